This design comes from an exercise in tuning for small area and a short achievable clock period on the open sky130 flow, not from production work. At most, simulation tests tie the RTL to the original design; equivalence was not proved. The runs stand in the order in which they began. Some may have run side by side, so a run need not build on the results above it, and the first need not be the original design. Some runs may be left out. An edit can pass the tests and still lose a function that they never use. No functional check of the RTL was part of runs 1 and 2.

==> design/flow/design.v <==
`timescale 1ns / 1ps
module alu(input logic [1:0] aluOP, input logic [7:0] data1, data2, output logic [7:0] sum, output logic equals);      
    always_comb
        case ( aluOP)
            2'b10:  
                begin 
                    equals = ( data1 == data2); 
                    sum = 8'b0; 
                end 
            2'b11:  
                begin 
                    equals = 0; 
                    sum = data1 + data2; 
                end 
            default: begin equals = 0;  sum = 8'b0; end
        endcase
endmodule
`timescale 1ns / 1ps
module register_file(input logic clk, reset, writeEnable,
input logic [3:0] readAddress1, readAddress2, writeAddress, input logic [7:0] writeData, output logic [7:0] readData1, readData2);
    logic [7:0] register [15:0];  
    always_ff @( posedge clk, posedge reset)
        if ( reset) begin
            for ( int i = 0; i < 16; i++) begin
                register[i] <= 8'b0;
            end
        end
        else if ( writeEnable)
            register[writeAddress] <= writeData;
    assign readData1 = register[readAddress1];
    assign readData2 = register[readAddress2];
endmodule
`timescale 1ns / 1ps
module dataMemory(input logic clk, reset, writeEnable, input logic [3:0] readAddress1, readAddress2, 
input logic [7:0] writeData,output logic [7:0] readData1, readData2);
    logic [7:0] memory [15:0];  
    always_ff @( posedge clk, posedge reset)
        if ( reset) begin
            for ( int i = 0; i < 16; i++) begin
                memory[i] <= 8'b0;
            end
        end
        else if ( writeEnable)
            memory[readAddress1] <= writeData;
    assign readData1 = memory[readAddress1];
    assign readData2 = memory[readAddress2];
endmodule
`timescale 1ns / 1ps
module instruction_memory(input logic [4:0] address, output logic [15:0] instruction);
    always_comb
            case ( address)
                5'b00000: instruction = 16'b001_0_0000_0000_0000;
                5'b00001: instruction = 16'b001_0_0000_0001_0001;
                5'b00010: instruction = 16'b001_1_0010_00000000;
                5'b00011: instruction = 16'b001_1_1111_00000000;
                5'b00100: instruction = 16'b001_1_0100_00000001;
                5'b00101: instruction = 16'b101_01001_0010_0001;
                5'b00110: instruction = 16'b010_0_1111_1111_0000;
                5'b00111: instruction = 16'b010_0_0010_0010_0100;
                5'b01000: instruction = 16'b101_00101_0000_0000;
                5'b01001: instruction = 16'b000_0_0000_1111_1111;
            default: instruction = 16'b111_0000000000000;
            endcase
endmodule
`timescale 1ns / 1ps
module controller_module(input logic clk, reset, insMem, inputInstr,
input logic [2:0] opcode,input logic immediateBit, equals,output logic outcnt, 
addr, data, regWriteEnable, memWriteEnable, memToReg, jumpEnable, stopEnable,output logic [1:0] aluOp);
    logic [8:0] controlOutputs; 
    assign {addr, data, regWriteEnable, memWriteEnable, memToReg, stopEnable, aluOp} = controlOutputs;
    always_comb
        case ( opcode)
            4'b010: controlOutputs = 9'b10100011;  
            4'b101: controlOutputs = 9'b00000010;  
            4'b111: controlOutputs = 9'b00000100;  
            default: case ( {opcode, immediateBit})
                4'b000_0: controlOutputs = 9'b00010000;  
                4'b000_1: controlOutputs = 9'b11010000;  
                4'b001_0: controlOutputs = 9'b00101000;  
                4'b001_1: controlOutputs = 9'b11100000;  
                default: controlOutputs = 9'b00000000;  
            endcase
        endcase
    assign outcnt = insMem;
    assign jumpEnable = equals;
endmodule
`timescale 1ns / 1ps
module datapath_module(input logic clk, reset, loadProgramCount,
output logic [4:0] outputCount,input logic [15:0] instruction,input logic address, data, regWriteEnable, 
memWriteEnable, memToReg, jumpEnable, stopEnable,input logic [1:0] aluOp,output logic equals,
output logic [3:0] addressMem,output logic [7:0] writeMemData,input logic [7:0] readMemData);
    logic [4:0] countTmp;
    logic [7:0] regData, readReg1, readReg2;
    logic [7:0] sum;
    logic [3:0] regAddr;
    logic [31:0] rom;
    always_ff @( posedge clk, posedge reset)
        if (reset) outputCount <= 5'b0000;
        else if ( (loadProgramCount && ~stopEnable) || jumpEnable) outputCount <= countTmp;
    assign countTmp = jumpEnable ? instruction[12:8] : (outputCount + 1);
    register_file registerfile( clk, reset, regWriteEnable, instruction[7:4], instruction[3:0], regAddr, regData,
                     readReg1, readReg2);
    assign regAddr = address ? instruction[11:8] : instruction[7:4];
    assign regData = data ? instruction[7:0] : ( memToReg ? readMemData : sum);
    alu ArithmeticLogicUnit( aluOp, readReg1, readReg2, sum, equals);
    assign addressMem = memWriteEnable ? (address ? instruction[11:8] : instruction[7:4]) : instruction[3:0];
    assign writeMemData = data ? instruction[7:0] : readReg2;
endmodule
`timescale 1ns / 1ps
module singleCycleProcessor(input logic clk, reset, nextInstruction, inputInstr,
output logic [4:0] outcnt,input logic [15:0] instrInMem, inputInstruction,
output logic memWriteEnable,output logic [3:0] addressMem,
output logic [7:0] writeMemData,input logic [7:0] readMemData);
    logic [15:0] instruction;         
    logic equals, stopEnable,  data, regWriteEnable,addr, memToReg, jumpEnable, loadcnt;
    logic [1:0] aluOp;
    always_ff @( posedge clk, posedge reset) begin
        if ( reset)
            instruction <= 16'b011_0000000000000;
        else if ( ~stopEnable) begin
            if ( nextInstruction)
                instruction <= instrInMem;
            else if ( inputInstr)
                instruction <= inputInstruction;
            else
                instruction <= 16'b011_0000000000000;
        end
    end
    controller_module controller( clk, reset, nextInstruction, inputInstr, instruction[15:13], instruction[12], equals, loadcnt,
                           addr, data, regWriteEnable, memWriteEnable, memToReg, jumpEnable, stopEnable, aluOp);
    datapath_module datapath( clk, reset, loadcnt, outcnt, instruction,
                       addr, data, regWriteEnable, memWriteEnable, memToReg, jumpEnable, stopEnable, aluOp,
                       equals, addressMem, writeMemData, readMemData);
endmodule
`timescale 1ns / 1ps
module cpu_system(input logic clk, reset,
input logic nextInstr, inputInstr, prevData, nextData,
input logic [15:0] inputInstruction,
output logic [15:0] nextInstruction,
output logic [4:0] pc,
output logic [3:0] dispAddr,
output logic [7:0] dispData);
    logic [4:0] count;
    logic memWrite;
    logic [3:0] addressMem;
    logic [3:0] addressSevSeg;
    logic [7:0] writeMemData, readMemData, readSevSegData;
    always_ff @( posedge clk, posedge reset)
    begin
        if ( reset)
            addressSevSeg <= 4'b0;
        else if ( prevData)
            addressSevSeg <= addressSevSeg - 1;
        else if ( nextData)
            addressSevSeg <= addressSevSeg + 1;
    end
    singleCycleProcessor processor( clk, reset, nextInstr, inputInstr, count, nextInstruction, inputInstruction, memWrite, addressMem, writeMemData, readMemData);
    instruction_memory instMem( count, nextInstruction);
    dataMemory dataMem( clk, reset, memWrite, addressMem, addressSevSeg, writeMemData, readMemData, readSevSegData);
    assign pc = count;
    assign dispAddr = addressSevSeg;
    assign dispData = readSevSegData;
endmodule
==> design/flow/run.sh <==
#!/bin/bash
# synth_recipe.tcl (not shown) runs the flow's synth.tcl, then flattens the netlist and writes it again
# the make line also repeats each setting of config.mk as NAME=value (left out here)
make -C /OpenROAD-flow-scripts/flow DESIGN_CONFIG=/design/flow/config.mk WORK_HOME=/design/flow/orfs CLKGATE_MAP_FILE= SYNTH_SCRIPT=/design/flow/synth_recipe.tcl finish
==> design/flow/config.mk <==
export PLATFORM = sky130hd
export DESIGN_NAME = cpu_system
export DESIGN_NICKNAME = cpu_system
export VERILOG_FILES = /design/flow/design.v
export SDC_FILE = /design/flow/constraint.sdc
export NUM_CORES = 4
export LEC_CHECK = 0
export CAP_MARGIN = 20
export CORE_MARGIN = 2
export CORE_UTILIZATION = 40
export SLEW_MARGIN = 20
==> design/flow/constraint.sdc <==
create_clock -name core_clock -period 6.5 [get_ports {clk}]
set_input_delay 1.3000 -clock core_clock [delete_from_list [all_inputs] [get_ports {clk}]]
set_output_delay 1.3000 -clock core_clock [all_outputs]
set_load 0.01 [all_outputs]
==> results of run 1 <==
## cell families (layout without fill, tap and decap cells)
logic type | Yosys count | count (layout) | synth area share, %
buf+inv | 211 | 214 | 5.18
mux | 118 | 118 | 7.79
simple gates | 614 | 614 | 16.7
xor+xnor | 7 | 7 | 0.359
fa+ha+maj | 19 | 19 | 1.44
flops | 281 | 281 | 41.2
compound gates | 702 | 702 | 27.3
## layer usage
metal	vias to the layer above	track usage [%]	routed length, microns
li1	7190	-	-
met1	7842	41.1	27200
met2	1029	44.9	28900
met3	231	5.21	6330
met4	0	14.6	3700
met5	-	0	0
## per-stage QoR
step                      cell area [sq um]  instances  hold slack, ns
final                                 19100       2494           0.512
after detailed placement              18000       2439           0.495
after global routing                  19100       2494           0.534
after global placement                18000       2438           0.488
after floorplan                       17100       1952           0.458
after CTS                             19100       2494           0.507
## layout make-up
| class | instances | area share [%] |
|---|---|---|
| clock inverter | 10 | 0.747 |
| clock buffer | 45 | 4.81 |
| inverter | 50 | 1.00 |
| tap | 539 | 3.53 |
| multi-input combinational | 1460 | 48.0 |
| sequential | 281 | 36.9 |
| timing repair buffer | 109 | 5.08 |
## cell usage in the layout, fill, tap and decap left out, types with 7 or more instances in the layout
cell             count
buf_4               53
o21ai_1              8
o2111ai_1           11
inv_1               46
a222oi_1            15
nand2b_1            19
nand3_1             49
and3_1              16
nor3_1              19
nand2_1            202
xnor2_1              7
clkdlybuf4s50_1     54
a221oi_1            32
mux2i_1             52
a22o_1              11
ha_1                18
a211oi_1            11
o31ai_1             37
a31oi_1             61
nand3b_1             7
mux2_2              58
clkbuf_8             9
a32oi_1             14
and2_1              17
o21ai_0            170
a22oi_1             59
dfrtp_1            277
a21oi_1            146
o22ai_1             38
nor2b_1             24
nor2_1             214
nand4_1              7
clkbuf_16           31
## synth_stat cells, types with 8 or more instances
library cell    n
nand3_1        49
a222oi_1       15
o22ai_1        38
a32oi_1        14
dfrtp_1       279
nor2_1        214
a22o_1         11
nor2b_1        24
clkbuf_1      108
o21ai_1         8
a21oi_1       146
a22oi_1        59
a31oi_1        61
buf_1          14
o2111ai_1      11
a221oi_1       32
nor3_1         19
and3_1         16
mux2_2         58
and2_1         17
nand2b_1       19
buf_2          28
mux2i_1        53
nand2_1       202
ha_1           18
o21ai_0       170
o31ai_1        37
a211oi_1       12
inv_1          47
## worst register-to-register path: cells and delay by family, from the launching register on
kind / cells / cell delay [ns]
AOI/OAI and AO/OA: 6 / 1.42
adders and majority gates: 2 / 0.68
buffers and inverters: 2 / 0.51
DFF: 1 / 0.60
and+or+nand+nor: 4 / 1.57
## path summary, 6_finish.rpt
check                                                                               to  depth (start not counted)
max in group asynchronous  processor.datapath.registerfile.register[14][1]$_DFFE_PP0P_                          4
setup reg to reg            processor.datapath.registerfile.register[0][4]$_DFFE_PP0P_                         14
setup / recovery                                                           dispData[0]                          9
min in group asynchronous                             dataMem.memory[6][2]$_DFFE_PP0P_                          3
hold reg to reg                                       dataMem.memory[2][0]$_DFFE_PP0P_                          2
hold / removal                                        dataMem.memory[2][0]$_DFFE_PP0P_                          2
## state kept, by name, indices dropped and copies added (netlist names)
name and cells:
addressSevSeg 4, dataMem.memory 128, processor.datapath.outputCount 5, processor.instruction 16, processor.datapath.registerfile.register 128
==> impl_results.md, run 1 <==
- Outcome: no timing/DRC/antenna violations
- Final ANT Viol Nets: 0
- Most used flip-flop cell after synthesis: dfrtp_1
- CTS tree: built
- Starting Density: between 40% and 50%
- IO Count: between 50 and 60
- Critical Path, Cell by Cell: inv_1 > ha_1 > buf_4 > a222oi_1 > and3_1 > a31oi_1 > a21oi_1 > a21oi_1 > clkdlybuf4s50_1
- Synth warn: 10
- CP Launch Type: flip-flop
- Cell area after synthesis: between 15000 and 20000 sq um
- Yosys reg bits: around 280
- Htree depth: 1
- Die W: approximately 210 microns
- Syn Inst Count: between 1500 and 2000
- Crit-path max cell delay: between 0.9 and 1 ns
- Clock skew: ~0.013 ns
- Drt pass-1 iters: 9
- Register Area: just over 7000 sq um
- Clock buffer depth: 3
- Reg2reg start: processor.instruction[3]$_DFFE_PP0N_
- Die Y: between 200 and 250 microns
- Post-route worst setup slack: 1.33 ns
- Distinct cells, synth: 90
- Clock sinks: 281
- Tcrit/Tclk final: between 70% and 80%
- Via count: ~16000
- CORE AREA: about 42000 sq um
- Fmax: around 0.19 GHz
- Required @ worst endpoint: 5.20 ns
- Syn avg cell area: 8.74 sq um
- Top cells by area, synth: dfrtp_1, o21ai_0, nor2_1, nand2_1, a21oi_1
- Max FO, Critical Path: 23
- Total GRT Usage: 29.7%
- Worst-Skew Late Latency: 0.60 ns
- Die area: about 44000 sq um
- CTS Hold Buffers Added: 0
- Setup TNS Final: 0 ns
- CP max stage cell: ha_1
- Worst EP arrival: around 3.9 ns
- CP top delay family: buffers and inverters
- Pin count of the biggest net entering global routing: 141
- Congestion Overflow GR: 0
- DRC viols: 0
- Unrepaired setup endpoints after global routing: no
- Dpl hpwl: around 46000 microns
- Max Slew Vio Count: 0
- WL per Instance: about 27 microns
- Reg2reg setup slack: ~1.6 ns
- Hold_sp: dataMem.memory[2][0]$_DFFE_PP0P_
- Fillcell total: just over 4000
- GP Congestion: slightly above 1
- Port Buffer Count: 54
- WL final: 66200 microns
- Async set-or-reset flop fraction in the synthesized netlist: 100%
- Min Tclk post-route: ~5.2 ns
- Post-synth top area cell: dfrtp_1
- Clock-pin slew on the worst setup and hold paths: ~0.060 ns
- Hold Vio Cnt, Final: 0
- Initial DRC Count: approximately 2100
- CTS root buf: clkbuf_16
- Crit. Startpoint: addressSevSeg[1]$_DFFE_PP0P_
- Relative slew slack: between 20% and 30%
- Max_cap viols: 0
- CP endpoint kind: output pin
- First-pass GRT wire length: about 100000 microns
- Setup bufs post-CTS: 0
- Num CTS Buffers: 31
- Rows: 75
- Number of flops mapped to enable cells by yosys: 0
- Synth top area share: around two fifths
- P&R area growth vs syn: 11.9%
- Antenna violations before repair: 0
- CP most frequent cell: a21oi_1
- Seq/Total Area, Yosys: 41.2%
- Post-CTS Resized: 0
- Footprint of the multi-input gates: 9150 sq um
- Setup CP Type: reg2out
- Vias in the first global route: roughly 15000
- Pre-CTS WS: about 1.7 ns
- Buf/Inv on CP: 3
- Post-layout util: between 40% and 50%
- Final Net Count: between 1500 and 2000
- Antenna cells: 0
- Setup-failing EPs final: 0
- Worst Max-Slew Pin Slew: 1.09 ns
- Hold WC Path Type: reg2reg
- Vias per inst: between 6 and 7
- Syn nets: roughly 2000
- Share of layout cells above drive strength 1: about a tenth
Power of run 1 is not shown: the default activity estimate is doubtful for this run.
==> run 2: changes to the inputs <==
==> design/flow/design.v (replaced) <==
module cpu_system(input logic clk, reset,
input logic nextInstr, inputInstr, prevData, nextData,
input logic [15:0] inputInstruction,
output logic [15:0] nextInstruction,
output logic [4:0] pc,
output logic [3:0] dispAddr,
output logic [7:0] dispData);
    logic [15:0] ir;
    logic [4:0]  pcr;
    logic [3:0]  dr;
    logic [7:0]  dd;         
    logic [15:0] ni;         
    logic [7:0]  opa, opb;   
    logic [7:0]  R [16];
    logic [7:0]  M [16];
    function automatic logic [15:0] rom(input logic [4:0] a);
        case (a)
            5'd0: rom = 16'b001_0_0000_0000_0000;
            5'd1: rom = 16'b001_0_0000_0001_0001;
            5'd2: rom = 16'b001_1_0010_00000000;
            5'd3: rom = 16'b001_1_1111_00000000;
            5'd4: rom = 16'b001_1_0100_00000001;
            5'd5: rom = 16'b101_01001_0010_0001;
            5'd6: rom = 16'b010_0_1111_1111_0000;
            5'd7: rom = 16'b010_0_0010_0010_0100;
            5'd8: rom = 16'b101_00101_0000_0000;
            5'd9: rom = 16'b000_0_0000_1111_1111;
            default: rom = 16'b111_0000000000000;
        endcase
    endfunction
    logic [127:0] Rf, Mf, Mn;
    always_comb
        for (int k = 0; k < 16; k++) begin
            Rf[k*8 +: 8] = R[k];
            Mf[k*8 +: 8] = M[k];
        end
    wire [2:0] op     = ir[15:13];
    wire       imm    = ir[12];
    wire       is_st  = (op == 3'b000);
    wire       is_ld  = (op == 3'b001);
    wire       is_add = (op == 3'b010);
    wire       is_br  = (op == 3'b101);
    wire       is_stop= (op == 3'b111);
    wire [7:0] ml;
    read_port rp_ml(ir[3:0], Mf, ml);
    wire [7:0] sum   = opa + opb;
    wire       taken = is_br & (opa == opb);
    wire       r_we = is_add | is_ld;
    wire [3:0] r_wa = (is_add | imm) ? ir[11:8] : ir[7:4];
    wire [7:0] r_wd = is_add ? sum : (imm ? ir[7:0] : ml);
    wire       m_we = is_st;
    wire [3:0] m_wa = imm ? ir[11:8] : ir[7:4];
    wire [7:0] m_wd = imm ? ir[7:0] : opb;
    wire [15:0] rom_pc = rom(pcr);
    wire [15:0] ir_n = is_stop    ? ir :
                       nextInstr  ? rom_pc :
                       inputInstr ? inputInstruction : 16'h6000;
    wire [4:0]  pc_n = taken ? ir[12:8] : (nextInstr && !is_stop) ? pcr + 5'd1 : pcr;
    wire [3:0]  dr_n = prevData ? dr - 4'd1 : nextData ? dr + 4'd1 : dr;
    wire [7:0]  ra, rb, dd_n;
    read_port rp_a(ir_n[7:4], Rf, ra);
    read_port rp_b(ir_n[3:0], Rf, rb);
    wire [7:0]  opa_n = (r_we && r_wa == ir_n[7:4]) ? r_wd : ra;
    wire [7:0]  opb_n = (r_we && r_wa == ir_n[3:0]) ? r_wd : rb;
    logic [15:0] sd, sd_n;
    always_comb
        for (int k = 0; k < 16; k++) begin
            sd[k] = (dr == k);
            Mn[k*8 +: 8] = (m_we && m_wa == k) ? m_wd : M[k];
        end
    always_comb
        for (int k = 0; k < 16; k++)
            sd_n[k] = prevData ? sd[(k+1)%16] : nextData ? sd[(k+15)%16] : sd[k];
    read_sel rp_d(sd_n, Mn, dd_n);
    always_ff @(posedge clk, posedge reset)
        if (reset) begin
            ir  <= 16'h6000;
            opa <= 8'd0;
            opb <= 8'd0;
            pcr <= 5'd0;
            ni  <= rom(5'd0);
            dr  <= 4'd0;
            dd  <= 8'd0;
        end else begin
            ir  <= ir_n;
            opa <= opa_n;
            opb <= opb_n;
            pcr <= pc_n;
            ni  <= rom(pc_n);
            dr  <= dr_n;
            dd  <= dd_n;
        end
    always_ff @(posedge clk, posedge reset)
        if (reset) begin
            for (int k = 0; k < 16; k++) R[k] <= 8'd0;
        end else if (r_we)
            R[r_wa] <= r_wd;
    always_ff @(posedge clk, posedge reset)
        if (reset) begin
            for (int k = 0; k < 16; k++) M[k] <= 8'd0;
        end else
            for (int k = 0; k < 16; k++) M[k] <= Mn[k*8 +: 8];
    assign nextInstruction = ni;
    assign pc       = pcr;
    assign dispAddr = dr;
    assign dispData = dd;
endmodule
module read_port(input logic [3:0] a, input logic [127:0] arr, output logic [7:0] q);
    logic [15:0] sel;
    decode16 dec(a, sel);
    read_sel rs(sel, arr, q);
endmodule
module read_sel(input logic [15:0] sel, input logic [127:0] arr, output logic [7:0] q);
    for (genvar b = 0; b < 8; b++) begin : g_bit
        logic [15:0] col;
        for (genvar k = 0; k < 16; k++) begin : g_word
            assign col[k] = arr[k*8 + b];
        end
        and_or16 ao(sel, col, q[b]);
    end
endmodule
module decode16(input logic [3:0] a, output logic [15:0] sel);
    always_comb
        for (int k = 0; k < 16; k++) sel[k] = (a == k);
endmodule
module and_or16(input logic [15:0] s, input logic [15:0] d, output logic q);
    assign q = |(s & d);
endmodule
--- a/design/flow/config.mk
+++ b/design/flow/config.mk
@@ -7,5 +7,9 @@
 export LEC_CHECK = 0
 export CAP_MARGIN = 20
 export CORE_MARGIN = 2
-export CORE_UTILIZATION = 40
+export CORE_UTILIZATION = 60
+export SETUP_SLACK_MARGIN = 4.1
 export SLEW_MARGIN = 20
+export SYNTH_HIERARCHICAL = 1
+export SYNTH_MINIMUM_KEEP_SIZE = 0
+export TNS_END_PERCENT = 5
==> run 2 against run 1 <==
  * Die area decreased by 32%
  * Critical endpoint is now opb[3]$_DFF_PP0_
  * First-iteration DRC count decreased by 28%
  * Clock skew increased by 0.0028 ns
  * Still clean
  * Count of clock-buffer cells in the layout increased by 9
  * Synthesized area increased by 1.8%
  * Cell area increased by 12%
  * Sequential cell count increased by 38
  * Core utilization increased by 30 points
  * Critical path type is now in2reg
  * Critical path depth increased by 2
==> impl_results.md, run 2 <==
- Synth top area share: 45.5% (+4.6 points)
- DP Area: 18300 sq um (+1.4%)
- Setup CP Type: in2reg
- Unrepaired setup endpoints after global routing: yes
- Dpl hpwl: 35500 microns (-23%)
- WL per Instance: 27.1 microns (+2.2%)
- Reg2reg start: ir[13]$_DFFE_PP1N_
- Post-synth top area cell: dfrtp_1
- Worst EP arrival: 3.54 ns (-0.33 ns)
- Fmax: 0.317 GHz (+64%)
- Congestion Overflow GR: 0 (unchanged)
- Port Buffer Count: 54 (unchanged)
- GP Congestion: 0.973 (-4.3%)
- Min Tclk post-route: 3.15 ns (-2.02 ns)
- DRC viols: 0 (unchanged)
- CP endpoint kind: flip-flop
- Hold WS: 0.524 ns (+0.0120 ns)
- Outcome: no timing/DRC/antenna violations
- Initial DRC Count: 1480 (-28%)
- Max_cap viols: 0 (unchanged)
- Hold WC Path Type: reg2reg
- First-pass GRT wire length: 82300 microns (-17%)
- Post-synth top cells: dfrtp_1, a22o_1, a221oi_2
- Clock-pin slew on the worst setup and hold paths: 0.06 ns (about the same)
- Hold path cells: 2 (unchanged)
- Drt pass-1 iters: 6 (-3)
- Most common cell after layout, fill and taps aside: dfrtp_1
- Syn avg cell area: 11.7 sq um (+33%)
- Clock buffer depth: 3 (unchanged)
- IO Count: 55 (unchanged)
- Hold_sp: M[2][4]$_DFF_PP0_
- Commonest cells after routing, fill and taps aside: dfrtp_1, a22o_1, mux2_2
- Syn nets: 1529 (-23%)
- Tcrit/Tclk final: 48.5% (-31 points)
- Final Net Count: 1708 (-13%)
- Seq/Total Area, Yosys: 46.0% (+4.8 points)
- CTS root buf: clkbuf_16
- Count leader, synth: dfrtp_1
- Rows: 62 (-17%)
- Antenna violations before repair: 1 (+1)
- CORE AREA: 28600 sq um (-32%)
- Die Y: 174 microns (-17%)
- CP Launch Type: input pin
- Pin count of the biggest net entering global routing: 131 (-7.1%)
- Required @ worst endpoint: 6.89 ns (+1.69 ns)
- Max Slew Vio Count: 0 (unchanged)
- Vias in the first global route: 13732 (-9.9%)
- Cell area after synthesis: 17400 sq um (+1.8%)
- Share of layout cells above drive strength 1: 36.2% (+26 points)
- Reg-to-reg critical path endpoint: R[3][1]$_DFFE_PP0P_
- Hold Vio Cnt, Final: 0 (unchanged)
- Setup TNS Final: 0 ns (unchanged)
- Die area: 30300 sq um (-32%)
- WL final: 56200 microns (-15%)
- Via count: 14308 (-12%)
- Syn Inst Count: 1489 (-24%)
- Top cells by area, synth: dfrtp_1, a221oi_2, mux2_2, a22o_1, nand2_1
- Most used flip-flop cell after synthesis: dfrtp_1
- Yosys reg bits: 319 (+14%)
- Setup-failing EPs final: 0 (unchanged)
- Distinct cells, synth: 64 (-29%)
- Relative slew slack: 28.3% (+1.3 points)
- Clock sinks: 319 (+14%)
- P&R area growth vs syn: 23.6%
- CTS tree: built
- Cell count of the worst reg-to-reg path: 7 (-7)
- Num CTS Buffers: 36 (+16%)
- Worst hold endpoint: M[2][4]$_DFF_PP0_
- Biggest regs: M x128, R x128, ir x16
- Die W: 174 microns (-17%)
- Worst Max-Slew Pin Slew: 1.07 ns (-0.0190 ns)
- Worst-Skew Late Latency: 0.51 ns (-0.09 ns)
- Post-layout instance area: 21500 sq um (+12%)
- Synth warn: 10 (unchanged)
- Number of flops mapped to enable cells by yosys: 0 (unchanged)
- Max FO, Critical Path: 8 (-65%)
- Final ANT Viol Nets: 0 (unchanged)
- Clock skew: 0.0162 ns (+0.00278 ns)
- Vias per inst: 6.91 (+5.7%)
- Starting Density: 60.7% (+20 points)
- Async set-or-reset flop fraction in the synthesized netlist: 100% (unchanged)
- Htree depth: 2 (+1)
- Total GRT Usage: 35.2% (+5.5 points)
- Reg2reg setup slack: 3.43 ns (+1.87 ns)
-- run 2: kinds of logic (layout without fill, tap and decap cells) --
logic type                 count (synthesis)  after routing  share of synthesized area [%]
adders and majority gates                 19             19                           1.40
buffers and inverters                     90            278                           2.58
and+or+nand+nor                          384            385                           12.9
muxes                                    171            173                           11.3
AOI/OAI and AO/OA                        487            494                           24.9
xor gates and xnor gates                  19             19                          0.958
other                                      0              1                              0
DFF                                      319            319                           46.0
-- run 2: worst max path at each step --
| stage | from | to | slack [ns] | cells after the start |
|---|---|---|---|---|
| 4_1_cts | nextInstr | opb[7]$_DFF_PP0_ | 3.40 | 10 |
| 3_5_place_dp | nextInstr | opb[7]$_DFF_PP0_ | 1.68 | 9 |
| 2_1_floorplan | reset | M[0][0]$_DFF_PP0_ | 0.95 | 1 |
| 5_1_grt | inputInstr | opb[6]$_DFF_PP0_ | 3.37 | 12 |
| 6_report | nextInstr | opb[3]$_DFF_PP0_ | 3.35 | 11 |
| 3_3_place_gp | nextInstr | opb[0]$_DFF_PP0_ | 1.71 | 9 |
-- run 2: stage by stage --
step	instances	worst slack, ns	util (%)
after global placement	1883	1.71	63.9
after CTS	2007	3.40	71.5
after floorplan	1489	0.950	-
after global routing	2071	3.37	75.0
after detailed placement	1883	1.68	63.9
final	2072	3.35	75.0
-- run 2: layout make-up --
cell class,count,area [sq um]
Timing Repair Buffer,201,1940
Inverter,20,78.8
Sequential cell,319,8010
Antenna cell,1,2.50
Fill cell,1783,7160
Tap cell,384,480
Clock inverter,3,43.8
Clock buffer,54,1050
Multi-Input combinational cell,1090,9860
-- run 2: per-module statistics from Yosys (local to each module, per instance), a selection --
module	cells inside	times used	flip-flops and latches	area [sq um]
decode16	20	3	0	277
and_or16	9	32	0	101
cpu_system	1141	1	319	13300
-- run 2: repair_timing --
item / 4_1_cts / 5_1_grt
setup endpoints to repair: 342 / 337
setup buffers: 57 / 61
gates cloned: 10 / 3
hold buffers: 0 / 0
resized for setup: 154 / 89
pin swaps: 48 / 57
-- run 2: routing by layer --
| metal | track usage (%) | vias up | routed length (microns) |
|---|---|---|---|
| met4 | 20.1 | 0 | 4010 |
| met3 | 4.09 | 256 | 3780 |
| met5 | 0 | - | 0 |
| li1 | - | 6186 | - |
| met2 | 57.7 | 802 | 26800 |
| met1 | 45.5 | 7064 | 21600 |
-- run 2: critical path, cell delays in order --
cell and delay [ns]:
buf_12 0.11, and2b_4 0.20, a22oi_2 0.18, buf_4 0.17, a21oi_4 0.09, buf_4 0.17
and4b_2 0.32, a22o_1 0.24, a221oi_2 0.29, nand4_1 0.17, mux2_4 0.30
Power of run 2 is not shown: the default activity estimate is doubtful for this run.
==> run 3: changes to the inputs <==
--- a/design/flow/design.v
+++ b/design/flow/design.v
@@ -6,6 +6,8 @@
 output logic [3:0] dispAddr,
 output logic [7:0] dispData);
     logic [15:0] ir;
+    logic [3:0]  wa;         
+    logic        rwe, mwe;   
     logic [4:0]  pcr;
     logic [3:0]  dr;
     logic [7:0]  dd;         
@@ -28,7 +30,7 @@
             default: rom = 16'b111_0000000000000;
         endcase
     endfunction
-    logic [127:0] Rf, Mf, Mn;
+    logic [127:0] Rf, Mf;
     always_comb
         for (int k = 0; k < 16; k++) begin
             Rf[k*8 +: 8] = R[k];
@@ -36,8 +38,6 @@
         end
     wire [2:0] op     = ir[15:13];
     wire       imm    = ir[12];
-    wire       is_st  = (op == 3'b000);
-    wire       is_ld  = (op == 3'b001);
     wire       is_add = (op == 3'b010);
     wire       is_br  = (op == 3'b101);
     wire       is_stop= (op == 3'b111);
@@ -45,36 +45,45 @@
     read_port rp_ml(ir[3:0], Mf, ml);
     wire [7:0] sum   = opa + opb;
     wire       taken = is_br & (opa == opb);
-    wire       r_we = is_add | is_ld;
-    wire [3:0] r_wa = (is_add | imm) ? ir[11:8] : ir[7:4];
-    wire [7:0] r_wd = is_add ? sum : (imm ? ir[7:0] : ml);
-    wire       m_we = is_st;
-    wire [3:0] m_wa = imm ? ir[11:8] : ir[7:4];
-    wire [7:0] m_wd = imm ? ir[7:0] : opb;
-    wire [15:0] rom_pc = rom(pcr);
+    wire [7:0] r_wd  = is_add ? sum : (imm ? ir[7:0] : ml);
+    wire [7:0] m_wd  = imm ? ir[7:0] : opb;
+    logic [15:0] wsel;
+    always_comb
+        for (int k = 0; k < 16; k++) wsel[k] = (wa == k);
     wire [15:0] ir_n = is_stop    ? ir :
-                       nextInstr  ? rom_pc :
+                       nextInstr  ? ni :
                        inputInstr ? inputInstruction : 16'h6000;
+    wire [2:0]  op_n  = ir_n[15:13];
+    wire        add_n = (op_n == 3'b010);
+    wire [3:0]  wa_n  = (add_n | ir_n[12]) ? ir_n[11:8] : ir_n[7:4];
+    wire        rwe_n = add_n | (op_n == 3'b001);
+    wire        mwe_n = (op_n == 3'b000);
     wire [4:0]  pc_n = taken ? ir[12:8] : (nextInstr && !is_stop) ? pcr + 5'd1 : pcr;
     wire [3:0]  dr_n = prevData ? dr - 4'd1 : nextData ? dr + 4'd1 : dr;
-    wire [7:0]  ra, rb, dd_n;
-    read_port rp_a(ir_n[7:4], Rf, ra);
-    read_port rp_b(ir_n[3:0], Rf, rb);
-    wire [7:0]  opa_n = (r_we && r_wa == ir_n[7:4]) ? r_wd : ra;
-    wire [7:0]  opb_n = (r_we && r_wa == ir_n[3:0]) ? r_wd : rb;
+    wire [3:0]  a_n = nextInstr ? ni[7:4] : inputInstruction[7:4];
+    wire [3:0]  b_n = nextInstr ? ni[3:0] : inputInstruction[3:0];
+    wire [7:0]  ra, rb, md;
+    read_port rp_a(a_n, Rf, ra);
+    read_port rp_b(b_n, Rf, rb);
+    wire [7:0]  opa_n = (rwe && wa == a_n) ? r_wd : ra;
+    wire [7:0]  opb_n = (rwe && wa == b_n) ? r_wd : rb;
     logic [15:0] sd, sd_n;
     always_comb
         for (int k = 0; k < 16; k++) begin
             sd[k] = (dr == k);
-            Mn[k*8 +: 8] = (m_we && m_wa == k) ? m_wd : M[k];
         end
     always_comb
         for (int k = 0; k < 16; k++)
             sd_n[k] = prevData ? sd[(k+1)%16] : nextData ? sd[(k+15)%16] : sd[k];
-    read_sel rp_d(sd_n, Mn, dd_n);
+    read_sel rp_d(sd_n, Mf, md);
+    wire        dhit = mwe & |(sd_n & wsel);
+    wire [7:0]  dd_n = dhit ? m_wd : md;
     always_ff @(posedge clk, posedge reset)
         if (reset) begin
             ir  <= 16'h6000;
+            wa  <= 4'd0;
+            rwe <= 1'b0;
+            mwe <= 1'b0;
             opa <= 8'd0;
             opb <= 8'd0;
             pcr <= 5'd0;
@@ -83,6 +92,9 @@
             dd  <= 8'd0;
         end else begin
             ir  <= ir_n;
+            wa  <= wa_n;
+            rwe <= rwe_n;
+            mwe <= mwe_n;
             opa <= opa_n;
             opb <= opb_n;
             pcr <= pc_n;
@@ -93,13 +105,15 @@
     always_ff @(posedge clk, posedge reset)
         if (reset) begin
             for (int k = 0; k < 16; k++) R[k] <= 8'd0;
-        end else if (r_we)
-            R[r_wa] <= r_wd;
+        end else
+            for (int k = 0; k < 16; k++)
+                if (rwe && wsel[k]) R[k] <= r_wd;
     always_ff @(posedge clk, posedge reset)
         if (reset) begin
             for (int k = 0; k < 16; k++) M[k] <= 8'd0;
         end else
-            for (int k = 0; k < 16; k++) M[k] <= Mn[k*8 +: 8];
+            for (int k = 0; k < 16; k++)
+                if (mwe && wsel[k]) M[k] <= m_wd;
     assign nextInstruction = ni;
     assign pc       = pcr;
     assign dispAddr = dr;
@@ -120,9 +134,36 @@
     end
 endmodule
 module decode16(input logic [3:0] a, output logic [15:0] sel);
+    logic [3:0] lo_n, hi_n;
+    decode4n dlo(a[1:0], lo_n);
+    decode4n dhi(a[3:2], hi_n);
+    for (genvar k = 0; k < 16; k++) begin : g_sel
+        nor2 u(lo_n[k%4], hi_n[k/4], sel[k]);
+    end
+endmodule
+module decode4n(input logic [1:0] a, output logic [3:0] y_n);
     always_comb
-        for (int k = 0; k < 16; k++) sel[k] = (a == k);
+        for (int k = 0; k < 4; k++) y_n[k] = (a != k);
+endmodule
+module nor2(input logic a, b, output logic y);
+    assign y = ~(a | b);
 endmodule
 module and_or16(input logic [15:0] s, input logic [15:0] d, output logic q);
-    assign q = |(s & d);
+    logic [5:0] t;
+    aoi222 u0(s[0], d[0], s[1], d[1], s[2], d[2], t[0]);
+    aoi222 u1(s[3], d[3], s[4], d[4], s[5], d[5], t[1]);
+    aoi222 u2(s[6], d[6], s[7], d[7], s[8], d[8], t[2]);
+    aoi222 u3(s[9], d[9], s[10], d[10], s[11], d[11], t[3]);
+    aoi222 u4(s[12], d[12], s[13], d[13], s[14], d[14], t[4]);
+    nand2  u5(s[15], d[15], t[5]);
+    nand6  u6(t, q);
 endmodule
+module aoi222(input logic a0, a1, b0, b1, c0, c1, output logic y);
+    assign y = ~(a0 & a1 | b0 & b1 | c0 & c1);
+endmodule
+module nand2(input logic a, b, output logic y);
+    assign y = ~(a & b);
+endmodule
+module nand6(input logic [5:0] a, output logic y);
+    assign y = ~&a;
+endmodule
--- a/design/flow/config.mk
+++ b/design/flow/config.mk
@@ -8,7 +8,7 @@
 export CAP_MARGIN = 20
 export CORE_MARGIN = 2
 export CORE_UTILIZATION = 60
-export SETUP_SLACK_MARGIN = 4.1
+export SETUP_SLACK_MARGIN = 4.2
 export SLEW_MARGIN = 20
 export SYNTH_HIERARCHICAL = 1
 export SYNTH_MINIMUM_KEEP_SIZE = 0
==> run 3 against run 2 <==
  * Clock skew up 0.0088 ns
  * Register-to-register slack improved by 0.22 ns
  * Sequential cell count is 6 higher
  * Count of clock-buffer cells in the layout is 2 lower
  * Cell count rose by 4.0%
  * Synthesized cell count increased by 13%
  * Worst setup slack better by 0.23 ns
  * Synthesized area fell by 8.6%
  * Maximum frequency grew 7.8%
  * Routed wire length is 2.8% lower
  * Non-clock buffer count shrank 51
  * Largest cell class unchanged
  * Hold slack worse by 0.015 ns
==> impl_results.md, run 3 <==
- Port Buffer Count: 54 (unchanged)
- Biggest regs: M x128, R x128, ir x16
- Worst Max-Slew Pin Slew: 1.09 ns (+0.0211 ns)
- Post-route worst setup slack: 3.58 ns (+0.228 ns)
- Max FO, Critical Path: 8 (unchanged)
- Synth warn: 10 (unchanged)
- Final Net Count: 1836 (+7.5%)
- P&R area growth vs syn: 23.2%
- Reg-to-reg critical path endpoint: R[12][7]$_DFFE_PP0P_
- Hold Vio Cnt, Final: 0 (unchanged)
- Num CTS Buffers: 36 (unchanged)
- Post-synthesis adder-cell area fraction: 1.70% (+0.30 points)
- Dpl hpwl: 36800 microns (+3.6%)
- Required @ worst endpoint: 6.89 ns (about the same)
- WL final: 54600 microns (-2.8%)
- Cell count of the worst reg-to-reg path: 11 (+4)
- Hold WC Path Type: reg2reg
- Count leader, synth: dfrtp_1
- Max Slew Vio Count: 0 (unchanged)
- CORE AREA: 26100 sq um (-9.0%)
- CTS Hold Buffers Added: 0 (unchanged)
- Post-layout util: 75.1% (+0.091 points)
- XOR/XNOR Fraction of Synth Area: 1.16% (+0.20 points)
- Drt pass-1 iters: 14 (+8)
- Pre-CTS WS: 2.03 ns (+0.347 ns)
- Critical Path Sink: opa[7]$_DFF_PP0_
- Syn avg cell area: 9.45 sq um (-19%)
- Min Tclk post-route: 2.92 ns (-0.228 ns)
- GP Congestion: 0.982 (+0.91%)
- Die Y: 167 microns (-4.3%)
- Htree depth: 2 (unchanged)
- Async set-or-reset flop fraction in the synthesized netlist: 100% (unchanged)
- Compound-Gate Fraction of Synth Area: 22.3% (-2.5 points)
- DRC viols: 0 (unchanged)
- Clock sinks: 325 (+1.9%)
- CTS tree: built
- Post-synth top cells: dfrtp_1, nand2_1, o21ai_0
- Register Area: 8150 sq um (+1.8%)
- Outcome: no timing/DRC/antenna violations
- Fmax: 0.342 GHz (+7.8%)
- Cell area after synthesis: 15900 sq um (-8.6%)
- Setup TNS Final: 0 ns (unchanged)
- Initial DRC Count: 3284 (+120%)
- DP Area: 16700 sq um (-8.6%)
- Clock buffer depth: 3 (unchanged)
- Setup CP Type: in2reg
- Relative slew slack: 26.9% (-1.4 points)
- Pin count of the biggest net entering global routing: 172 (+31%)
- First-pass GRT wire length: 83900 microns (+1.9%)
- Largest family of logic cells by synthesized area: compound AO/OA/AOI/OAI gates
- Max_cap viols: 0 (unchanged)
- Yosys reg bits: 325 (+1.9%)
- Clock skew: 0.0251 ns (+0.00885 ns)
- Number of flops mapped to enable cells by yosys: 0 (unchanged)
- Worst-Skew Late Latency: 0.54 ns (+0.03 ns)
- Post-synth top area cell: dfrtp_1
- Antenna violations before repair: 1 (unchanged)
- IO Count: 55 (unchanged)
- Reg2reg setup slack: 3.65 ns (+0.22 ns)
- Starting Density: 61.0% (+0.27 points)
- Antenna cells: 0 (-1)
- Syn nets: 1723 (+13%)
- Mux cell area share after synthesis: 2.71% (-8.6 points)
- CTS root buf: clkbuf_16
- Commonest cells after routing, fill and taps aside: dfrtp_1, nand2_1, o21ai_0
- Setup-failing EPs final: 0 (unchanged)
- Total GRT Usage: 38.6% (+3.4 points)
- Reg2reg start: ir[2]$_DFFE_PP0N_
- Die W: 167 microns (-4.3%)
- Worst EP arrival: 3.32 ns (-0.22 ns)
- Vias in the first global route: 14338 (+4.4%)
- Synth top area share: 50.7% (+5.2 points)
- Footprint of the multi-input gates: 8150 sq um (-17%)
- Clock-pin slew on the worst setup and hold paths: 0.06 ns (about the same)
- Via count: 15023 (+5.0%)
- Top cells by area, synth: dfrtp_1, a222oi_1, nand2_1, o21ai_0, nor2_1
- Congestion Overflow GR: 0 (unchanged)
- Final ANT Viol Nets: 0 (unchanged)
- Syn Inst Count: 1680 (+13%)
- Share of layout cells above drive strength 1: 18.3% (-18 points)
- WL per Instance: 25.3 microns (-6.6%)
- Crit. Startpoint: nextInstr
- CP endpoint kind: flip-flop
- Post-Synth Simple-Gate Area: 18.1% (+5.2 points)
- Vias per inst: 6.97 (+0.95%)
- Post-layout instance area: 19600 sq um (-8.9%)
- CP Launch Type: input pin
- Distinct cells, synth: 61 (-4.7%)
- Die area: 27800 sq um (-8.4%)
- Most used flip-flop cell after synthesis: dfrtp_1
- Unrepaired setup endpoints after global routing: yes
- Most common cell after layout, fill and taps aside: dfrtp_1
- Rows: 59 (-4.8%)
- Seq/Total Area, Yosys: 51.2% (+5.2 points)
- Tcrit/Tclk final: 44.9% (-3.5 points)
- Fillcell total: 1811 (+1.6%)
## run 3: metal layers
metal / global-route usage [%] / up-vias / part of all wire, %
li1: - / 6522 / -
met1: 57.4 / 7245 / 40
met2: 55.7 / 1093 / 42
met3: 10.8 / 161 / 14
met4: 11.0 / 2 / 3.1
met5: 0 / - / 0.024
## run 3: per-module statistics from Yosys (local to each module, per instance), excerpt
module / cells / flip-flops and latches / area (sq um) / times used
nor2: 1 / 0 / 3.75 / 48
cpu_system: 1352 / 325 / 13400 / 1
nand2: 1 / 0 / 3.75 / 32
decode4n: 4 / 0 / 22.5 / 6
nand6: 2 / 0 / 13.8 / 32
aoi222: 1 / 0 / 10.0 / 160
## run 3: cells by family (layout without fill, tap and decap cells)
| family | count (synthesis) | in the layout |
|---|---|---|
| xor+xnor | 21 | 21 |
| compound gates | 516 | 516 |
| simple gates | 646 | 646 |
| fa+ha+maj | 21 | 21 |
| flops | 325 | 325 |
| buf+inv | 110 | 250 |
| mux | 41 | 41 |
## run 3: area by class of cell
| class | instances | share of cell area [%] |
|---|---|---|
| Inverter | 35 | 0.703 |
| Multi-Input combinational cell | 1245 | 41.7 |
| Timing Repair Buffer | 150 | 7.47 |
| Tap cell | 335 | 2.14 |
| Sequential cell | 325 | 41.7 |
| Clock inverter | 13 | 0.831 |
| Clock buffer | 52 | 5.54 |
## run 3: worst min path at each step
| stage | from | to | slack [ns] | cells after the start |
|---|---|---|---|---|
| finish | R[4][3]$_DFFE_PP0P_ | R[4][3]$_DFFE_PP0P_ | 0.51 | 2 |
| global route | R[3][5]$_DFFE_PP0P_ | R[3][5]$_DFFE_PP0P_ | 0.53 | 2 |
| CTS | R[9][3]$_DFFE_PP0P_ | R[9][3]$_DFFE_PP0P_ | 0.51 | 2 |
| detailed placement | R[9][3]$_DFFE_PP0P_ | R[9][3]$_DFFE_PP0P_ | 0.49 | 2 |
| global placement | M[3][4]$_DFFE_PP0P_ | M[3][4]$_DFFE_PP0P_ | 0.48 | 2 |
| floorplan | M[0][0]$_DFFE_PP0P_ | M[0][0]$_DFFE_PP0P_ | 0.47 | 2 |
## run 3: per-stage QoR
step	std cells	hold WS (ns)
after floorplan	1680	0.469
after global placement	2013	0.482
after detailed placement	2013	0.491
after CTS	2126	0.506
after global routing	2155	0.535
final	2155	0.509
## run 3: critical path, cell delays in order
cell and delay, ns:
buf_12 0.11, buf_12 0.14, mux2i_4 0.20, inv_2 0.12, or2_4 0.18, nor2_4 0.07, a222oi_1 0.51, and4_2 0.38
nand3_2 0.11, nand2_1 0.09, o21ai_1 0.09
## run 3: what timing repair did
item	in CTS	in global routing
endpoints found under the setup margin	269	324
gates resized for setup	207	94
pin swaps	49	47
setup buffers	45	26
gates cloned	3	3
Power of run 3 is not shown: the default activity estimate is doubtful for this run.
==> run 4: changes to the inputs <==
==> design/flow/flow/run.sh (new file) <==
#!/bin/bash
# The standard layout, with two ORFS settings changed:
# - the port buffers are buf_4 cells instead of the buffer buffer_ports picks
#   by default (a slow delay cell on this platform);
# - timing repair may swap a cell for one with a different footprint.
set -euo pipefail
bash standard.sh \
  "BUFFER_PORTS_ARGS=-buffer_cell sky130_fd_sc_hd__buf_4" \
  MATCH_CELL_FOOTPRINT=0 \
  finish > standard.log 2>&1
==> design/flow/standard.sh (new file) <==
#!/bin/bash
# synth_recipe.tcl (not shown) runs the flow's synth.tcl, then flattens the netlist and writes it again
# the make line also repeats each setting of config.mk as NAME=value (left out here)
make -C /OpenROAD-flow-scripts/flow DESIGN_CONFIG=/design/flow/config.mk WORK_HOME=/design/flow/orfs CLKGATE_MAP_FILE= SYNTH_SCRIPT=/design/flow/synth_recipe.tcl "${@:-finish}"
removed: design/flow/run.sh
==> run 4 against run 3 <==
  * Synthesized area is the same
  * Core utilization decreased by 1.3 points
  * Still clean
  * Global-route usage shrank 0.79 points
  * Synthesized cell count stayed put
  * Die area did not move
  * Sequential share of layout area increased by 0.76 points
  * Clock skew down 0.0095 ns
==> impl_results.md, run 4 <==
- Distinct cells, synth: 61 (unchanged)
- Clock buffer depth: 3 (unchanged)
- Synth warn: 10 (unchanged)
- Unrepaired setup endpoints after global routing: yes
- Biggest regs: M x128, R x128, ir x16
- Syn avg cell area: 9.45 sq um (unchanged)
- Die W: 167 microns (unchanged)
- Congestion Overflow GR: 0 (unchanged)
- Count leader, synth: dfrtp_1
- Post-synth top cells: dfrtp_1, nand2_1, o21ai_0
- CP max stage cell: a222oi_1
- Drt pass-1 iters: 11 (-3)
- Starting Density: 61.0% (unchanged)
- Clock skew: 0.0155 ns (-0.00954 ns)
- Commonest cells after routing, fill and taps aside: dfrtp_1, nand2_1, o21ai_0
- Vias per inst: 6.95 (-0.33%)
- Pre-CTS WS: 2.62 ns (+0.593 ns)
- Synth top area share: 50.7% (unchanged)
- GP Congestion: 0.970 (-1.3%)
- Critical Path, Cell by Cell: buf_16 > mux2i_4 > inv_2 > or2_4 > nor2_4 > a222oi_1 > and4_1 > nand3_1 > nand2_1 > o21ai_1
- Worst-Skew Late Latency: 0.52 ns (-0.02 ns)
- Setup TNS Final: 0 ns (unchanged)
- Post-route worst setup slack: 3.69 ns (+0.108 ns)
- Dpl hpwl: 35500 microns (-3.5%)
- Final ANT Viol Nets: 0 (unchanged)
- Max_cap viols: 0 (unchanged)
- Seq/Total Area, Yosys: 51.2% (unchanged)
- Tcrit/Tclk final: 43.3% (-1.7 points)
- Antenna violations before repair: 1 (unchanged)
- Number of flops mapped to enable cells by yosys: 0 (unchanged)
- Top cells by area, synth: dfrtp_1, a222oi_1, nand2_1, o21ai_0, nor2_1
- Max FO, Critical Path: 8 (unchanged)
- Outcome: no timing/DRC/antenna violations
- Required @ worst endpoint: 6.89 ns (about the same)
- Relative slew slack: 29.3% (+2.4 points)
- Syn nets: 1723 (unchanged)
- First-pass GRT wire length: 81500 microns (-2.9%)
- Max Slew Vio Count: 0 (unchanged)
- Most common cell after layout, fill and taps aside: dfrtp_1
- Antenna cells: 0 (unchanged)
- Htree depth: 2 (unchanged)
- Min Tclk post-route: 2.81 ns (-0.108 ns)
- Rows: 59 (unchanged)
- CORE AREA: 26100 sq um (unchanged)
- Clock sinks: 325 (unchanged)
- CP Launch Type: input pin
- WL per Instance: 25.0 microns (-1.2%)
- Fillcell total: 1869 (+3.2%)
- Total GRT Usage: 37.8% (-0.79 points)
- Hold WC Path Type: reg2reg
- Cell area after synthesis: 15900 sq um (unchanged)
- Share of layout cells above drive strength 1: 19.5% (+1.2 points)
- CTS root buf: clkbuf_16
- Pin count of the biggest net entering global routing: 170 (-1.2%)
- Fmax: 0.355 GHz (+3.8%)
- Die Y: 167 microns (unchanged)
- Vias in the first global route: 13949 (-2.7%)
- WL final: 53600 microns (-1.8%)
- Num CTS Buffers: 36 (unchanged)
- Yosys reg bits: 325 (unchanged)
- CTS Hold Buffers Added: 0 (unchanged)
- Most used flip-flop cell after synthesis: dfrtp_1
- CP endpoint kind: flip-flop
- Syn Inst Count: 1680 (unchanged)
- P&R area growth vs syn: 21.0%
- Setup-failing EPs final: 0 (unchanged)
- DRC viols: 0 (unchanged)
- Setup CP Type: in2reg
- Post-layout instance area: 19200 sq um (-1.8%)
- IO Count: 55 (unchanged)
- Worst Max-Slew Pin Slew: 1.06 ns (-0.0356 ns)
- Async set-or-reset flop fraction in the synthesized netlist: 100% (unchanged)
- Final Net Count: 1826 (-0.54%)
- Worst EP arrival: 3.20 ns (-0.12 ns)
- Post-synth top area cell: dfrtp_1
- Hold Vio Cnt, Final: 0 (unchanged)
- Die area: 27800 sq um (unchanged)
- Via count: 14890 (-0.89%)
- Crit-path max cell delay: 0.51 ns (about the same)
- Port Buffer Count: 54 (unchanged)
- DP Area: 16600 sq um (-0.78%)
- CTS tree: built
- Initial DRC Count: 3154 (-4.0%)
- Clock-pin slew on the worst setup and hold paths: 0.06 ns (about the same)
[run 4: cell counts after synthesis]
No cell type changed its count.
[run 4: path summary, 6_finish.rpt]
check / to / slack, ns / depth (start not counted) / startpoint
max in group asynchronous: ir[0]$_DFFE_PP0N_ / 4.60 / 3 / reset
hold / removal: M[7][2]$_DFFE_PP0P_ / 0.51 / 2 / M[7][2]$_DFFE_PP0P_
setup / recovery: opb[5]$_DFF_PP0_ / 3.69 / 10 / nextInstr
hold reg to reg: M[7][2]$_DFFE_PP0P_ / 0.51 / 2 / M[7][2]$_DFFE_PP0P_
min in group asynchronous: pcr[1]$_DFF_PP0_ / 1.00 / 3 / reset
setup reg to reg: M[5][5]$_DFFE_PP0P_ / 3.75 / 5 / wa[2]$_DFF_PP0_
[run 4: modules after synthesis, one instance, submodules excluded, a selection]
module | times used | area, sq um | flops+latches | cells inside
nor2 | 48 | 3.75 | 0 | 1
nand6 | 32 | 13.8 | 0 | 2
decode4n | 6 | 22.5 | 0 | 4
nand2 | 32 | 3.75 | 0 | 1
aoi222 | 160 | 10.0 | 0 | 1
cpu_system | 1 | 13400 | 325 | 1352
[run 4: timing repair]
item                       4_1_cts  5_1_grt
setup endpoints to repair      280      296
pin swaps                       45       50
buffers inserted                40       22
gates cloned                     3        1
resized for setup              176       60
[run 4: area by class of cell]
cell class                 count  area (sq um)  share of cell area, %
inverter                      35           143                  0.742
clock buffer                  56          1060                   5.50
multi-input combinational   1245          8100                   42.1
clock inverter                 7          87.6                  0.456
tap                          335           419                   2.18
sequential                   325          8150                   42.4
timing repair buffer         140          1260                   6.56
[run 4: kinds of logic (layout without fill, tap and decap cells)]
family,after synthesis,count (layout),share of synthesized area (%)
compound gates,516,516,22.3
fa+ha+maj,21,21,1.70
xor+xnor,21,21,1.16
buf+inv,110,238,2.82
flops,325,325,51.2
mux,41,41,2.71
simple gates,646,646,18.1
[run 4: worst max-delay path: cells and delay by family]
kind            cells  cell delay, ns
simple gates        5            0.82
buf+inv             2            0.27
mux                 1            0.21
compound gates      2            0.59
[run 4: routing by layer]
layer  share of wire, %  vias to the layer above  wire [microns]  track usage (%)
met4                3.1                        0            1680             10.6
met1                 41                     7201           22200             57.6
met2                 42                     1026           22500             53.9
li1                   -                     6498               -                -
met3                 14                      165            7300             9.46
met5                  0                        -               0                0
[run 4: per-stage QoR]
stage / util (%) / hold slack (ns) / instances
2_1_floorplan: - / 0.469 / 1680
3_5_place_dp: 63.6 / 0.493 / 2013
5_1_grt: 73.7 / 0.532 / 2143
6_report: 73.7 / 0.507 / 2143
3_3_place_gp: 63.6 / 0.483 / 2013
4_1_cts: 72.1 / 0.506 / 2119
Power of run 4 is not shown: the default activity estimate is doubtful for this run.
==> run 5: changes to the inputs <==
--- a/design/flow/design.v
+++ b/design/flow/design.v
@@ -80,28 +80,28 @@
     wire [7:0]  dd_n = dhit ? m_wd : md;
     always_ff @(posedge clk, posedge reset)
         if (reset) begin
-            ir  <= 16'h6000;
-            wa  <= 4'd0;
+            ir[15:13] <= 3'b011;
             rwe <= 1'b0;
             mwe <= 1'b0;
-            opa <= 8'd0;
-            opb <= 8'd0;
             pcr <= 5'd0;
             ni  <= rom(5'd0);
             dr  <= 4'd0;
             dd  <= 8'd0;
         end else begin
-            ir  <= ir_n;
-            wa  <= wa_n;
+            ir[15:13] <= ir_n[15:13];
             rwe <= rwe_n;
             mwe <= mwe_n;
-            opa <= opa_n;
-            opb <= opb_n;
             pcr <= pc_n;
             ni  <= rom(pc_n);
             dr  <= dr_n;
             dd  <= dd_n;
         end
+    always_ff @(posedge clk) begin
+        ir[12:0] <= ir_n[12:0];
+        wa  <= wa_n;
+        opa <= opa_n;
+        opb <= opb_n;
+    end
     always_ff @(posedge clk, posedge reset)
         if (reset) begin
             for (int k = 0; k < 16; k++) R[k] <= 8'd0;
--- a/design/flow/config.mk
+++ b/design/flow/config.mk
@@ -8,6 +8,8 @@
 export CAP_MARGIN = 20
 export CORE_MARGIN = 2
 export CORE_UTILIZATION = 60
+export CTS_CLUSTER_DIAMETER = 100
+export CTS_CLUSTER_SIZE = 30
 export SETUP_SLACK_MARGIN = 4.2
 export SLEW_MARGIN = 20
 export SYNTH_HIERARCHICAL = 1
==> run 5 against run 4 <==
  * Via count fell by 5.9%
  * Count of clock-buffer cells in the layout down 37
  * Register-to-register slack got worse by 0.15 ns
  * Worst setup slack worse by 0.083 ns
  * First-iteration DRC count fell by 15%
  * Core utilization decreased by 4.6 points
  * Maximum frequency decreased by 2.9%
  * Cell count fell by 6.1%
  * Global-route usage down 2.2 points
  * Critical path type is now reg2reg
  * Largest cell class unchanged
==> impl_results.md, run 5 <==
- Htree depth: 1 (-1)
- Die W: 167 microns (about the same)
- Syn avg cell area: 9.76 sq um (+3.2%)
- Seq/Total Area, Yosys: 50.5% (-0.73 points)
- Most used flip-flop cell after synthesis: dfrtp_1
- Clock-pin slew on the worst setup and hold paths: 0.11 ns (+0.05 ns)
- Setup-failing EPs final: 0 (unchanged)
- CP endpoint kind: flip-flop
- Worst-Skew Late Latency: 0.52 ns (about the same)
- Die area: 27800 sq um (-0.11%)
- GP Congestion: 0.976 (+0.67%)
- Biggest regs: M x128, R x128, ir x16
- P&R area growth vs syn: 13.2%
- Count leader, synth: nand2_1
- CP Launch Type: flip-flop
- Commonest cells after routing, fill and taps aside: nand2_1, dfrtp_1, o21ai_0
- Die Y: 167 microns (about the same)
- Unrepaired setup endpoints after global routing: yes
- Dpl hpwl: 34400 microns (-3.0%)
- Yosys reg bits: 325 (unchanged)
- Max_cap viols: 0 (unchanged)
- Initial DRC Count: 2667 (-15%)
- Vias in the first global route: 13268 (-4.9%)
- First-pass GRT wire length: 77700 microns (-4.6%)
- Compound-Gate Fraction of Synth Area: 21.3% (-0.98 points)
- Syn Inst Count: 1626 (-3.2%)
- Final ANT Viol Nets: 0 (unchanged)
- Fmax: 0.345 GHz (-2.9%)
- Async set-or-reset flop fraction in the synthesized netlist: 89.8% (-10 points)
- Post-Synth Simple-Gate Area: 16.9% (-1.2 points)
- Setup CP Type: reg2reg
- CORE AREA: 26000 sq um (-0.28%)
- Worst Max-Slew Pin Slew: 1.07 ns (+0.0173 ns)
- Pre-CTS WS: 2.70 ns (+0.0804 ns)
- Post-synthesis adder-cell area fraction: 1.77% (+0.065 points)
- Congestion Overflow GR: 0 (unchanged)
- Min Tclk post-route: 2.90 ns (+0.0828 ns)
- Drt pass-1 iters: 11 (unchanged)
- Max Slew Vio Count: 0 (unchanged)
- WL final: 51300 microns (-4.3%)
- Via count: 14008 (-5.9%)
- Top cells by area, synth: dfrtp_1, a222oi_1, nand2_1, o21ai_0, dfxtp_1
- Post-synth top cells: nand2_1, dfrtp_1, o21ai_0
- Required @ worst endpoint: 6.88 ns (about the same)
- Pin count of the biggest net entering global routing: 149 (-12%)
- Antenna violations before repair: 0 (-1)
- Hold WC Path Type: reg2reg
- Num CTS Buffers: 15 (-58%)
- Synth warn: 10 (unchanged)
- Max FO, Critical Path: 8 (unchanged)
- IO Count: 55 (unchanged)
- Worst EP arrival: 3.27 ns (+0.07 ns)
- Largest family of logic cells by synthesized area: compound AO/OA/AOI/OAI gates
- Cell area after synthesis: 15900 sq um (-0.11%)
- CTS root buf: clkbuf_16
- Clock sinks: 325 (unchanged)
- Syn nets: 1669 (-3.1%)
- DRC viols: 0 (unchanged)
- WL per Instance: 25.5 microns (+1.8%)
- Mux cell area share after synthesis: 5.49% (+2.8 points)
- XOR/XNOR Fraction of Synth Area: 1.10% (-0.054 points)
- Tcrit/Tclk final: 44.6% (+1.3 points)
- Port Buffer Count: 54 (unchanged)
- Clock buffer depth: 3 (unchanged)
- Distinct cells, synth: 67 (+9.8%)
- Relative slew slack: 28.1% (-1.2 points)
- Setup TNS Final: 0 ns (unchanged)
- Total GRT Usage: 35.6% (-2.2 points)
- Post-route worst setup slack: 3.60 ns (-0.0828 ns)
- Hold Vio Cnt, Final: 0 (unchanged)
- Most common cell after layout, fill and taps aside: nand2_1
- Rows: 59 (unchanged)
- CTS tree: built
- CTS Hold Buffers Added: 0 (unchanged)
- Synth top area share: 45.6% (-5.1 points)
- Post-synth top area cell: dfrtp_1
- Post-layout util: 69.1% (-4.6 points)
- Number of flops mapped to enable cells by yosys: 4 (+4)
- Outcome: no timing/DRC/antenna violations
- Clock skew: 0.0199 ns (+0.00436 ns)
- Final Net Count: 1715 (-6.1%)
- Share of layout cells above drive strength 1: 18.1% (-1.4 points)
- Antenna cells: 0 (unchanged)
- Starting Density: 61.1% (+0.11 points)
- Vias per inst: 6.96 (+0.15%)
[run 5: what timing repair did]
action                     in CTS  in global routing
setup endpoints to repair     225                411
gates resized for setup       126                 66
pin swaps                      23                 16
setup buffers                  18                  9
gates cloned                    4                  6
[run 5: final cells by class]
type | instances | area, sq um
Clock buffer | 19 | 390
Clock inverter | 4 | 71.3
Fill cell | 2013 | 8030
Inverter | 30 | 116
Multi-Input combinational cell | 1191 | 7910
Sequential cell | 325 | 8020
Tap cell | 335 | 419
Timing Repair Buffer | 109 | 1030
[run 5: layer usage]
metal | track usage (%) | part of all wire [%] | vias up
met1 | 48.3 | 40 | 6756
met4 | 17.4 | 6.0 | 0
met2 | 56.4 | 46 | 857
met3 | 5.28 | 8.7 | 189
met5 | 0 | 0 | -
li1 | - | - | 6206
[run 5: final timing paths]
kind / cells past startpoint / start / endpoint / slack (ns)
worst max-delay path: 10 / ir[0]$_DFFE_PN_ / R[14][0]$_DFFE_PP0P_ / 3.60
worst min-delay path: 2 / M[7][6]$_DFFE_PP0P_ / M[7][6]$_DFFE_PP0P_ / 0.52
worst max register to register: 10 / ir[0]$_DFFE_PN_ / R[14][0]$_DFFE_PP0P_ / 3.60
worst min register to register: 2 / M[7][6]$_DFFE_PP0P_ / M[7][6]$_DFFE_PP0P_ / 0.52
max in group asynchronous: 4 / reset / R[5][5]$_DFFE_PP0P_ / 4.32
min in group asynchronous: 3 / reset / M[12][2]$_DFFE_PP0P_ / 0.94
[run 5: kinds of logic after synthesis]
family / Yosys count
simple gates: 591
compound gates: 481
flops: 325
buf+inv: 110
mux: 77
fa+ha+maj: 22
xor+xnor: 20
[run 5: critical path, cell delays in order, from the launching register on]
cell and delay, ns:
edfxtp_1 0.54, nand2b_4 0.27, nor2_2 0.12, a222oi_1 0.48, and4_4 0.35, nand3_2 0.11
mux2i_1 0.21, nor2_2 0.08, a21oi_4 0.26, buf_4 0.23, o21ai_0 0.09
[run 5: through the flow]
stage / cells / hold slack (ns) / cell area, sq um
finish: 2013 / 0.521 / 18000
global route: 2013 / 0.553 / 18000
CTS: 1998 / 0.519 / 17700
detailed placement: 1953 / 0.493 / 16500
global placement: 1953 / 0.484 / 16500
floorplan: 1626 / 0.461 / 15900
[run 5: Yosys stat by module, one instance, submodules excluded, excerpt]
module / times used / area [sq um] / flip-flops and latches
decode4n: 6 / 22.5 / 0
nor2: 48 / 3.75 / 0
nand2: 32 / 3.75 / 0
aoi222: 160 / 10.0 / 0
cpu_system: 1 / 13400 / 325
nand6: 32 / 13.8 / 0
Power of run 5 is not shown: the default activity estimate is doubtful for this run.
==> run 6: changes to the inputs <==
==> design/flow/flow/run.sh (replaced) <==
#!/bin/bash
# The standard layout, with two ORFS settings changed:
# - the port buffers are buf_2 cells instead of the buffer buffer_ports picks
#   by default (a slow delay cell on this platform);
# - timing repair may swap a cell for one with a different footprint.
set -euo pipefail
bash standard.sh \
  "BUFFER_PORTS_ARGS=-buffer_cell sky130_fd_sc_hd__buf_2" \
  MATCH_CELL_FOOTPRINT=0 \
  finish > standard.log 2>&1
--- a/design/flow/config.mk
+++ b/design/flow/config.mk
@@ -9,7 +9,7 @@
 export CORE_MARGIN = 2
 export CORE_UTILIZATION = 60
 export CTS_CLUSTER_DIAMETER = 100
-export CTS_CLUSTER_SIZE = 30
+export CTS_CLUSTER_SIZE = 20
 export SETUP_SLACK_MARGIN = 4.2
 export SLEW_MARGIN = 20
 export SYNTH_HIERARCHICAL = 1
==> run 6 against run 5 <==
  * Routed wire length is 3.2% higher
  * Synthesized cell count stayed put
  * Critical path depth stayed put
  * Sequential share of layout area is 1.0 points lower
  * Clock skew is 0.010 ns higher
  * Cell count is 1.8% higher
==> impl_results.md, run 6 <==
- Outcome: no timing/DRC/antenna violations
- CP max stage cell: a222oi_1
- Count leader, synth: nand2_1
- Worst EP arrival: 3.21 ns (-0.06 ns)
- Post-synth top cells: nand2_1, dfrtp_1, o21ai_0
- Async set-or-reset flop fraction in the synthesized netlist: 89.8% (unchanged)
- Pin count of the biggest net entering global routing: 150 (+0.67%)
- Top cells by area, synth: dfrtp_1, a222oi_1, nand2_1, o21ai_0, dfxtp_1
- Clock skew: 0.0303 ns (+0.0104 ns)
- CTS tree: built
- Die W: 167 microns (unchanged)
- CP Launch Type: input pin
- WL final: 53000 microns (+3.2%)
- Most common cell after layout, fill and taps aside: dfrtp_1
- Relative slew slack: 30.5% (+2.4 points)
- Critical Path, Cell by Cell: buf_16 > mux2i_4 > inv_2 > nand2b_4 > nor2_4 > a222oi_1 > and4_1 > nand3_1 > nand2_1 > o21ai_0
- Yosys reg bits: 325 (unchanged)
- WL per Instance: 25.8 microns (+1.4%)
- Via count: 14210 (+1.4%)
- Pre-CTS WS: 2.46 ns (-0.237 ns)
- Port Buffer Count: 54 (unchanged)
- Setup CP Type: in2reg
- Hold_sp: R[7][6]$_DFFE_PP0P_
- Die area: 27800 sq um (unchanged)
- Clock-pin slew on the worst setup and hold paths: 0.09 ns (-0.02 ns)
- Distinct cells, synth: 67 (unchanged)
- Fmax: 0.356 GHz (+3.0%)
- Clock sinks: 325 (unchanged)
- Congestion Overflow GR: 0 (unchanged)
- Post-route worst setup slack: 3.69 ns (+0.0836 ns)
- Setup-failing EPs final: 0 (unchanged)
- Initial DRC Count: 2613 (-2.0%)
- Final ANT Viol Nets: 0 (unchanged)
- Antenna violations before repair: 1 (+1)
- Number of flops mapped to enable cells by yosys: 4 (unchanged)
- Min Tclk post-route: 2.81 ns (-0.0836 ns)
- Vias in the first global route: 13276 (+0.060%)
- Crit. Startpoint: nextInstr
- Rows: 59 (unchanged)
- Max Slew Vio Count: 0 (unchanged)
- Setup TNS Final: 0 ns (unchanged)
- First-pass GRT wire length: 79100 microns (+1.7%)
- Cell area after synthesis: 15900 sq um (unchanged)
- Drt pass-1 iters: 12 (+1)
- GP Congestion: 0.978 (+0.16%)
- CTS Hold Buffers Added: 0 (unchanged)
- Worst Max-Slew Pin Slew: 1.04 ns (-0.0356 ns)
- Num CTS Buffers: 20 (+5)
- Post-synth top area cell: dfrtp_1
- Reg2reg start: ir[0]$_DFFE_PN_
- Max FO, Critical Path: 6 (-2)
- Syn avg cell area: 9.76 sq um (unchanged)
- Syn Inst Count: 1626 (unchanged)
- Final Net Count: 1748 (+1.9%)
- Seq/Total Area, Yosys: 50.5% (unchanged)
- Share of layout cells above drive strength 1: 21.9% (+3.8 points)
- Synth top area share: 45.6% (unchanged)
- Biggest regs: M x128, R x128, ir x16
- CTS root buf: clkbuf_16
- Dpl hpwl: 35300 microns (+2.6%)
- Most used flip-flop cell after synthesis: dfrtp_1
- Max_cap viols: 0 (unchanged)
- Die Y: 167 microns (unchanged)
- Required @ worst endpoint: 6.90 ns (+0.02 ns)
- CORE AREA: 26000 sq um (unchanged)
- Clock buffer depth: 3 (unchanged)
- Crit-path max cell delay: 0.47 ns (-0.07 ns)
- Syn nets: 1669 (unchanged)
- Total GRT Usage: 36.3% (+0.75 points)
- Hold Vio Cnt, Final: 0 (unchanged)
- Tcrit/Tclk final: 43.3% (-1.3 points)
- DRC viols: 0 (unchanged)
- IO Count: 55 (unchanged)
- Unrepaired setup endpoints after global routing: yes
- Worst-Skew Late Latency: 0.53 ns (about the same)
- Hold WC Path Type: reg2reg
- Starting Density: 61.1% (unchanged)
- Vias per inst: 6.94 (-0.34%)
- Synth warn: 10 (unchanged)
- Htree depth: 1 (unchanged)
- CP endpoint kind: flip-flop
- Commonest cells after routing, fill and taps aside: dfrtp_1, nand2_1, o21ai_0
- P&R area growth vs syn: 16.1%
## run 6: cell counts after synthesis
Identical to the previous run, type by type.
## run 6: layer usage
metal,GRT usage [%],up-vias,routed length [microns]
met5,0,-,0
met4,19.4,0,3790
met3,4.68,207,4550
met2,58.0,899,24200
met1,48.7,6834,20500
li1,-,6270,-
## run 6: worst paths after layout
| kind | end | slack [ns] | cells after the start |
|---|---|---|---|
| setup / recovery | opa[1]$_DFF_P_ | 3.69 | 10 |
| hold / removal | R[7][6]$_DFFE_PP0P_ | 0.51 | 2 |
| setup reg to reg | R[15][6]$_DFFE_PP0P_ | 3.71 | 11 |
| hold reg to reg | R[7][6]$_DFFE_PP0P_ | 0.51 | 2 |
| max in group asynchronous | ni[14]$_DFF_PP0_ | 4.19 | 3 |
| min in group asynchronous | M[12][2]$_DFFE_PP0P_ | 0.96 | 2 |
## run 6: kinds of logic (layout without fill, tap and decap cells)
logic type | Yosys count | in the layout | share of synthesized area, %
AND/OR/NAND/NOR | 591 | 592 | 16.9
other | 0 | 1 | 0
AO/OA/AOI/OAI | 481 | 481 | 21.3
flip-flops | 325 | 325 | 50.5
XOR/XNOR | 20 | 20 | 1.10
adder cells (fa/ha/maj) | 22 | 22 | 1.77
buffers and inverters | 110 | 196 | 2.93
multiplexers | 77 | 77 | 5.49
## run 6: area by class of cell
cell class / count / area [sq um]
timing repair buffer: 136 / 1110
antenna: 1 / 2.50
sequential: 325 / 8030
fill: 1960 / 7570
multi-input combinational: 1192 / 8170
tap: 335 / 419
clock inverter: 1 / 16.3
inverter: 30 / 116
clock buffer: 29 / 556
## run 6: stage by stage
stage | utilization, % | instance area, sq um | hold WS, ns | cells
2_1_floorplan | - | 15900 | 0.461 | 1626
3_3_place_gp | 63.0 | 16400 | 0.482 | 1954
3_5_place_dp | 63.0 | 16400 | 0.493 | 1954
4_1_cts | 67.9 | 17600 | 0.513 | 2003
5_1_grt | 70.9 | 18400 | 0.536 | 2049
6_report | 70.9 | 18400 | 0.512 | 2049
## run 6: Yosys stat by module (local to each module, per instance), a selection
module | cell area (sq um) | cells | times used | flops+latches
nand6 | 13.8 | 2 | 32 | 0
cpu_system | 13400 | 1298 | 1 | 325
decode4n | 22.5 | 4 | 6 | 0
nand2 | 3.75 | 1 | 32 | 0
aoi222 | 10.0 | 1 | 160 | 0
nor2 | 3.75 | 1 | 48 | 0
## run 6: critical path: cells and delay by family
kind | cells | cell delay [ns]
mux | 1 | 0.20
simple gates | 5 | 0.89
compound gates | 2 | 0.57
buf+inv | 2 | 0.26
## run 6: repair_timing
| action | 4_1_cts | 5_1_grt |
|---|---|---|
| resized for setup | 131 | 122 |
| setup buffers | 16 | 38 |
| gates cloned | 3 | 7 |
| setup endpoints to repair | 287 | 492 |
| pin swaps | 35 | 48 |
Power of run 6 is not shown: the default activity estimate is doubtful for this run.
==> run 7: changes to the inputs <==
--- a/design/flow/config.mk
+++ b/design/flow/config.mk
@@ -10,7 +10,7 @@
 export CORE_UTILIZATION = 60
 export CTS_CLUSTER_DIAMETER = 100
 export CTS_CLUSTER_SIZE = 20
-export SETUP_SLACK_MARGIN = 4.2
+export SETUP_SLACK_MARGIN = 3.7
 export SLEW_MARGIN = 20
 export SYNTH_HIERARCHICAL = 1
 export SYNTH_MINIMUM_KEEP_SIZE = 0
==> run 7 against run 6 <==
  * Still clean
  * Critical endpoint is now opa[6]$_DFF_P_
  * Core utilization shrank 3.5 points
  * Count of clock-buffer cells in the layout is the same
  * Non-clock buffer count shrank 44
  * Sequential share of layout area grew 2.2 points
  * Cell count shrank 2.2%
  * Cell area shrank 5.0%
==> impl_results.md, run 7 <==
- Async set-or-reset flop fraction in the synthesized netlist: 89.8% (unchanged)
- Post-synth top area cell: dfrtp_1
- Worst-Skew Late Latency: 0.53 ns (about the same)
- Syn nets: 1669 (unchanged)
- Outcome: no timing/DRC/antenna violations
- Top cells by area, synth: dfrtp_1, a222oi_1, nand2_1, o21ai_0, dfxtp_1
- Die W: 167 microns (unchanged)
- Hold Vio Cnt, Final: 0 (unchanged)
- Post-synth top cells: nand2_1, dfrtp_1, o21ai_0
- Cell area after synthesis: 15900 sq um (unchanged)
- Reg2reg setup slack: 3.67 ns (-0.04 ns)
- DP Area: 16400 sq um (unchanged)
- Final Net Count: 1703 (-2.6%)
- Most used flip-flop cell after synthesis: dfrtp_1
- Reg2reg start: ir[2]$_DFFE_PN_
- Tcrit/Tclk final: 44.8% (+1.5 points)
- CP Launch Type: input pin
- Die Y: 167 microns (unchanged)
- Syn Inst Count: 1626 (unchanged)
- Via count: 13791 (-2.9%)
- Total GRT Usage: 35.6% (-0.73 points)
- Unrepaired setup endpoints after global routing: yes
- Setup CP Type: in2reg
- Setup TNS Final: 0 ns (unchanged)
- Max Slew Vio Count: 0 (unchanged)
- Most common cell after layout, fill and taps aside: nand2_1
- DRC viols: 0 (unchanged)
- Congestion Overflow GR: 0 (unchanged)
- Antenna cells: 0 (-1)
- Clock-pin slew on the worst setup and hold paths: 0.09 ns (about the same)
- Reg-to-reg critical path endpoint: R[9][5]$_DFFE_PP0P_
- Pin count of the biggest net entering global routing: 150 (unchanged)
- GP Congestion: 0.978 (unchanged)
- Initial DRC Count: 2305 (-12%)
- Share of layout cells above drive strength 1: 16.1% (-5.8 points)
- Hold_sp: R[7][6]$_DFFE_PP0P_
- Final ANT Viol Nets: 0 (unchanged)
- Port Buffer Count: 54 (unchanged)
- First-pass GRT wire length: 77400 microns (-2.1%)
- Worst EP arrival: 3.35 ns (+0.14 ns)
- Number of flops mapped to enable cells by yosys: 4 (unchanged)
- Yosys reg bits: 325 (unchanged)
- CP endpoint kind: flip-flop
- CTS root buf: clkbuf_16
- Synth top area share: 45.6% (unchanged)
- P&R area growth vs syn: 10.3%
- Rows: 59 (unchanged)
- Die area: 27800 sq um (unchanged)
- Relative slew slack: 27.6% (-2.9 points)
- IO Count: 55 (unchanged)
- Vias in the first global route: 13025 (-1.9%)
- WL final: 50000 microns (-5.5%)
- Seq/Total Area, Yosys: 50.5% (unchanged)
- Worst Max-Slew Pin Slew: 1.08 ns (+0.0437 ns)
- Setup-failing EPs final: 0 (unchanged)
- Post-layout instance area: 17500 sq um (-5.0%)
- Drt pass-1 iters: 10 (-2)
- Max FO, Critical Path: 25 (+19)
- Commonest cells after routing, fill and taps aside: nand2_1, dfrtp_1, o21ai_0
- Hold WC Path Type: reg2reg
- Count leader, synth: nand2_1
- Hold path cells: 2 (unchanged)
- Starting Density: 61.1% (unchanged)
- CTS tree: built
- Cell count of the worst reg-to-reg path: 10 (-1)
- Vias per inst: 6.89 (-0.72%)
- Synth warn: 10 (unchanged)
- Worst hold endpoint: R[7][6]$_DFFE_PP0P_
- Biggest regs: M x128, R x128, ir x16
- Antenna violations before repair: 0 (-1)
- Clock sinks: 325 (unchanged)
- Required @ worst endpoint: 6.94 ns (+0.04 ns)
- Num CTS Buffers: 20 (unchanged)
- Dpl hpwl: 35300 microns (unchanged)
- Min Tclk post-route: 2.91 ns (+0.0967 ns)
- Clock skew: 0.0241 ns (-0.00615 ns)
- WL per Instance: 25.0 microns (-3.4%)
- Max_cap viols: 0 (unchanged)
- Clock buffer depth: 3 (unchanged)
- CORE AREA: 26000 sq um (unchanged)
- Distinct cells, synth: 67 (unchanged)
- Fmax: 0.344 GHz (-3.3%)
- Htree depth: 1 (unchanged)
- Syn avg cell area: 9.76 sq um (unchanged)
- CTS Hold Buffers Added: 0 (unchanged)
==> run 7: cell counts after synthesis <==
Identical to the previous run, type by type.
==> run 7: worst max path at each step <==
stage / start / to / slack, ns / depth (start not counted)
after floorplan: reset / M[0][0]$_DFFE_PP0P_ / 1.33 / 1
after global placement: nextInstr / opa[7]$_DFF_P_ / 2.49 / 8
after detailed placement: nextInstr / opa[7]$_DFF_P_ / 2.46 / 8
after CTS: nextData / dd[5]$_DFF_PP0_ / 3.61 / 10
after global routing: opb[3]$_DFF_P_ / ni[13]$_DFF_PP1_ / 3.60 / 9
final: nextInstr / opa[6]$_DFF_P_ / 3.59 / 10
==> run 7: critical path: stages <==
cell      delay [ns]
buf_12          0.17
mux2i_4         0.30
inv_2           0.10
nand2b_4        0.19
nor2_1          0.50
a222oi_1        0.25
and4_2          0.28
nand3_1         0.10
nand2_1         0.05
o21ai_0         0.09
==> run 7: per-module statistics from Yosys, one instance, submodules excluded, a selection <==
module,times used,flops+latches,cells
decode4n,6,0,4
nand2,32,0,1
cpu_system,1,325,1298
aoi222,160,0,1
nand6,32,0,2
nor2,48,0,1
==> run 7: kinds of logic after synthesis <==
group                      after synthesis  synth area share (%)
AOI/OAI and AO/OA                      481                  21.3
xor gates and xnor gates                20                  1.10
adders and majority gates               22                  1.77
buffers and inverters                  110                  2.93
DFF                                    325                  50.5
muxes                                   77                  5.49
and+or+nand+nor                        591                  16.9
==> run 7: cell type report <==
class,count,area [sq um]
inverter,30,116
clock buffer,29,556
sequential,325,8020
clock inverter,1,16.3
fill,2115,8480
tap,335,419
timing repair buffer,92,607
multi-input combinational,1191,7770
==> run 7: layer usage <==
metal	GRT usage, %	vias up	share of wire [%]
met5	0	-	0
met4	17.9	0	6.2
met3	4.54	181	8.2
met1	47.5	6601	39
met2	57.7	838	47
li1	-	6171	-
==> run 7: metrics by stage <==
| step | std cells | setup WS, ns | util [%] | hold WS (ns) |
|---|---|---|---|---|
| floorplan | 1626 | 1.33 | - | 0.461 |
| global placement | 1954 | 2.49 | 63.0 | 0.482 |
| detailed placement | 1954 | 2.46 | 63.0 | 0.493 |
| CTS | 1986 | 3.61 | 66.2 | 0.513 |
| global route | 2003 | 3.60 | 67.4 | 0.536 |
| finish | 2003 | 3.59 | 67.4 | 0.513 |
==> run 7: timing repair <==
action                                  CTS  global route
buffers inserted                          2            17
endpoints found under the setup margin  111           166
gates resized for setup                  68            50
pin swaps                                 6            17
Power of run 7 is not shown: the default activity estimate is doubtful for this run.
==> run 8: changes to the inputs <==
--- a/design/flow/config.mk
+++ b/design/flow/config.mk
@@ -10,7 +10,7 @@
 export CORE_UTILIZATION = 60
 export CTS_CLUSTER_DIAMETER = 100
 export CTS_CLUSTER_SIZE = 20
-export SETUP_SLACK_MARGIN = 3.7
+export SETUP_SLACK_MARGIN = 3.8
 export SLEW_MARGIN = 20
 export SYNTH_HIERARCHICAL = 1
 export SYNTH_MINIMUM_KEEP_SIZE = 0
==> run 8 against run 7 <==
  * Critical path type unchanged
  * Non-clock buffer count fell by 3
  * Critical path depth did not move
  * Synthesized area did not move
  * Critical endpoint is now opa[3]$_DFF_P_
  * Synthesized cell count did not move
  * Global-route usage rose by 0.19 points
  * Still clean on timing, DRC and antenna
  * Clock skew rose by 0.0045 ns
  * Sequential cell count did not move
  * Via count barely moved
  * Cell area rose by 0.11%
  * Register-to-register slack barely moved
  * Die area did not move
  * Hold slack got worse by 0.00058 ns
==> impl_results.md, run 8 <==
- Unrepaired setup endpoints after global routing: yes
- Distinct cells, synth: 67 (unchanged)
- Synth top area share: 45.6% (unchanged)
- Initial DRC Count: 2473 (+7.3%)
- Starting Density: 61.1% (unchanged)
- Register Area: 8020 sq um (unchanged)
- Crit. Startpoint: nextInstr
- Clock-pin slew on the worst setup and hold paths: 0.09 ns (about the same)
- Clock buffer depth: 3 (unchanged)
- Num CTS Buffers: 20 (unchanged)
- Setup-failing EPs final: 0 (unchanged)
- Syn avg cell area: 9.76 sq um (unchanged)
- Pin count of the biggest net entering global routing: 150 (unchanged)
- Setup TNS Final: 0 ns (unchanged)
- Die Y: 167 microns (unchanged)
- Die W: 167 microns (unchanged)
- Async set-or-reset flop fraction in the synthesized netlist: 89.8% (unchanged)
- Worst EP arrival: 3.29 ns (-0.06 ns)
- CTS Hold Buffers Added: 0 (unchanged)
- Reg2reg start: ir[3]$_DFFE_PN_
- Cell area after synthesis: 15900 sq um (unchanged)
- Seq/Total Area, Yosys: 50.5% (unchanged)
- WL final: 50100 microns (+0.22%)
- Die area: 27800 sq um (unchanged)
- Vias in the first global route: 13077 (+0.40%)
- First-pass GRT wire length: 77900 microns (+0.63%)
- Max FO, Critical Path: 12 (-52%)
- Via count: 13787 (-0.029%)
- Tcrit/Tclk final: 43.7% (-1.0 points)
- Port Buffer Count: 54 (unchanged)
- CORE AREA: 26000 sq um (unchanged)
- Syn nets: 1669 (unchanged)
- Worst Max-Slew Pin Slew: 1.03 ns (-0.0479 ns)
- Reg-to-reg critical path endpoint: R[13][0]$_DFFE_PP0P_
- P&R area growth vs syn: 10.4%
- Share of layout cells above drive strength 1: 15.9% (-0.27 points)
- Number of flops mapped to enable cells by yosys: 4 (unchanged)
- GP Congestion: 0.978 (unchanged)
- CTS root buf: clkbuf_16
- Hold path cells: 2 (unchanged)
- Dpl hpwl: 35300 microns (unchanged)
- Clock skew: 0.0286 ns (+0.00451 ns)
- Cell count of the worst reg-to-reg path: 10 (unchanged)
- Max_cap viols: 0 (unchanged)
- Congestion Overflow GR: 0 (unchanged)
- Clock sinks: 325 (unchanged)
- Relative slew slack: 30.8% (+3.2 points)
- Final Net Count: 1700 (-0.18%)
- Drt pass-1 iters: 12 (+2)
- Biggest regs: M x128, R x128, ir x16
- Fmax: 0.352 GHz (+2.4%)
- Fillcell total: 2099 (-0.76%)
- Synth warn: 10 (unchanged)
- Post-synth top area cell: dfrtp_1
- Antenna violations before repair: 0 (unchanged)
- DRC viols: 0 (unchanged)
- Antenna cells: 0 (unchanged)
- Footprint of the multi-input gates: 7790 sq um (+0.21%)
- Count leader, synth: nand2_1
- Top cells by area, synth: dfrtp_1, a222oi_1, nand2_1, o21ai_0, dfxtp_1
- Final ANT Viol Nets: 0 (unchanged)
- Vias per inst: 6.89 (+0.12%)
- Most used flip-flop cell after synthesis: dfrtp_1
- Commonest cells after routing, fill and taps aside: dfrtp_1, nand2_1, o21ai_0
- Hold_sp: R[4][2]$_DFFE_PP0P_
- Reg2reg setup slack: 3.68 ns (about the same)
- Setup CP Type: in2reg
- Syn Inst Count: 1626 (unchanged)
- Hold WC Path Type: reg2reg
- Outcome: no timing/DRC/antenna violations
- Rows: 59 (unchanged)
- CTS tree: built
- Htree depth: 1 (unchanged)
- CP Launch Type: input pin
- Total GRT Usage: 35.8% (+0.19 points)
- Hold Vio Cnt, Final: 0 (unchanged)
- Max Slew Vio Count: 0 (unchanged)
- IO Count: 55 (unchanged)
- WL per Instance: 25.1 microns (+0.37%)
- Required @ worst endpoint: 6.94 ns (about the same)
- Post-synth top cells: nand2_1, dfrtp_1, o21ai_0
- Worst hold endpoint: R[4][2]$_DFFE_PP0P_
- Worst-Skew Late Latency: 0.53 ns (about the same)
- CP endpoint kind: flip-flop
- Min Tclk post-route: 2.84 ns (-0.0671 ns)
- Yosys reg bits: 325 (unchanged)
==> run 8: cell counts after synthesis <==
Identical to the previous run, type by type.
==> run 8: cells by family (layout without fill, tap and decap cells) <==
group           count (synthesis)  after routing  share of synthesized area, %
buf+inv                       110            149                          2.93
flops                         325            325                          50.5
simple gates                  591            591                          16.9
mux                            77             77                          5.49
compound gates                481            481                          21.3
fa+ha+maj                      22             22                          1.77
xor+xnor                       20             20                          1.10
==> run 8: worst max path at each step <==
stage | cells after the start | slack (ns) | end
3_5_place_dp | 8 | 2.46 | opa[7]$_DFF_P_
4_1_cts | 1 | 3.73 | dispAddr[3]
3_3_place_gp | 8 | 2.49 | opa[7]$_DFF_P_
2_1_floorplan | 1 | 1.33 | M[0][0]$_DFFE_PP0P_
5_1_grt | 9 | 3.62 | ni[13]$_DFF_PP1_
6_report | 10 | 3.66 | opa[3]$_DFF_P_
==> run 8: critical path, cell delays in order <==
cell and delay (ns):
buf_16 0.14, mux2i_4 0.29, inv_2 0.10, nand2b_4 0.19
nor2_1 0.46, a222oi_1 0.25, and4_1 0.28, nand3_1 0.11
nand2_1 0.05, o21ai_0 0.09
==> run 8: per-module statistics from Yosys, one instance, submodules excluded, a selection <==
module      area (sq um)  flip-flops and latches
aoi222              10.0                       0
cpu_system         13400                     325
decode4n            22.5                       0
nand2               3.75                       0
nand6               13.8                       0
nor2                3.75                       0
==> run 8: layout make-up <==
cell class | instances | area share [%]
sequential | 325 | 45.7
multi-input combinational | 1191 | 44.5
timing repair buffer | 89 | 3.48
clock buffer | 29 | 3.17
tap | 335 | 2.39
inverter | 30 | 0.664
clock inverter | 1 | 0.0928
==> run 8: metal layers <==
metal / GRT usage [%] / wire (microns) / vias to the layer above
li1: - / - / 6170
met1: 47.8 / 19800 / 6643
met2: 57.9 / 23200 / 790
met3: 4.78 / 3980 / 184
met4: 17.7 / 3130 / 0
met5: 0 / 0 / -
==> run 8: per-stage QoR <==
stage	instance area (sq um)	cells	util (%)	setup WS, ns	hold slack [ns]
finish	17500	2000	67.4	3.66	0.513
global route	17500	2000	67.4	3.62	0.536
detailed placement	16400	1954	63.0	2.46	0.493
CTS	17300	1989	66.7	3.73	0.513
floorplan	15900	1626	-	1.33	0.461
global placement	16400	1954	63.0	2.49	0.482
==> run 8: timing repair <==
action,in CTS,in global routing
gates resized for setup,94,28
endpoints found under the setup margin,168,165
pin swaps,11,15
gates cloned,1,0
setup buffers,4,11
Power of run 8 is not shown: the default activity estimate is doubtful for this run.
==> run 9: changes to the inputs <==
--- a/design/flow/config.mk
+++ b/design/flow/config.mk
@@ -9,7 +9,7 @@
 export CORE_MARGIN = 2
 export CORE_UTILIZATION = 60
 export CTS_CLUSTER_DIAMETER = 100
-export CTS_CLUSTER_SIZE = 20
+export CTS_CLUSTER_SIZE = 25
 export SETUP_SLACK_MARGIN = 3.8
 export SLEW_MARGIN = 20
 export SYNTH_HIERARCHICAL = 1
==> run 9 against run 8 <==
  * Sequential share of layout area fell by 0.14 points
  * Count of clock-buffer cells in the layout shrank 6
  * Still clean
  * Sequential cell count is the same
  * Non-clock buffer count rose by 3
  * Maximum frequency decreased by 1.5%
==> impl_results.md, run 9 <==
- Antenna violations before repair: 0 (unchanged)
- Vias in the first global route: 13109 (+0.24%)
- Post-route insts no fill: 1998 (-0.10%)
- Max_cap viols: 0 (unchanged)
- Worst Max-Slew Pin Slew: 1.04 ns (+0.00231 ns)
- P&R area growth vs syn: 10.8%
- CORE AREA: 26000 sq um (unchanged)
- Syn Inst Count: 1626 (unchanged)
- Compound-Gate Fraction of Synth Area: 21.3% (unchanged)
- Num CTS Buffers: 16 (-20%)
- Number of flops mapped to enable cells by yosys: 4 (unchanged)
- Starting Density: 61.1% (unchanged)
- Die Y: 167 microns (unchanged)
- Critical Path, Cell by Cell: clkbuf_16 > o21ai_4 > nand2b_4 > nor2_4 > a222oi_1 > and4_1 > nand3_2 > mux2_2
- Final Net Count: 1701 (+0.059%)
- Seq/Total Area, Yosys: 50.5% (unchanged)
- Clock skew: 0.0254 ns (-0.00324 ns)
- Clock-pin slew on the worst setup and hold paths: 0.11 ns (+0.02 ns)
- CP Launch Type: input pin
- Setup-failing EPs final: 0 (unchanged)
- CP max stage cell: a222oi_1
- Worst-Skew Late Latency: 0.53 ns (about the same)
- Clock buffer depth: 3 (unchanged)
- Post-route worst setup slack: 3.61 ns (-0.0444 ns)
- Port Buffer Count: 54 (unchanged)
- Required @ worst endpoint: 6.92 ns (-0.02 ns)
- Fmax: 0.346 GHz (-1.5%)
- Fillcell total: 2090 (-0.43%)
- WL final: 51200 microns (+2.2%)
- Most common cell after layout, fill and taps aside: dfrtp_1
- IO Count: 55 (unchanged)
- CP endpoint kind: flip-flop
- WL per Instance: 25.6 microns (+2.3%)
- Worst EP arrival: 3.30 ns (about the same)
- Antenna cells: 0 (unchanged)
- Crit-path max cell delay: 0.47 ns (about the same)
- Setup CP Type: in2reg
- Congestion Overflow GR: 0 (unchanged)
- Pin count of the biggest net entering global routing: 150 (unchanged)
- DRC viols: 0 (unchanged)
- Die area: 27800 sq um (unchanged)
- Footprint of the multi-input gates: 7890 sq um (+1.3%)
- Count leader, synth: nand2_1
- First-pass GRT wire length: 77900 microns (about the same)
- Post-synthesis adder-cell area fraction: 1.77% (unchanged)
- Dpl hpwl: 35300 microns (unchanged)
- Outcome: no timing/DRC/antenna violations
- Cell area after synthesis: 15900 sq um (unchanged)
- Die W: 167 microns (unchanged)
- Hold Vio Cnt, Final: 0 (unchanged)
- Clock sinks: 325 (unchanged)
- CTS root buf: clkbuf_16
- Max FO, Critical Path: 8 (-4)
- Yosys reg bits: 325 (unchanged)
- Drt pass-1 iters: 10 (-2)
- Setup TNS Final: 0 ns (unchanged)
- Relative slew slack: 30.6% (-0.15 points)
- Total GRT Usage: 35.8% (about the same)
- Syn nets: 1669 (unchanged)
- Largest family of logic cells by synthesized area: compound AO/OA/AOI/OAI gates
- CTS tree: built
- Synth warn: 10 (unchanged)
- Post-Place Cells: 1954 (unchanged)
- Commonest cells after routing, fill and taps aside: dfrtp_1, nand2_1, o21ai_0
- Min Tclk post-route: 2.89 ns (+0.0444 ns)
- Mux cell area share after synthesis: 5.49% (unchanged)
- XOR/XNOR Fraction of Synth Area: 1.10% (unchanged)
- Share of layout cells above drive strength 1: 16.7% (+0.80 points)
- Post-Synth Simple-Gate Area: 16.9% (unchanged)
- Register Area: 8020 sq um (unchanged)
- Max Slew Vio Count: 0 (unchanged)
- Unrepaired setup endpoints after global routing: yes
- Post-layout instance area: 17600 sq um (+0.31%)
- Pre-CTS WS: 2.46 ns (unchanged)
- Vias per inst: 6.99 (+1.4%)
- Final ANT Viol Nets: 0 (unchanged)
- Tcrit/Tclk final: 44.4% (+0.68 points)
- Post-synth top area cell: dfrtp_1
- Initial DRC Count: 2617 (+5.8%)
- Biggest regs: M x128, R x128, ir x16
- Via count: 13962 (+1.3%)
- DP Area: 16400 sq um (unchanged)
- Hold WC Path Type: reg2reg
- Post-synth top cells: nand2_1, dfrtp_1, o21ai_0
- Synth top area share: 45.6% (unchanged)
- Htree depth: 1 (unchanged)
- Rows: 59 (unchanged)
- Async set-or-reset flop fraction in the synthesized netlist: 89.8% (unchanged)
- Distinct cells, synth: 67 (unchanged)
- Syn avg cell area: 9.76 sq um (unchanged)
- CTS Hold Buffers Added: 0 (unchanged)
- GP Congestion: 0.978 (unchanged)
- Top cells by area, synth: dfrtp_1, a222oi_1, nand2_1, o21ai_0, dfxtp_1
- Most used flip-flop cell after synthesis: dfrtp_1
[run 9: cell count changes in the layout (fill, tap and decap cells not counted), sizes merged]
cell,before,now
clkbuf,30,26
inv,30,29
o31a,1,3
buf,88,89
[run 9: layer usage]
metal  track usage [%]  share of wire [%]  wire (microns)  vias to the layer above
li1                  -                  -               -                     6181
met5                 0                  0               0                        -
met1              48.4                 39           19800                     6714
met2              57.5                 46           23700                      871
met3              4.13                8.6            4420                      196
met4              18.4                6.6            3380                        0
[run 9: critical path: cells and delay by family]
family                 cells  cell delay [ns]
AOI/OAI and AO/OA          2             0.76
buffers and inverters      1             0.15
muxes                      1             0.31
and+or+nand+nor            4             0.76
[run 9: path summary, 6_finish.rpt]
check / endpoint / slack [ns] / startpoint / depth (start not counted)
setup / recovery: opa[7]$_DFF_P_ / 3.61 / nextInstr / 8
hold / removal: M[4][2]$_DFFE_PP0P_ / 0.52 / M[4][2]$_DFFE_PP0P_ / 2
setup reg to reg: R[11][1]$_DFFE_PP0P_ / 3.67 / ir[2]$_DFFE_PN_ / 10
hold reg to reg: M[4][2]$_DFFE_PP0P_ / 0.52 / M[4][2]$_DFFE_PP0P_ / 2
max in group asynchronous: ni[14]$_DFF_PP0_ / 4.20 / reset / 3
min in group asynchronous: M[13][3]$_DFFE_PP0P_ / 0.96 / reset / 2
[run 9: cells by family (layout without fill, tap and decap cells)]
group / after synthesis / in the layout
flops: 325 / 325
mux: 77 / 77
fa+ha+maj: 22 / 22
compound gates: 481 / 483
buf+inv: 110 / 145
xor+xnor: 20 / 20
simple gates: 591 / 591
[run 9: cell type report]
class	count	share of cell area [%]
Sequential cell	325	45.6
Multi-Input combinational cell	1193	44.9
Timing Repair Buffer	92	3.90
Clock buffer	23	2.55
Tap cell	335	2.38
Inverter	30	0.662
[run 9: metrics by stage]
step	util, %	hold WS, ns
floorplan	-	0.461
global placement	63.0	0.482
detailed placement	63.0	0.493
CTS	66.3	0.517
global route	67.6	0.540
finish	67.6	0.517
[run 9: what timing repair did]
item / CTS / global route
cloned: 1 / 5
gates resized for setup: 100 / 51
setup endpoints to repair: 169 / 166
pin swaps: 13 / 18
setup buffers: 4 / 11
[run 9: modules after synthesis (local to each module, per instance), excerpt]
module / flops+latches / copies in the design
nand6: 0 / 32
nor2: 0 / 48
cpu_system: 325 / 1
nand2: 0 / 32
decode4n: 0 / 6
aoi222: 0 / 160
Power of run 9 is not shown: the default activity estimate is doubtful for this run.

## afterwards: timing with drivers on the ports
No port has a modelled driver above. Below, the same layouts with a new extraction and two added sets of constraints. Step 1 assumes that a clkbuf_16 drives the clock port and a buf_2 every other input. Step 2 also shifts input and output timing later by t, the mid clock arrival at the registers, as if the neighbouring blocks saw the same clock. Three values: ideal, step 1, step 2; two values: the first two.
run	t (ns)	setup slack, ns	worst hold slack (ns)
run 1	0.657	1.330 / 1.271 / 1.564	0.512 / 0.512 / 0.512
run 2	0.557	3.350 / 3.357 / 2.800	0.524 / 0.524 / 0.524
run 3	0.577	3.579 / 3.579 / 3.002	0.509 / 0.509 / 0.509
run 4	0.562	3.686 / 3.543 / 2.981	0.507 / 0.507 / 0.507
run 5	0.567	3.604 / 3.604 / 3.048	0.521 / 0.521 / 0.521
run 6	0.571	3.687 / 3.616 / 3.045	0.512 / 0.512 / 0.512
run 7	0.573	3.591 / 3.577 / 3.004	0.513 / 0.513 / 0.513
run 8	0.573	3.658 / 3.579 / 3.006	0.513 / 0.513 / 0.513
run 9	0.570	3.613 / 3.503 / 2.933	0.517 / 0.517 / 0.517
After both steps every run listed still meets setup and hold. For run 4, which loses most, drivers alone change the setup slack by -0.143 ns; drivers and shift together by -0.705 ns.
